This is an optimization exercise on Yosys and OpenROAD, whose aim is a short achievable clock period and few clock cycles, not a production implementation. The RTL was checked by simulation tests, not by an equivalence proof against the original design. The runs stand in the order in which they began. Some may have run side by side, so a run need not build on the results above it, and the first need not be the original design. Not every run is shown, and edits may drop behaviour that the tests do not exercise. Power and IR drop assume default switching activity.

## design/flow/design.v

```verilog
`timescale 1ns / 1ps
module mux2_1(a,b,s,result);
input [31:0]a,b;
input s;
output [31:0] result;
assign result = s ? b : a ;
endmodule
`timescale 1ns / 1ps
module mux4_1(a,b,c,d,s,result);
input [31:0]a,b,c,d;
input [1:0] s;
output [31:0] result;
assign result = (s==2'b00) ? a :
                 (s==2'b01) ? b :
                 (s==2'b10) ? c :d ;
endmodule
`timescale 1ns / 1ps
module PCPlus4(a,b,s);
input [31:0] a,b;
output [31:0] s;
assign s = a + b;
endmodule
`timescale 1ns / 1ps
module PC_mem(PC_NEXT,clk,rst,PC,en);
input [31:0] PC_NEXT;
input clk,rst,en;
output reg [31:0] PC;
always @ (posedge clk or negedge rst)
if(rst == 1'b0)
begin
    PC <= 32'h00000000; 
end
else if (en)
begin
 PC <= PC;
 end
 else if(rst == 1'b1)
 begin
  PC <= PC_NEXT;
 end
endmodule
`timescale 1ns / 1ps
module Fetch_Cycle(clk,clear,rst,PCTargetE,PCSrcE,imem_addr,imem_rdata,InstrD,PCD,PCPlus4D,EN,StallF);
input [31:0] PCTargetE;
input PCSrcE,clk,rst,clear;
input [31:0] imem_rdata;
output [31:0] imem_addr;
output [31:0] InstrD,PCD,PCPlus4D;
wire [31:0] PC_F,PCF,PCPlus4F,RD_Instruct_F;
input EN,StallF;
reg [31:0] RD_Instruct_reg;
reg [31:0] PCF_reg;
reg [31:0] PCPlus4F_reg;
mux2_1 mux_f(
            .a(PCPlus4F),
            .b(PCTargetE),
            .s(PCSrcE),
            .result(PC_F)
            );
PC_mem PC_module(
                .PC_NEXT(PC_F),
                .clk(clk),
                .rst(rst),
                .PC(PCF),
                .en(StallF)
              );
PCPlus4 PC_adder(
                .a(PCF),
                .b(32'h00000004),
                .s(PCPlus4F)
);
assign imem_addr = PCF;
assign RD_Instruct_F = (rst == 1'b0) ? 32'h00000000 : imem_rdata;
 always @(posedge clk or negedge rst) 
 begin
    if ( rst == 1'b0) begin 
    RD_Instruct_reg <=32'h00000000;
    PCF_reg <=32'h00000000;
    PCPlus4F_reg <=32'h00000000;
    end
   else if (EN)
    begin
         RD_Instruct_reg <=RD_Instruct_reg;
         PCF_reg <=PCF_reg;
         PCPlus4F_reg <=PCPlus4F_reg;
end
else if (clear)
   begin
       RD_Instruct_reg <=32'h00000000;
       PCF_reg <=32'h00000000;
        PCPlus4F_reg <=32'h00000000;
end
else if ( rst == 1'b1)
     begin
     RD_Instruct_reg <=RD_Instruct_F;
     PCF_reg <=PCF;
     PCPlus4F_reg <=PCPlus4F;
       end
end
assign InstrD = (rst == 1'b0) ? 32'h00000000 :  RD_Instruct_reg;
assign PCD  = (rst == 1'b0) ? 32'h00000000 :  PCF_reg;
assign PCPlus4D  = (rst == 1'b0) ? 32'h00000000 :  PCPlus4F_reg;
endmodule
`timescale 1ns / 1ps
module Reg_mem(A1,A2,A3,WD3,clk,rst,WE3,RD1,RD2);
input [19:15] A1;
input [24:20]A2;
input [11:7] A3;
input [31:0] WD3;
input clk,rst,WE3;
output [31:0] RD1,RD2;
reg [31:0] Register_memory [31:0] ;
wire [31:0] RF1,RF2;
assign RF1 = (A1 == 5'h00) ? 32'h00000000 :
             (WE3 & (A3 == A1)) ? WD3 : Register_memory[A1];
assign RF2 = (A2 == 5'h00) ? 32'h00000000 :
             (WE3 & (A3 == A2)) ? WD3 : Register_memory[A2];
assign RD1 = (!rst) ? 32'h00000000 : RF1;
assign RD2 = (!rst) ? 32'h00000000 : RF2;
always @ (posedge clk )
    begin
      if(WE3 & (A3 != 5'h00)) 
        begin
            Register_memory[A3] <= WD3;
        end
    end
endmodule
`timescale 1ns / 1ps
module sign_ext(In,ImmExt,ImmSrc);
input [31:0] In;
input  [1:0] ImmSrc;
output [31:0] ImmExt;
assign ImmExt = (ImmSrc == 2'b01 ) ? {{20{In[31]}}, In[31:25], In[11:7]} :
                (ImmSrc == 2'b10 ) ? {{20{In[31]}}, In[7], In[30:25], In[11:8], 1'b0} :
                (ImmSrc == 2'b11 ) ? {{12{In[31]}}, In[19:12], In[20], In[30:21], 1'b0}:
                {{20{In[31]}}, In[31:20]} ;
endmodule
`timescale 1ns / 1ps
module main_decoder(Op  ,ResultSrc ,MemWrite ,AluSrc,Branch ,ImmSrc ,RegWrite, ALUOp,jump);
 input [6:0] Op;
 output  MemWrite,AluSrc,RegWrite,Branch,jump;
 output   [1:0] ALUOp ;
 output   [1:0] ImmSrc ;
 output  [1:0] ResultSrc;
wire res_or1,res_or2;
 assign RegWrite = (Op==7'b0000011 | Op==7'b0110011| Op == 7'b0010011 | Op==7'b1101111) ? 1'b1 : 1'b0;
 assign AluSrc = (res_or1 | Op==7'b0010011| Op==7'b0100011 ) ? 1'b1 : 1'b0; 
 assign res_or1 = ( Op==7'b0000011  ) ? 1'b1 : 1'b0; 
 assign MemWrite = (Op==7'b0100011) ? 1'b1 : 1'b0;
 assign Branch = (Op==7'b1100011) ? 1'b1 : 1'b0;
  assign jump = (Op==7'b1101111) ? 1'b1 : 1'b0;
 assign ALUOp = (Op==7'b0110011 | Op==7'b0010011 ) ? 2'b10 :
                (Op==7'b1100011) ? 2'b01 : 2'b00;
 assign ImmSrc = (Op==7'b0100011) ? 2'b01 : 
                 (Op==7'b1100011) ? 2'b10 :
                 (Op==7'b1101111) ? 2'b11 : 2'b00;
 assign ResultSrc = (Op==7'b0000011) ? 2'b01 :
                    (Op==7'b1101111) ? 2'b10 :
                     2'b00; 
endmodule
`timescale 1ns / 1ps
module alu_decoder(ALUOp,op,func3,func7,ALUControl);
input [6:0] op;
input [6:0] func7;
input [1:0] ALUOp;
input [2:0] func3;
output [2:0] ALUControl;
wire [1:0] cancatenation;
assign cancatenation = {op[5],func7[5]};
assign ALUControl = (ALUOp == 2'b00) ? 3'b000 :
                    (ALUOp == 2'b01) ? 3'b001 :
                    ((ALUOp == 2'b10) & (func3 == 3'b010)) ? 3'b101 :
                    ((ALUOp == 2'b10) & (func3 == 3'b110)) ? 3'b011 :
                    ((ALUOp == 2'b10) & (func3 == 3'b111)) ? 3'b010 :
                    ((ALUOp == 2'b10) & (func3 == 3'b000) & (cancatenation == 2'b11)) ? 3'b001 :
                    ((ALUOp == 2'b10) & (func3 == 3'b000) & (cancatenation != 2'b11)) ? 3'b000 : 3'b000;
endmodule
`timescale 1ns / 1ps
module Control_unit_top(Op,func3,func7,ResultSrc ,MemWrite,Branch ,AluSrc ,ImmSrc ,RegWrite,ALUControl,jump);
input [6:0] Op;
input [2:0] func3;
input [6:0] func7;
output [2:0] ALUControl;
output MemWrite,AluSrc,RegWrite,Branch,jump;
output [1:0] ImmSrc;
output [1:0] ResultSrc;
wire [1:0] ALUOp;
main_decoder main_Decoder(
                        .Op(Op),
                        .ResultSrc(ResultSrc),
                        .MemWrite(MemWrite),
                        .AluSrc(AluSrc),
                        .ImmSrc(ImmSrc),
                        .RegWrite(RegWrite), 
                        .ALUOp(ALUOp),
                        .Branch(Branch),
                       .jump(jump)
                        );
alu_decoder ALU_decoder(
                        .ALUOp(ALUOp),
                        .op(Op),
                        .func3(func3),
                        .func7(func7),
                        .ALUControl(ALUControl)
                                   );
endmodule
`timescale 1ns / 1ps
module Decode_cycle(clk,clr,rst,RdW,RegWriteW,RdE,InstrD,ResultW,PCD,PCPlus4D,
RD1E,RD2E,PCE,ImmExtE,PCPlus4E,RegWriteE,ResultWSrcE,MemWriteE,BranchE,ALUControlE,ALUSrcE,Rs1E,Rs2E,Rs1D,Rs2D,JumpE);
input [31:0] InstrD,PCD,PCPlus4D,ResultW;
input [4:0] RdW;
input clk,rst,RegWriteW,clr;
output [31:0] RD1E,RD2E,PCE,ImmExtE,PCPlus4E;
output [4:0] RdE,Rs1E,Rs2E,Rs1D,Rs2D;
output RegWriteE,MemWriteE,BranchE,ALUSrcE,JumpE;
output [1:0] ResultWSrcE;
output [2:0] ALUControlE;
wire [31:0] RD1_dec,RD2_dec,ImmExtD;
wire RegWriteD,MemWriteD,BranchD,ALUSrcD,JumpD;
wire [1:0] ImmSrcD_ext,ResultWSrcD;
wire [2:0] ALUControlD;
reg RegWriteD_reg,MemWriteD_reg,BranchD_reg,ALUSrcD_reg,JumpD_reg;
reg [1:0] ResultWSrcD_reg;
reg [2:0] ALUControlD_reg;
reg [31:0] RD1_dec_reg;
reg [31:0] RD2_dec_reg;
reg [31:0] PCD_reg;
reg [31:0] ImmExtD_reg;
reg [31:0] PCPlus4D_reg;
reg [4:0] RdD_reg;
reg [4:0] Rs1D_reg,Rs2D_reg;
Reg_mem Reg_decode_file(
                        .A1(InstrD[19:15]),
                        .A2(InstrD[24:20]),
                        .A3(RdW),
                        .WD3(ResultW),
                        .clk(clk),
                        .rst(rst),
                        .WE3(RegWriteW),
                        .RD1(RD1_dec),
                        .RD2(RD2_dec)
                        );
sign_ext sign_decode_ext(
                         .In(InstrD),
                         .ImmExt(ImmExtD),
                         .ImmSrc(ImmSrcD_ext)
                            );
Control_unit_top Control_unit_decode_top(
                                         .Op(InstrD[6:0]),
                                         .func3(InstrD[14:12]), 
                                         .func7(InstrD[31:25]),
                                         .ResultSrc(ResultWSrcD),
                                         .MemWrite(MemWriteD),
                                         .Branch(BranchD) ,
                                         .AluSrc(ALUSrcD),
                                         .ImmSrc(ImmSrcD_ext),
                                         .RegWrite(RegWriteD),
                                         .ALUControl(ALUControlD),
                                         .jump(JumpD)
                                         );
 always @( posedge clk or negedge rst )
 begin
    if (rst == 1'b0) begin
    RD1_dec_reg <= 32'h00000000;
    RD2_dec_reg <= 32'h00000000;
    PCD_reg <= 32'h00000000;
    ImmExtD_reg <= 32'h00000000;
    PCPlus4D_reg <= 32'h00000000;
    RdD_reg <= 5'h00;
    RegWriteD_reg <= 1'b0;
    MemWriteD_reg <= 1'b0;
   JumpD_reg <= 1'b0;
    BranchD_reg <= 1'b0;
    ALUSrcD_reg <= 1'b0;
    ResultWSrcD_reg <= 2'b00;
    ALUControlD_reg <= 3'b000;
   Rs1D_reg <= 5'h00;
  Rs2D_reg <= 5'h00;
    end
      else if (clr) begin
        RD1_dec_reg <= 32'h00000000;
          RD2_dec_reg <= 32'h00000000;
          PCD_reg <= 32'h00000000;
          ImmExtD_reg <= 32'h00000000;
          PCPlus4D_reg <= 32'h00000000;
          RdD_reg <= 5'h00;
          RegWriteD_reg <= 1'b0;
          MemWriteD_reg <= 1'b0;
        JumpD_reg <= 1'b0;
          BranchD_reg <= 1'b0;
          ALUSrcD_reg <= 1'b0;
          ResultWSrcD_reg <= 2'b00;
          ALUControlD_reg <= 3'b000;
         Rs1D_reg <= 5'h00;
        Rs2D_reg <= 5'h00;
        end
        else if ( rst == 1'b1)
             begin
                RD1_dec_reg <= RD1_dec;
                RD2_dec_reg <= RD2_dec;
                PCD_reg <= PCD;
                ImmExtD_reg <=  ImmExtD;
                PCPlus4D_reg <= PCPlus4D;
                RdD_reg <= InstrD[11:7];
                RegWriteD_reg <= RegWriteD;
                MemWriteD_reg <= MemWriteD;
                JumpD_reg <= JumpD;
                BranchD_reg <= BranchD;
                ALUSrcD_reg <= ALUSrcD;
                ResultWSrcD_reg <= ResultWSrcD;
                ALUControlD_reg <= ALUControlD;
               Rs1D_reg <= InstrD[19:15];
              Rs2D_reg <= InstrD[24:20];
                end
end
assign RD1E = (rst == 1'b0 ) ? 32'h00000000 : RD1_dec_reg;
assign RD2E = (rst == 1'b0 ) ? 32'h00000000 : RD2_dec_reg;
assign PCE = (rst == 1'b0 ) ? 32'h00000000 : PCD_reg;
assign ImmExtE = (rst == 1'b0 ) ? 32'h00000000 : ImmExtD_reg;
assign PCPlus4E = (rst == 1'b0 ) ? 32'h00000000 : PCPlus4D_reg;
assign RdE = (rst == 1'b0 ) ? 5'h00  : RdD_reg;
assign JumpE= (rst == 1'b0 ) ?1'b0 : JumpD_reg;
assign RegWriteE = (rst == 1'b0 ) ? 1'b0 : RegWriteD_reg;
assign ResultWSrcE = (rst == 1'b0 ) ? 2'b00 : ResultWSrcD_reg;
assign MemWriteE = (rst == 1'b0 ) ? 1'b0 : MemWriteD_reg;
assign BranchE = (rst == 1'b0 ) ? 1'b0 : BranchD_reg;
assign ALUControlE = (rst == 1'b0 ) ? 3'b000 : ALUControlD_reg;
assign ALUSrcE = (rst == 1'b0 ) ? 1'b0 : ALUSrcD_reg;
assign Rs1E = (rst == 1'b0 ) ? 5'h00 : Rs1D_reg;
assign Rs2E = (rst == 1'b0 ) ? 5'h00 : Rs2D_reg;
assign Rs1D = (rst == 1'b0 ) ? 5'h00 : InstrD[19:15];
assign Rs2D = (rst == 1'b0 ) ? 5'h00 : InstrD[24:20];
endmodule 
`timescale 1ns / 1ps
module ALU_8(A,B,ALUControls,result,Zero,N,C,V,stl);
input [31:0] A,B;
input [2:0] ALUControls;
output Zero;
output [31:0] result,  N, C, V, stl;
wire [31:0] a_and_b;
wire [31:0] a_or_b;
wire [31:0] not_b;
wire [31:0] mux_1;
wire [31:0] sum;
wire [31:0] mux_2;
wire [31:0] cout;
assign a_and_b = A & B;
assign a_or_b = A | B;
assign not_b = ~B;
assign mux_1= (ALUControls[0] == 1'b0) ? B : not_b; 
assign {cout,sum}= A + mux_1 + ALUControls[0];
assign mux_2= (ALUControls[2:0] == 3'b000) ? sum :
              (ALUControls[2:0] == 3'b001) ? sum :
              (ALUControls[2:0] == 3'b010) ? a_and_b :
              (ALUControls[2:0] == 3'b011) ? a_or_b : 
              (ALUControls[2:0] == 3'b101) ? stl : 32'h00000000;
assign result=mux_2;
assign Zero = (result == 32'h00000000);
assign N = result[31];
assign C = cout & (~ALUControls[1]);
assign V = (~ALUControls[1]) & (A[31] ^ sum[31]) & (~(A[31] ^ B[31] ^ ALUControls[0]));
assign stl = {31'b0000000000000000000000000000000 , sum[31] ^ V[0]};
endmodule
`timescale 1ns / 1ps
module Execute_Cycle(clk,rst,RegWriteE,JumpE,ResultSrcE,MemWriteE,BranchE,ALUControlE,ALUSrcE,RD1E,ForwardBE,
RD2E,PCE,RdE,ImmExtE,PCPlus4E,RegWriteM,ResultSrcM,MemWriteM,ALUResultM,WriteDataM,RdM,PCPlus4M,ForwardAE,
PCTargetE,ResultW,Rs1E,Rs2E,PCSrcE);
input clk,rst,RegWriteE,MemWriteE,BranchE,ALUSrcE,JumpE;
input[2:0] ALUControlE;
input [1:0] ResultSrcE,ForwardAE,ForwardBE;
input [31:0] RD1E,RD2E,PCE,ImmExtE,PCPlus4E,ResultW;
input [4:0] RdE;
input [4:0] Rs1E,Rs2E;
output RegWriteM,MemWriteM;
output [1:0] ResultSrcM;
output [31:0] ALUResultM,WriteDataM,PCPlus4M,PCTargetE;
output [4:0] RdM;
wire [31:0] SrcBE,ALU_result,SrcAE,SrcBE2;
wire ZeroE;
output PCSrcE;
reg RegWriteE_reg,MemWriteE_reg;
reg [1:0] ResultSrcE_reg;
reg [31:0] ALU_result_reg,WriteDataE_reg,PCPlus4E_reg;
reg [4:0] RdE_reg;
ALU_8 ALU_Execute(
                  .A(SrcAE),
                  .B(SrcBE),
                  .ALUControls(ALUControlE),
                  .result(ALU_result),
                  .Zero(ZeroE),
                  .N(),
                  .C(),
                  .V(),
                  .stl()
               );
mux2_1 mux_Execute(
                    .a(SrcBE2),
                    .b(ImmExtE),
                    .s(ALUSrcE),
                    .result(SrcBE)
                );               
mux4_1 mux3_1(
               .a(RD1E),
               .b(ResultW),
               .c(ALUResultM),
               .d(32'h00000000),
               .s(ForwardAE),
               .result(SrcAE)
                );
mux4_1 mux3_2(
                .a(RD2E),
                .b(ResultW),
                .c(ALUResultM),
                .d(32'h00000000),
                .s(ForwardBE),
                .result(SrcBE2)
                );
PCPlus4 Execute_adder(
                        .a(PCE),
                        .b(ImmExtE),
                        .s(PCTargetE)
                        );
always @(posedge clk or negedge rst )
begin
    if (rst == 1'b0)
        begin
        RegWriteE_reg <= 1'b0;
        MemWriteE_reg <= 1'b0;
        ResultSrcE_reg <= 2'b00;
        ALU_result_reg <=32'h00000000;
        WriteDataE_reg <=32'h00000000;
        RdE_reg <=5'h00;
        PCPlus4E_reg <=32'h00000000;
        end
        else begin
        RegWriteE_reg <= RegWriteE;
        MemWriteE_reg <=  MemWriteE;
        ResultSrcE_reg <= ResultSrcE;
        ALU_result_reg <=ALU_result;
        WriteDataE_reg <= SrcBE2;
        RdE_reg <= RdE;
        PCPlus4E_reg <= PCPlus4E;
        end
end
assign RegWriteM = ( rst == 1'b0 ) ? 1'b0 : RegWriteE_reg;
assign MemWriteM = ( rst == 1'b0 ) ? 1'b0 : MemWriteE_reg;
assign ResultSrcM = ( rst == 1'b0 ) ? 2'b00 : ResultSrcE_reg;
assign ALUResultM = ( rst == 1'b0 ) ? 32'h00000000 : ALU_result_reg;
assign WriteDataM = ( rst == 1'b0 ) ? 32'h00000000 : WriteDataE_reg;
assign RdM = ( rst == 1'b0 ) ? 5'h00 : RdE_reg;
assign PCPlus4M = ( rst == 1'b0 ) ? 32'h00000000 : PCPlus4E_reg;
assign PCSrcE =  (JumpE | (ZeroE & BranchE)); 
endmodule
`timescale 1ns / 1ps
module Memory_cycle(rst,clk,RegWriteM,ResultSrcM,MemWriteM,ALUResultM,WriteDataM,RdM,PCPlus4M,
RegWriteW,ResultSrcW,ReadDataW,RdW,PCPlus4W,ALUResultW,dmem_addr,dmem_wdata,dmem_we,dmem_rdata);
input RegWriteM,MemWriteM,rst,clk;
input [1:0] ResultSrcM;
input [31:0] ALUResultM,WriteDataM,PCPlus4M;
input [4:0] RdM;    
output RegWriteW;
output [1:0] ResultSrcW;
output [31:0] ReadDataW,PCPlus4W,ALUResultW;
output [4:0] RdW;
output [31:0] dmem_addr,dmem_wdata;
output dmem_we;
input [31:0] dmem_rdata;
wire [31:0] ReadDataM_top;
reg RegWriteM_reg;
reg [1:0] ResultSrcM_reg;
reg [31:0] ReadDataM_reg,PCPlus4M_reg;
reg [4:0] RdM_reg;
reg [31:0] ALUResultM_reg;
assign dmem_addr = ALUResultM;
assign dmem_wdata = WriteDataM;
assign dmem_we = MemWriteM;
assign ReadDataM_top = (rst == 1'b0 ) ? 32'h00000000 : dmem_rdata;
always @(posedge clk or negedge rst)
begin
    if (rst == 1'b0)begin
    RegWriteM_reg <= 1'b0;
     ResultSrcM_reg <= 2'b00;
    ReadDataM_reg <= 32'h00000000;
    PCPlus4M_reg <= 32'h00000000;
    RdM_reg <= 5'h00;
    ALUResultM_reg <= 32'h00000000;
    end
    else begin
    RegWriteM_reg <= RegWriteM;
         ResultSrcM_reg <=  ResultSrcM;
        ReadDataM_reg <= ReadDataM_top;
        PCPlus4M_reg <= PCPlus4M;
        RdM_reg <=  RdM;
        ALUResultM_reg <= ALUResultM;
        end
end
assign RegWriteW = (rst == 1'b0 ) ? 1'b0 : RegWriteM_reg;
assign ResultSrcW = (rst == 1'b0 ) ? 2'b00 : ResultSrcM_reg;
assign ReadDataW = (rst == 1'b0 ) ? 32'h0000000 : ReadDataM_reg;
assign RdW = (rst == 1'b0 ) ? 5'h00 : RdM_reg;
assign PCPlus4W = (rst == 1'b0 ) ? 32'h0000000 : PCPlus4M_reg;
assign ALUResultW = (rst == 1'b0 ) ? 32'h0000000 : ALUResultM_reg;
endmodule
`timescale 1ns / 1ps
module Writeback_cycle(clk,rst,ResultSrcW,ReadDataW,ALUResultW,
PCPlus4W,ResultW);
input clk,rst;
input [1:0] ResultSrcW;
input [31:0] ReadDataW,ALUResultW,PCPlus4W;
output [31:0] ResultW;
mux4_1 mux_writeback(
                     .a(ALUResultW),
                     .b(ReadDataW),
                     .c(PCPlus4W),
                     .d(32'h00000000),
                     .s(ResultSrcW),
                     .result(ResultW)
                     );
endmodule
`timescale 1ns / 1ps
module Hazard_unit(rst,Rs1E,Rs2E,RdM,RegWriteM,RdW,RegWriteW,ForwardAE,ForwardBE
,StallF,StallD,FlushE,Rs1D,Rs2D,RdE,ResultSrcE,PCSrcE,FlushD);
input  rst,RegWriteW,RegWriteM,PCSrcE;
input [1:0] ResultSrcE;
input [4:0] Rs1E,Rs2E,RdM,RdW,RdE,Rs1D,Rs2D;
output [1:0] ForwardAE,ForwardBE;
output StallF,StallD,FlushE,FlushD;
wire lwStall;
assign ForwardAE = (rst == 1'b0) ? 2'b00 :
                    ((Rs1E == RdM) & (RegWriteM == 1'b1) & (RdM != 5'h00)) ? 2'b10 :
                    ((Rs1E == RdW) & (RegWriteW == 1'b1) & (RdW != 5'h00)) ? 2'b01 : 2'b00;
assign ForwardBE = (rst == 1'b0) ? 2'b00 :
                    ((Rs2E == RdM) & (RegWriteM == 1'b1) & (Rs2E != 5'h00)) ? 2'b10 :
                    ((Rs2E == RdW) & (RegWriteW == 1'b1) & (Rs2E != 5'h00)) ? 2'b01 : 2'b00;
assign lwStall = (rst == 1'b0) ? 1'b0 : ResultSrcE[0] & ((Rs1D == RdE) | (Rs2D == RdE));
assign  StallF = (rst == 1'b0)  ? 1'b0 : lwStall; 
assign  StallD = (rst == 1'b0)  ? 1'b0 : lwStall; 
assign FlushD = PCSrcE;
assign FlushE = lwStall | PCSrcE;
endmodule
`timescale 1ns / 1ps
module Pipeline_top(clk,rst,imem_addr,imem_rdata,dmem_addr,dmem_wdata,dmem_we,dmem_rdata);
input clk,rst;
output [31:0] imem_addr;
input  [31:0] imem_rdata;
output [31:0] dmem_addr;
output [31:0] dmem_wdata;
output dmem_we;
input  [31:0] dmem_rdata;
wire PCSrcE,RegWriteW,RegWriteE,MemWriteE,BranchE,ALUSrcE,RegWriteM,MemWriteM,
StallF,StallD,FlushE,JumpE,FlushD;
wire [31:0] PCTargetE,InstrD,PCD,PCPlus4D,ResultW,RD1E,RD2E,
PCE,ImmExtE,PCPlus4E,ALUResultM,WriteDataM,PCPlus4M,ReadDataW,PCPlus4W,ALUResultW;
wire [4:0] RdW,RdE,RdM,Rs1E,Rs2E,Rs2D,Rs1D;
wire [1:0] ResultSrcE,ResultSrcM,ResultSrcW,ForwardAE,ForwardBE;
wire [2:0] ALUControlE;
Fetch_Cycle Fetch_top(
                    .clk(clk),
                    .rst(rst),
                    .PCTargetE(PCTargetE),
                    .PCSrcE(PCSrcE),
                    .imem_addr(imem_addr),
                    .imem_rdata(imem_rdata),
                    .InstrD(InstrD),
                    .PCD(PCD),
                    .PCPlus4D(PCPlus4D),    
                    .EN(StallD),
                    .StallF(StallF),
                   .clear(FlushD)
                    );
Decode_cycle Decode_top(
                        .clk(clk),
                        .rst(rst),
                        .RdW(RdW),
                        .RegWriteW(RegWriteW),
                        .RdE(RdE),
                        .InstrD(InstrD),
                        .ResultW(ResultW),
                        .PCD(PCD),
                        .PCPlus4D(PCPlus4D),
                        .RD1E(RD1E),
                        .RD2E(RD2E),
                        .PCE(PCE),
                        .ImmExtE(ImmExtE),
                        .PCPlus4E(PCPlus4E),
                        .RegWriteE(RegWriteE),
                        .ResultWSrcE(ResultSrcE),
                        .MemWriteE(MemWriteE),
                        .BranchE(BranchE),
                        .ALUControlE(ALUControlE),
                        .ALUSrcE(ALUSrcE),
                        .Rs1E(Rs1E),
                        .Rs2E(Rs2E),
                        .Rs1D(Rs1D),
                        .Rs2D(Rs2D),
                        .clr(FlushE),
                        .JumpE(JumpE)
                        );
Execute_Cycle Execute_top(
                            .clk(clk),
                            .rst(rst),
                            .RegWriteE(RegWriteE),
                            .ResultSrcE(ResultSrcE),
                            .MemWriteE(MemWriteE),
                            .BranchE(BranchE),
                            .ALUControlE(ALUControlE),
                            .ALUSrcE(ALUSrcE),
                            .RD1E(RD1E),
                            .RD2E(RD2E),
                            .PCE(PCE),
                            .RdE(RdE),
                            .ImmExtE(ImmExtE),
                            .PCPlus4E(PCPlus4E),
                            .RegWriteM(RegWriteM),
                            .ResultSrcM(ResultSrcM),
                            .MemWriteM(MemWriteM),
                            .ALUResultM(ALUResultM),
                            .WriteDataM(WriteDataM),
                            .RdM(RdM),
                            .PCSrcE(PCSrcE),
                            .PCPlus4M(PCPlus4M),
                            .PCTargetE(PCTargetE),
                            .Rs1E(Rs1E),
                            .Rs2E(Rs2E),
                            .ResultW(ResultW),
                            .ForwardBE(ForwardBE),
                            .ForwardAE(ForwardAE),
                            .JumpE(JumpE)
                            );
Memory_cycle Memory_top(
                            .rst(rst),
                            .clk(clk),
                            .RegWriteM(RegWriteM),
                            .ResultSrcM(ResultSrcM),
                            .MemWriteM(MemWriteM),
                            .ALUResultM(ALUResultM),
                            .WriteDataM(WriteDataM),
                            .RdM(RdM),
                            .PCPlus4M(PCPlus4M),
                            .RegWriteW(RegWriteW),
                            .ResultSrcW(ResultSrcW),
                            .ReadDataW(ReadDataW),
                            .RdW(RdW),
                            .PCPlus4W(PCPlus4W),
                            .ALUResultW(ALUResultW),
                            .dmem_addr(dmem_addr),
                            .dmem_wdata(dmem_wdata),
                            .dmem_we(dmem_we),
                            .dmem_rdata(dmem_rdata)
                            );
Writeback_cycle Writeback_top(
                            .clk(clk),
                            .rst(rst),
                            .ResultSrcW(ResultSrcW),
                            .ReadDataW(ReadDataW),
                            .ALUResultW(ALUResultW),
                            .PCPlus4W(PCPlus4W),
                            .ResultW(ResultW)
                            );
Hazard_unit Hazard_top(
                          .rst(rst),
                           .Rs1E(Rs1E),
                           .Rs2E(Rs2E),
                           .RdM(RdM),
                            .RegWriteM(RegWriteM),
                            .RdW(RdW),
                            .RegWriteW(RegWriteW),
                            .ForwardAE(ForwardAE),
                            .ForwardBE(ForwardBE),
                             .StallF(StallF),
                             .StallD(StallD),
                             .FlushE(FlushE),
                             .ResultSrcE(ResultSrcE),
                             .RdE(RdE),
                             .Rs1D(Rs1D),
                             .Rs2D(Rs2D),
                             .PCSrcE(PCSrcE),
                             .FlushD(FlushD)
                            );
endmodule
```

## design/flow/run.sh

```bash
#!/bin/bash
# synth_recipe.tcl (not shown) runs the flow's synth.tcl, then flattens the netlist and writes it again
# the make line also repeats each setting of config.mk as NAME=value (left out here)
make -C /OpenROAD-flow-scripts/flow DESIGN_CONFIG=/design/flow/config.mk WORK_HOME=/design/flow/orfs CLKGATE_MAP_FILE= SYNTH_SCRIPT=/design/flow/synth_recipe.tcl finish
```

## design/flow/config.mk

```make
export PLATFORM = sky130hd
export DESIGN_NAME = Pipeline_top
export DESIGN_NICKNAME = Pipeline_top
export VERILOG_FILES = /design/flow/design.v
export SDC_FILE = /design/flow/constraint.sdc
export NUM_CORES = 4
export LEC_CHECK = 0
export CAP_MARGIN = 20
export CORE_MARGIN = 2
export CORE_UTILIZATION = 40
export PLACE_DENSITY = 0.6
export SLEW_MARGIN = 20
```

## design/flow/constraint.sdc

```tcl
create_clock -name core_clock -period 8.0 [get_ports {clk}]
set_input_delay 1.6000 -clock core_clock [delete_from_list [all_inputs] [get_ports {clk}]]
set_output_delay 1.6000 -clock core_clock [all_outputs]
set_load 0.01 [all_outputs]
```

==> metrics.md, run 1 <==
| Metric | Value |
|---|---|
| Outcome | timing/DRC/antenna clean |
| Die area | 0.1942 sq mm |
| # Post-CTS Setup Buffers | 0 |
| Yosys top cell by area | edfxtp_1 |
| Core Region | 0.1898 sq mm |
| Crit path largest cell delay | 650 ps |
| Proportion of layout cells with a drive suffix above 1 | 20.37% |
| Antenna Nets Post-Route | 0 |
| Buf/Inv on CP | 6 |
| Synth Flop Type | edfxtp_1 |
| Peak Freq | 0.1315 GHz |
| Met1 WL | 111.3 mm |
| Crit share post-route | 95.08% |
| Vias/cell | 6.329 |
| Largest net degree at the start of global routing | 160 |
| Hold path startpoint | Execute_top.PCPlus4E_reg[3]$_DFF_PN0_ |
| Clock buffer depth | 3 |
| Final setup violating endpoints | 0 |
| Post-synth top cells | 1024 x edfxtp_1, 756 x nand2_1, 507 x dfrtp_1 |
| Hold endpoint | Memory_top.PCPlus4M_reg[3]$_DFF_PN0_ |
| Hold Path Depth | 1 |
| Combinational power share | 17.3% |
| Clk network pwr share | 37.1% |
| Root Driver | clkbuf_16 |
| Mapped Area | 0.07626 sq mm |
| Synth warn | 6 |
| Sw frac | 29.06% |
| Final net count | 6309 |
| Reg clk slew, reported paths | 60 ps |
| Vias in the first global route | 54554 |
| Syn avg cell area | 13.00 sq um |
| Drt total wl | 283.6 mm |
| Die H | 440.6 um |
| Number of gates resized after CTS | 0 |
| Worst path arrival time | 8260 ps |
| Placed cell area | 0.08339 sq mm |
| Initial Utilization | 40.18% |
| Crit path top cell by count | buf_4 |
| Pre-CTS setup slack | -166.7 ps |
| Worst R2R Setup Slack | 510 ps |
| Startpoint Class | input pin |
| RR Startpoint | Decode_top.Rs2D_reg[1]$_DFFE_PN0P_ |
| Worst-Skew Late Latency | 860 ps |
| Kind of critical path | in -> reg |
| Avg WL per Cell | 32.11 um |
| Num rows | 160 |
| Final WS setup | 393.8 ps |
| Biggest register | Decode_top.Reg_decode_file.Register_memory |
| R2r endpoint | Fetch_top.PC_module.PC[11]$_DFFE_PN0P_ |
| Final hold vios | 0 |
| Worst Hold Class | reg -> reg |
| Largest register FFs | 1024 |
| Async SR Flop Fraction | 33.12% |
| Most common cell in the netlist | edfxtp_1 |
| Die width | 440.6 um |
| Register share of total power | 45.6% |
| Metal2 WL | 127.1 mm |
| Slowest stage cell, crit path | o311ai_0 |
| # hold bufs at CTS | 0 |
| GR Overflow Total | 0 |
| Minimum clock period | 7606 ps |
| Rel. slew slack | 13.70% |
| EDFF count, synth | 1024 |
| Yosys reg bits | 1531 |
| Routed wl met3 | 30.60 mm |
| Total track usage | 28.92% |
| DRT Pass-1 Iters | 7 |
| Slew @ Worst Pin | 1289 ps |
| I/O pins | 163 |
| Fillers | 16782 |
| Syn Inst Count | 5868 |
| Max-slew violation count | 0 |
| Crit. End Element | register |
| Fin area | 0.08873 sq mm |
| TritonCTS buffer count | 165 |
| First-pass GRT wire length | 403.6 mm |
| Cells on worst reg2reg path | 28 |
| Critical Path Fanout Max | 25 |
| Register area share after synthesis | 56.96% |
| Htree depth | 4 |
| Antenna violations before repair | 10 |
| Crit path max-delay family | compound AO/OA/AOI/OAI gates |
| Worst Path Required | 8650 ps |
| DP Wirelength | 187.4 mm |
| Gpl congestion | 1.015 |
| Routed via count | 55883 |
| # Max-Cap Violations | 0 |
| Cell variety after synth | 100 |
| CTS sink cnt | 1531 |
| Top layer in use | met5 |
| Clock Skews | 51.64 ps |
| Layout area overhead | 16.35% |
| Synth top area share | 40.32% |
| Leak pwr | 0.03293 uW |
| Sw Pwr | 5966 uW |
| Pint | 14570 uW |
| # port buffers | 162 |
| Area contributors post-synth | edfxtp_1 40%, dfrtp_1 17%, mux4_2 13% |
| Pwr/cell area | 231.4 mW/mm^2 |
| Core Util, Final | 46.75% |
| RSZ-0062 raised after global routing | false |
| VDD IR max | 0.2448 mV |
| Residual DRC count | 0 |
| Initial DRC count | 7461 |
| TritonCTS clock tree | built |
-- per-stage QoR --
stage / total power, uW / hold slack [ps] / TNS, ps / instances
2_1_floorplan: 11280 / 433.7 / 0 / 5899
3_5_place_dp: 12980 / 439.3 / -12930 / 8518
6_report: 20530 / 451.6 / 0 / 8830
3_3_place_gp: 12960 / 435.4 / -3631 / 8513
5_1_grt: 21130 / 460.0 / 0 / 8825
4_1_cts: 20530 / 453.1 / 0 / 8824
-- routing by layer --
metal	track usage (%)	up-vias
met2	43.85	3350
met3	7.348	674
met5	0	-
met1	39.30	28609
met4	12.78	8
li1	-	23242
-- final cells by class --
cell class / instances / area (sq um) / area share [%]
clock buffer: 211 / 4474 / 5.043
sequential: 1531 / 43450 / 48.97
clock inverter: 95 / 848.3 / 0.9561
antenna: 6 / 15.01 / 0.01692
inverter: 93 / 356.6 / 0.4019
multi-input combinational: 3800 / 31140 / 35.10
tap: 2511 / 3142 / 3.541
timing repair buffer: 583 / 5293 / 5.965
-- how the worst max path moves through the flow --
| stage | from | end | slack [ps] | cells past startpoint |
|---|---|---|---|---|
| global route | rst | Fetch_top.PC_module.PC[2]$_DFFE_PN0P_ | 210 | 29 |
| global placement | rst | Fetch_top.PC_module.PC[11]$_DFFE_PN0P_ | -120 | 28 |
| finish | rst | Fetch_top.PC_module.PC[11]$_DFFE_PN0P_ | 390 | 28 |
| floorplan | rst | Fetch_top.PC_module.PC[27]$_DFFE_PN0P_ | 20 | 32 |
| CTS | rst | Fetch_top.PC_module.PC[11]$_DFFE_PN0P_ | 660 | 28 |
| detailed placement | rst | Fetch_top.PC_module.PC[11]$_DFFE_PN0P_ | -170 | 28 |
-- power groups by stage --
| stage | clock network, uW | registers [uW] | logic [uW] |
|---|---|---|---|
| after detailed placement | 0 | 9510 | 3470 |
| after global placement | 0 | 9510 | 3450 |
| after floorplan | 0 | 9270 | 2010 |
| after CTS | 7690 | 9350 | 3490 |
| after global routing | 8000 | 9390 | 3740 |
| final | 7620 | 9360 | 3550 |
-- logic make-up after synthesis --
kind of cell	synth area share, %
AND/OR/NAND/NOR	10.73
flip-flops	56.96
AO/OA/AOI/OAI	11.44
multiplexers	15.32
buffers and inverters	2.942
XOR/XNOR	1.436
adder cells (fa/ha/maj)	1.165
other	0.004917
-- cells in the final DEF, fill, tap and decap left out, drive strengths merged, types with 19 or more instances in the layout --
master,synthesis,routed
a221oi,33,33
mux2i,132,132
o31ai,47,47
a2111oi,25,25
buf,131,422
and3,53,53
clkdlybuf4s50,0,161
nor3,63,63
nor2b,19,19
xnor2,75,75
nor2,225,225
a32o,19,19
a22oi,57,57
a31oi,65,65
conb,1,32
xor2,50,50
nand3,225,225
ha,67,67
edfxtp,1024,1024
clkinv,1,66
inv,92,101
o2bb2ai,62,62
a311oi,27,27
and2,234,234
a22o,101,101
o21ai,247,247
a21oi,227,227
o22ai,47,47
nand3b,19,19
a21o,40,40
nand4,25,25
o211ai,48,48
mux2,28,28
nand2,757,757
dfrtp,507,507
nand2b,19,19
mux4,446,446
nor4,21,21
clkbuf,344,211
a211oi,58,58
Testbench counts, summed over its fixed seeds: cycles 24,737.
==> run 2: changes to the inputs <==
==> design/flow/design.v (replaced) <==
`timescale 1ns / 1ps
module Pipeline_top(clk,rst,imem_addr,imem_rdata,dmem_addr,dmem_wdata,dmem_we,dmem_rdata);
input clk,rst;
output [31:0] imem_addr;
input  [31:0] imem_rdata;
output [31:0] dmem_addr;
output [31:0] dmem_wdata;
output dmem_we;
input  [31:0] dmem_rdata;
localparam [6:0] OP_R = 7'b0110011, OP_I = 7'b0010011, OP_L = 7'b0000011,
                 OP_S = 7'b0100011, OP_B = 7'b1100011, OP_J = 7'b1101111;
wire        stall;           
wire        redir;           
wire [31:0] redir_pc;        
reg  [11:1] fpc;
wire [31:0] fi = imem_rdata;
assign imem_addr = {20'h00000, fpc, 1'b0};
wire f_jal  = (fi[6:0] == OP_J);
wire f_beq  = (fi[6:0] == OP_B);
wire f_take = f_jal | (f_beq & ((fi[19:15] == fi[24:20]) | fi[31]));
wire [11:1] f_seq = fpc + 11'd2;
wire [11:1] f_tgt_j = fpc + {fi[20], fi[30:21]};
wire [11:1] f_tgt_b = fpc + {fi[7], fi[30:25], fi[11:8]};
always @(posedge clk or negedge rst)
  if (!rst)          fpc <= 11'd0;
  else if (redir)    fpc <= redir_pc[11:1];
  else if (stall)    fpc <= fpc;
  else if (f_take)   fpc <= f_jal ? f_tgt_j : f_tgt_b;
  else               fpc <= f_seq;
reg        vD;           
reg [31:0] iD;
reg        ptD;          
reg        newD;         
reg [31:0] rpc;
reg [31:0] pcD;
always @(posedge clk or negedge rst)
  if (!rst) begin
    vD <= 1'b0; newD <= 1'b1; rpc <= 32'h0;
  end else if (redir) begin
    vD <= 1'b0; newD <= 1'b1; rpc <= redir_pc;
  end else if (!stall) begin
    vD <= 1'b1; newD <= 1'b0;
  end
wire [6:0] opD = iD[6:0];
wire [4:0] rdD = iD[11:7];
wire [4:0] rs1D = iD[19:15];
wire [4:0] rs2D = iD[24:20];
wire [2:0] f3D = iD[14:12];
wire isR = (opD == OP_R);
wire isI = (opD == OP_I);
wire isL = (opD == OP_L);
wire isS = (opD == OP_S);
wire isB = (opD == OP_B);
wire isJ = (opD == OP_J);
wire [31:0] immI = {{20{iD[31]}}, iD[31:20]};
wire [31:0] immS = {{20{iD[31]}}, iD[31:25], iD[11:7]};
wire [31:0] immB = {{20{iD[31]}}, iD[7], iD[30:25], iD[11:8], 1'b0};
wire [31:0] immJ = {{12{iD[31]}}, iD[19:12], iD[20], iD[30:21], 1'b0};
wire [31:0] pcD4   = pcD + 32'd4;
wire [31:0] pcDimm = pcD + (iD[3] ? immJ : immB);
wire [31:0] pcF    = newD ? rpc : (ptD ? pcDimm : pcD4);
always @(posedge clk)
  if (!stall) begin
    iD  <= fi;
    ptD <= f_take;
    pcD <= pcF;
  end
reg  [31:0] rf [1:31];
reg         wrW;
reg  [4:0]  rdW;
reg  [31:0] resW;
always @(posedge clk)
  if (wrW) rf[rdW] <= resW;
wire [31:0] rd1 = (rs1D == 5'd0) ? 32'h0 : (wrW & (rdW == rs1D)) ? resW : rf[rs1D];
wire [31:0] rd2 = (rs2D == 5'd0) ? 32'h0 : (wrW & (rdW == rs2D)) ? resW : rf[rs2D];
wire use1 = isR | isI | isL | isS | isB;
wire use2 = isR | isS | isB;
wire wrD  = vD & (isR | isI | isL | isJ) & (rdD != 5'd0);
wire useImm = isI | isL | isS | isJ;
reg        wrE, ldE, stE, brE;
reg  [4:0] rdE;
reg        wrM, ldM, stM;
reg  [4:0] rdM;
reg  [31:0] resM;
assign stall = vD & ldE & wrE & ((use1 & (rdE == rs1D)) | (use2 & (rdE == rs2D)));
wire go = vD & ~stall & ~redir;
wire a_m = use1 & wrE & (rdE == rs1D);
wire a_w = use1 & wrM & (rdM == rs1D) & ~a_m;
wire r2_m = use2 & wrE & (rdE == rs2D);
wire r2_w = use2 & wrM & (rdM == rs2D) & ~r2_m;
wire alu_slt = (isR | isI) & (f3D == 3'b010);
wire alu_or  = (isR | isI) & (f3D == 3'b110);
wire alu_and = (isR | isI) & (f3D == 3'b111);
wire alu_sub = isR & iD[30] & ~alu_slt & ~alu_or & ~alu_and;
wire alu_add = ~alu_slt & ~alu_or & ~alu_and & ~alu_sub;
wire [31:0] immD = isJ ? pcD4 : isS ? immS : immI;
reg [31:0] aE, bE, sdE, altE;
reg        am_E, aw_E, bm_E, bw_E, sm_E, sw_E;
reg        addE, subE, andE, orE, sltE, ptE;
always @(posedge clk or negedge rst)
  if (!rst) begin
    wrE <= 1'b0; ldE <= 1'b0; stE <= 1'b0; brE <= 1'b0;
  end else begin
    wrE <= go & wrD;
    ldE <= go & isL;
    stE <= go & isS;
    brE <= go & isB;
  end
always @(posedge clk) begin
  rdE  <= rdD;
  aE   <= isJ ? 32'h0 : rd1;
  bE   <= useImm ? immD : rd2;
  sdE  <= rd2;
  am_E <= a_m & ~isJ;
  aw_E <= a_w & ~isJ;
  bm_E <= r2_m & ~useImm;
  bw_E <= r2_w & ~useImm;
  sm_E <= r2_m;
  sw_E <= r2_w;
  addE <= alu_add;
  subE <= alu_sub;
  andE <= alu_and;
  orE  <= alu_or;
  sltE <= alu_slt;
  ptE  <= ptD;
  altE <= ptD ? pcD4 : pcDimm;
end
wire [31:0] A  = am_E ? resM : aw_E ? resW : aE;
wire [31:0] B  = bm_E ? resM : bw_E ? resW : bE;
wire [31:0] SD = sm_E ? resM : sw_E ? resW : sdE;
wire [31:0] sum = A + B;
wire [31:0] dif = A - B;
wire        lt  = (A[31] ^ B[31]) ? A[31] : dif[31];
wire [31:0] res = ({32{addE}} & sum) | ({32{subE}} & dif) | ({32{andE}} & (A & B)) |
                  ({32{orE}} & (A | B)) | {31'h0, sltE & lt};
wire eq = (A == B);
assign redir    = brE & (eq ^ ptE);
assign redir_pc = altE;
reg [31:0] sdM;
always @(posedge clk or negedge rst)
  if (!rst) begin
    wrM <= 1'b0; ldM <= 1'b0; stM <= 1'b0;
  end else begin
    wrM <= wrE; ldM <= ldE; stM <= stE;
  end
always @(posedge clk) begin
  rdM  <= rdE;
  resM <= res;
  sdM  <= SD;
end
assign dmem_addr  = resM;
assign dmem_wdata = sdM;
assign dmem_we    = stM;
always @(posedge clk or negedge rst)
  if (!rst) wrW <= 1'b0;
  else      wrW <= wrM;
always @(posedge clk) begin
  rdW  <= rdM;
  resW <= ldM ? dmem_rdata : resM;
end
endmodule
==> run 2 against run 1 <==
  * Sequential share of layout area grew 0.67 points
  * Clock power shrank 9.2%
  * Routed wire length shrank 16%
  * Cell count shrank 16%
  * Setup slack gained 1900 ps
  * Flip-flop and latch count shrank 165
  * Power shrank 0.38%
==> metrics.md, run 2 <==
| Metric | Value |
|---|---|
| Die H | 416.9 um |
| Antenna violations before repair | 4 |
| Initial DRC count | 5472 |
| Root Driver | clkbuf_16 |
| # Post-CTS Setup Buffers | 0 |
| Fin area | 0.07701 sq mm |
| Crit path max-delay family | simple AND/OR/NAND/NOR gates |
| # Max-Cap Violations | 0 |
| Antenna diode count | 0 |
| Commonest non-fill, non-tap cell in the layout | edfxtp_1 |
| Met3 Usage GRT | 5.097% |
| Startpoint Class | register |
| EDFF count, synth | 1057 |
| Placed cell area | 0.07217 sq mm |
| Initial Utilization | 40.24% |
| Leak pwr | 0.02660 uW |
| Rel. slew slack | 24.53% |
| Htree depth | 4 |
| # port buffers | 141 |
| Antenna Nets Post-Route | 0 |
| Syn Inst Count | 5004 |
| Slowest stage cell, crit path | dfxtp_2 |
| Pwr/cell area | 265.6 mW/mm^2 |
| Die area | 0.1738 sq mm |
| TritonCTS clock tree | built |
| DRT Pass-1 Iters | 6 |
| Biggest register | rf |
| RSZ-0062 raised after global routing | false |
| Top Usage Layer GRT | met2 |
| Final hold vios | 0 |
| Pre-CTS setup slack | 2428 ps |
| Core Region | 0.1695 sq mm |
| Yosys reg bits | 1366 |
| Reg clk slew, reported paths | 60 ps |
| Layout area overhead | 12.91% |
| Clock buffer depth | 3 |
| Slew @ Worst Pin | 1132 ps |
| Number of gates resized after CTS | 0 |
| CTS sink cnt | 1366 |
| Crit path largest cell delay | 770 ps |
| VDD IR max | 0.1912 mV |
| DP Wirelength | 140.1 mm |
| Residual DRC count | 0 |
| Worst path arrival time | 6370 ps |
| Vias in the first global route | 45941 |
| Proportion of layout cells with a drive suffix above 1 | 17.56% |
| Crit. End Element | register |
| Async SR Flop Fraction | 3.880% |
| Most common cell in the netlist | edfxtp_1 |
| I/O pins | 163 |
| Met2 Track Usage GR | 42.94% |
| Final net count | 5264 |
| Vias/cell | 6.300 |
| Largest net degree at the start of global routing | 109 |
| Routed via count | 46592 |
| Final Power | 20450 uW |
| # hold bufs at CTS | 0 |
| Cell variety after synth | 94 |
| Worst-Skew Late Latency | 790 ps |
| Area contributors post-synth | edfxtp_1 47%, mux4_2 14%, dfxtp_1 7.5% |
| Total track usage | 26.88% |
| Buf/Inv on CP | 3 |
| Outcome | timing/DRC/antenna clean |
| Final WS setup | 2305 ps |
| Met1 Track Usage GR | 35.61% |
| Worst Hold Class | reg -> reg |
| Synth top area share | 46.54% |
| Sum of negative setup slack | 0 ps |
| Yosys top cell by area | edfxtp_1 |
| Minimum clock period | 5695 ps |
| Synth Flop Type | edfxtp_1 |
| Num rows | 151 |
| Crit path cell chain | buf_4 > mux2i_1 > o21a_1 > ha_1 > nor3_1 > nand2_1 > nor2_1 > nand4_1 > nor3_1 > xnor2_1 > nor2b_4 > buf_4 > inv_2 > nand3_1 > nor4b_1 |
| Synth warn | 1 |
| Register area share after synthesis | 56.00% |
| Post-synth top cells | 1057 x edfxtp_1, 425 x nand2_1, 411 x mux4_2 |
| Syn avg cell area | 13.63 sq um |
| Peak Freq | 0.1756 GHz |
| Gpl congestion | 0.9639 |
| Worst Path Required | 8680 ps |
| First-pass GRT wire length | 336.1 mm |
| Crit share post-route | 71.19% |
| Largest register FFs | 992 |
| GR Overflow Total | 0 |
| Most frequent cells in the layout | 1057 x edfxtp_1, 424 x nand2_1, 411 x mux4_2 |
| TritonCTS buffer count | 146 |
| Drt total wl | 237.6 mm |
| Die width | 416.9 um |
| Kind of critical path | reg -> reg |
| Max-slew violation count | 0 |
| Final setup violating endpoints | 0 |
| Clock Skews | 28.14 ps |
| Critical Path Fanout Max | 45 |
| Avg WL per Cell | 32.13 um |
| Mapped Area | 0.06820 sq mm |
-- run 2: cells by family after synthesis --
| logic type | Yosys count | share of synthesized area [%] |
|---|---|---|
| fa+ha+maj | 142 | 2.660 |
| flops | 1366 | 56.00 |
| mux | 865 | 20.33 |
| buf+inv | 509 | 3.143 |
| xor+xnor | 112 | 1.438 |
| other cells | 1 | 0.005498 |
| simple gates | 977 | 6.238 |
| compound gates | 1032 | 10.18 |
-- run 2: layer usage --
layer  up-vias  part of all wire [%]
li1      19627                     -
met1     24048                    40
met2      2376                    47
met3       537                   8.5
met4         4                   5.0
met5         -                 0.017
-- run 2: path summary, 6_finish.rpt --
path                               start             endpoint  slack (ps)  depth (start not counted)
setup / recovery            aw_E$_DFF_P_        ldE$_DFF_PN0_        2300                         15
hold / removal             stE$_DFF_PN0_        stM$_DFF_PN0_         360                          0
setup reg to reg            aw_E$_DFF_P_        ldE$_DFF_PN0_        2300                         15
hold reg to reg            stE$_DFF_PN0_        stM$_DFF_PN0_         360                          0
max in group asynchronous            rst  rpc[25]$_DFFE_PN0P_        6480                          2
min in group asynchronous            rst   fpc[1]$_DFFE_PN0P_         990                          2
-- run 2: metrics by stage --
stage	util (%)	hold WS, ps	std cells
global route	45.44	375.6	7396
global placement	42.58	353.7	7125
detailed placement	42.58	353.0	7126
floorplan	-	331.2	5024
CTS	45.43	364.6	7396
finish	45.44	357.7	7396
-- run 2: where the power goes --
part,total [uW],switching (uW),internal [uW]
logic,4110,2540,1570
registers,9420,688,8730
clock network,6920,2960,3960
-- run 2: area by class of cell --
type,count,area (sq um)
Fill cell,14930,92470
Clock inverter,72,750.7
Timing Repair Buffer,263,2445
Inverter,130,488.0
Multi-Input combinational cell,3149,28240
Clock buffer,198,4075
Tap cell,2218,2775
Sequential cell,1366,38230
Testbench counts for the RTL of run 2, summed over its fixed seeds: cycles 19,944.
==> run 3: changes to the inputs <==
--- a/design/flow/design.v
+++ b/design/flow/design.v
@@ -21,12 +21,15 @@
 wire [11:1] f_seq = fpc + 11'd2;
 wire [11:1] f_tgt_j = fpc + {fi[20], fi[30:21]};
 wire [11:1] f_tgt_b = fpc + {fi[7], fi[30:25], fi[11:8]};
+wire s_j = ~redir & ~stall & f_jal;
+wire s_b = ~redir & ~stall & f_take & ~f_jal;
+wire s_s = ~redir & ~stall & ~f_take;
+wire s_h = ~redir & stall;
+wire [11:1] fpc_n = ({11{redir}} & redir_pc[11:1]) | ({11{s_h}} & fpc) |
+                    ({11{s_j}} & f_tgt_j) | ({11{s_b}} & f_tgt_b) | ({11{s_s}} & f_seq);
 always @(posedge clk or negedge rst)
-  if (!rst)          fpc <= 11'd0;
-  else if (redir)    fpc <= redir_pc[11:1];
-  else if (stall)    fpc <= fpc;
-  else if (f_take)   fpc <= f_jal ? f_tgt_j : f_tgt_b;
-  else               fpc <= f_seq;
+  if (!rst) fpc <= 11'd0;
+  else      fpc <= fpc_n;
 reg        vD;           
 reg [31:0] iD;
 reg        ptD;          
@@ -36,10 +39,13 @@
 always @(posedge clk or negedge rst)
   if (!rst) begin
     vD <= 1'b0; newD <= 1'b1; rpc <= 32'h0;
-  end else if (redir) begin
-    vD <= 1'b0; newD <= 1'b1; rpc <= redir_pc;
-  end else if (!stall) begin
-    vD <= 1'b1; newD <= 1'b0;
+  end else begin
+    rpc <= redir_pc;
+    if (redir) begin
+      vD <= 1'b0; newD <= 1'b1;
+    end else if (!stall) begin
+      vD <= 1'b1; newD <= 1'b0;
+    end
   end
 wire [6:0] opD = iD[6:0];
 wire [4:0] rdD = iD[11:7];
@@ -77,13 +83,18 @@
 wire use2 = isR | isS | isB;
 wire wrD  = vD & (isR | isI | isL | isJ) & (rdD != 5'd0);
 wire useImm = isI | isL | isS | isJ;
-reg        wrE, ldE, stE, brE;
+reg        wrE0, ldE0, stE0, brE0, sqE;
+wire       wrE = wrE0 & ~sqE;
+wire       ldE = ldE0 & ~sqE;
+wire       stE = stE0 & ~sqE;
+wire       brE = brE0 & ~sqE;
 reg  [4:0] rdE;
 reg        wrM, ldM, stM;
 reg  [4:0] rdM;
 reg  [31:0] resM;
 assign stall = vD & ldE & wrE & ((use1 & (rdE == rs1D)) | (use2 & (rdE == rs2D)));
-wire go = vD & ~stall & ~redir;
+wire go = vD & ~stall;
+wire [31:0] resW_n = ldM ? dmem_rdata : resM;
 wire a_m = use1 & wrE & (rdE == rs1D);
 wire a_w = use1 & wrM & (rdM == rs1D) & ~a_m;
 wire r2_m = use2 & wrE & (rdE == rs2D);
@@ -95,28 +106,26 @@
 wire alu_add = ~alu_slt & ~alu_or & ~alu_and & ~alu_sub;
 wire [31:0] immD = isJ ? pcD4 : isS ? immS : immI;
 reg [31:0] aE, bE, sdE, altE;
-reg        am_E, aw_E, bm_E, bw_E, sm_E, sw_E;
+reg        am_E, bm_E, sm_E;
 reg        addE, subE, andE, orE, sltE, ptE;
 always @(posedge clk or negedge rst)
   if (!rst) begin
-    wrE <= 1'b0; ldE <= 1'b0; stE <= 1'b0; brE <= 1'b0;
+    wrE0 <= 1'b0; ldE0 <= 1'b0; stE0 <= 1'b0; brE0 <= 1'b0; sqE <= 1'b0;
   end else begin
-    wrE <= go & wrD;
-    ldE <= go & isL;
-    stE <= go & isS;
-    brE <= go & isB;
+    wrE0 <= go & wrD;
+    ldE0 <= go & isL;
+    stE0 <= go & isS;
+    brE0 <= go & isB;
+    sqE  <= redir;
   end
 always @(posedge clk) begin
   rdE  <= rdD;
-  aE   <= isJ ? 32'h0 : rd1;
-  bE   <= useImm ? immD : rd2;
-  sdE  <= rd2;
+  aE   <= isJ ? 32'h0 : a_w ? resW_n : rd1;
+  bE   <= useImm ? immD : r2_w ? resW_n : rd2;
+  sdE  <= r2_w ? resW_n : rd2;
   am_E <= a_m & ~isJ;
-  aw_E <= a_w & ~isJ;
   bm_E <= r2_m & ~useImm;
-  bw_E <= r2_w & ~useImm;
   sm_E <= r2_m;
-  sw_E <= r2_w;
   addE <= alu_add;
   subE <= alu_sub;
   andE <= alu_and;
@@ -125,9 +134,9 @@
   ptE  <= ptD;
   altE <= ptD ? pcD4 : pcDimm;
 end
-wire [31:0] A  = am_E ? resM : aw_E ? resW : aE;
-wire [31:0] B  = bm_E ? resM : bw_E ? resW : bE;
-wire [31:0] SD = sm_E ? resM : sw_E ? resW : sdE;
+wire [31:0] A  = am_E ? resM : aE;
+wire [31:0] B  = bm_E ? resM : bE;
+wire [31:0] SD = sm_E ? resM : sdE;
 wire [31:0] sum = A + B;
 wire [31:0] dif = A - B;
 wire        lt  = (A[31] ^ B[31]) ? A[31] : dif[31];
@@ -156,6 +165,6 @@
   else      wrW <= wrM;
 always @(posedge clk) begin
   rdW  <= rdM;
-  resW <= ldM ? dmem_rdata : resM;
+  resW <= resW_n;
 end
 endmodule
--- a/design/flow/config.mk
+++ b/design/flow/config.mk
@@ -5,8 +5,11 @@
 export SDC_FILE = /design/flow/constraint.sdc
 export NUM_CORES = 4
 export LEC_CHECK = 0
+export ABC_CLOCK_PERIOD_IN_PS = 2500
 export CAP_MARGIN = 20
 export CORE_MARGIN = 2
 export CORE_UTILIZATION = 40
 export PLACE_DENSITY = 0.6
+export SETUP_SLACK_MARGIN = 5
 export SLEW_MARGIN = 20
+export TNS_END_PERCENT = 100
==> run 3 against run 2 <==
  * First-iteration DRC count increased by 8.9%
  * Combinational power increased by 28%
  * Maximum frequency increased by 46%
  * Sequential power increased by 7%
  * Critical endpoint is now resM[31]$_DFF_P_
==> metrics.md, run 3 <==
| Metric | Value |
|---|---|
| TritonCTS buffer count | 150 |
| GR Overflow Total | 0 |
| Worst path arrival time | 4600 ps |
| Critical Path Fanout Max | 7 |
| Synth Flop Type | edfxtp_1 |
| Startpoint Class | register |
| Die width | 415.1 um |
| Core Region | 0.1676 sq mm |
| Yosys top cell by area | edfxtp_1 |
| Clock buffer depth | 3 |
| DRT Pass-1 Iters | 7 |
| Core Util, Final | 49.52% |
| Vias in the first global route | 43954 |
| CTS sink cnt | 1369 |
| Leak pwr | 0.02877 uW |
| Crit path top cell by count | a221o_1 |
| Synth warn | 1 |
| Initial DRC count | 5957 |
| Proportion of layout cells with a drive suffix above 1 | 34.95% |
| Non-Filler Instances | 7285 |
| Placed cell area | 0.07196 sq mm |
| Worst-Skew Late Latency | 810 ps |
| Gpl congestion | 0.9546 |
| # port buffers | 141 |
| Final net count | 5167 |
| Area contributors post-synth | edfxtp_1 47%, mux4_2 18%, dfxtp_1 7.6% |
| Commonest non-fill, non-tap cell in the layout | edfxtp_1 |
| Initial Utilization | 40.33% |
| First-pass GRT wire length | 325.9 mm |
| Crit share post-route | 48.86% |
| Kind of critical path | reg -> reg |
| Pwr/cell area | 266.5 mW/mm^2 |
| Total track usage | 26.31% |
| Fin area | 0.08300 sq mm |
| Async SR Flop Fraction | 3.944% |
| Register area share after synthesis | 56.60% |
| # Max-Cap Violations | 0 |
| Root Driver | clkbuf_16 |
| EDFF count, synth | 1057 |
| Post-synth top cells | 1057 x edfxtp_1, 550 x mux4_2, 265 x nand2_1 |
| Crit path largest cell delay | 470 ps |
| Vias/cell | 6.252 |
| Final Power | 22120 uW |
| Max-slew violation count | 0 |
| Drt total wl | 236.7 mm |
| Antenna violations before repair | 7 |
| DP Wirelength | 130.5 mm |
| Syn Inst Count | 4575 |
| Rel. slew slack | 15.83% |
| Clock Skews | 39.47 ps |
| Synth top area share | 46.96% |
| RSZ-0062 raised after global routing | true |
| Avg WL per Cell | 32.49 um |
| Most common cell in the netlist | edfxtp_1 |
| Slew @ Worst Pin | 1227 ps |
| Crit path cell chain | buf_12 > mux2i_4 > buf_4 > buf_6 > inv_1 > ha_4 > a211oi_2 > o211ai_1 > a32oi_2 > o21ai_2 > a221o_1 > a221oi_4 > o31ai_2 > xor2_1 > a221o_1 |
| Crit. End Element | register |
| Num rows | 150 |
| Die H | 415.1 um |
| Cell variety after synth | 91 |
| Biggest register | rf |
| Final setup violating endpoints | 0 |
| Antenna Nets Post-Route | 0 |
| Layout area overhead | 22.79% |
| VDD IR max | 0.1795 mV |
| Fillers | 13936 |
| Sum of negative setup slack | 0 ps |
| Routed via count | 45544 |
| Worst Hold Class | reg -> reg |
| Worst Path Required | 8690 ps |
| Reg clk slew, reported paths | 70 ps |
| I/O pins | 163 |
| Peak Freq | 0.2559 GHz |
| TritonCTS clock tree | built |
| Placed Cells | 6694 |
| Outcome | timing/DRC/antenna clean |
| Syn avg cell area | 14.78 sq um |
| Most frequent cells in the layout | 1057 x edfxtp_1, 550 x mux4_2, 254 x nand2_1 |
| Residual DRC count | 0 |
| Largest register FFs | 992 |
| Final hold vios | 0 |
| Die area | 0.1723 sq mm |
| Yosys reg bits | 1369 |
| Largest net degree at the start of global routing | 65 |
| Htree depth | 4 |
| Slowest stage cell, crit path | dfxtp_4 |
| Mapped Area | 0.06760 sq mm |
| Minimum clock period | 3908 ps |
==> run 3: cell type report <==
type	instances	area, sq um	area share (%)
flip-flops and latches	1369	38450	46.33
well taps	2204	2758	3.322
clock inverters	78	659.4	0.7944
inverters	163	630.6	0.7598
clock buffers	200	4055	4.886
repair buffers	537	6177	7.442
diodes	2	5.005	0.006030
multi-input cells	2732	30260	36.46
==> run 3: timing repair <==
action                     CTS  global route
setup buffers              162           109
setup endpoints to repair  360           219
pin swaps                  105           110
gates resized for setup    747           273
cloned                      23            16
hold buffers                 0             0
==> run 3: logic make-up after synthesis <==
logic type	share of synthesized area (%)
flip-flops	56.60
multiplexers	22.98
AO/OA/AOI/OAI	7.611
AND/OR/NAND/NOR	5.253
buffers and inverters	3.126
adder cells (fa/ha/maj)	2.806
XOR/XNOR	1.620
other	0.005548
==> run 3: layer usage <==
metal	routed length (um)	vias up	global-route usage (%)
met5	26	-	0
met1	92480	23753	35.49
li1	-	18835	-
met2	111300	2477	41.62
met3	22620	475	5.594
met4	10230	4	10.45
==> run 3: per-stage QoR <==
| step | worst slack (ps) | hold WS (ps) |
|---|---|---|
| global placement | 2420 | 317.3 |
| detailed placement | 2401 | 319.5 |
| finish | 4092 | 322.7 |
| global route | 4058 | 328.1 |
| floorplan | 4470 | 316.3 |
| CTS | 4117 | 321.4 |
==> run 3: power breakdown <==
| part | total, uW | internal [uW] | switching (uW) |
|---|---|---|---|
| clock network | 6730 | 3760 | 2980 |
| logic | 5250 | 2400 | 2860 |
| registers | 10100 | 8960 | 1170 |
| total | 22100 | 15100 | 7000 |
==> run 3: final timing paths <==
kind,startpoint,endpoint,slack [ps],cells past startpoint
max in group asynchronous,rst,fpc[9]$_DFF_PN0_,6360,2
hold reg to reg,altE[17]$_DFF_P_,rpc[17]$_DFF_PN0_,320,0
min in group asynchronous,rst,rpc[9]$_DFF_PN0_,960,2
hold / removal,altE[17]$_DFF_P_,rpc[17]$_DFF_PN0_,320,0
setup reg to reg,am_E$_DFF_P_,resM[31]$_DFF_P_,4090,15
setup / recovery,am_E$_DFF_P_,resM[31]$_DFF_P_,4090,15
==> run 3: critical path, delay by kind of cell (launching register included) <==
| family | cells | cell delay, ps |
|---|---|---|
| xor+xnor | 1 | 200 |
| mux | 1 | 280 |
| fa+ha+maj | 1 | 180 |
| flops | 1 | 470 |
| buf+inv | 4 | 460 |
| compound gates | 8 | 2160 |
Testbench counts for the RTL of run 3, summed over its fixed seeds: cycles 19,944.
==> run 4: changes to the inputs <==
==> design/flow/design.v (replaced) <==
`timescale 1ns / 1ps
module Pipeline_top(clk,rst,imem_addr,imem_rdata,dmem_addr,dmem_wdata,dmem_we,dmem_rdata);
input clk,rst;
output [31:0] imem_addr;
input  [31:0] imem_rdata;
output [31:0] dmem_addr;
output [31:0] dmem_wdata;
output dmem_we;
input  [31:0] dmem_rdata;
localparam [6:0] OP_R = 7'b0110011, OP_I = 7'b0010011, OP_L = 7'b0000011,
                 OP_S = 7'b0100011, OP_B = 7'b1100011, OP_J = 7'b1101111;
wire        stall;           
wire        redir;           
wire [11:1] redir_lo;        
reg  [11:1] fpc;
wire [31:0] fi = imem_rdata;
assign imem_addr = {20'h00000, fpc, 1'b0};
wire f_jal  = (fi[6:0] == OP_J);
wire f_beq  = (fi[6:0] == OP_B);
wire f_take = f_jal | (f_beq & ((fi[19:15] == fi[24:20]) | fi[31]));
wire [11:1] f_seq = fpc + 11'd2;
wire [11:1] f_tgt_j = fpc + {fi[20], fi[30:21]};
wire [11:1] f_tgt_b = fpc + {fi[7], fi[30:25], fi[11:8]};
wire s_j = ~redir & ~stall & f_jal;
wire s_b = ~redir & ~stall & f_take & ~f_jal;
wire s_s = ~redir & ~stall & ~f_take;
wire s_h = ~redir & stall;
wire [11:1] fpc_n = ({11{redir}} & redir_lo) | ({11{s_h}} & fpc) |
                    ({11{s_j}} & f_tgt_j) | ({11{s_b}} & f_tgt_b) | ({11{s_s}} & f_seq);
always @(posedge clk or negedge rst)
  if (!rst) fpc <= 11'd0;
  else      fpc <= fpc_n;
reg        vD;           
reg [31:0] iD;
reg        ptD;          
reg        newD;         
reg [31:0] rpcS, rpcC;   
reg [31:0] altS, altC;   
always @(posedge clk or negedge rst)
  if (!rst) begin
    vD <= 1'b0; newD <= 1'b1; rpcS <= 32'h0; rpcC <= 32'h0;
  end else begin
    rpcS <= altS;
    rpcC <= altC;
    if (redir) begin
      vD <= 1'b0; newD <= 1'b1;
    end else if (!stall) begin
      vD <= 1'b1; newD <= 1'b0;
    end
  end
wire [6:0] opD = iD[6:0];
wire [4:0] rdD = iD[11:7];
wire [4:0] rs1D = iD[19:15];
wire [4:0] rs2D = iD[24:20];
wire [2:0] f3D = iD[14:12];
wire isR = (opD == OP_R);
wire isI = (opD == OP_I);
wire isL = (opD == OP_L);
wire isS = (opD == OP_S);
wire isB = (opD == OP_B);
wire isJ = (opD == OP_J);
wire [31:0] immI = {{20{iD[31]}}, iD[31:20]};
wire [31:0] immS = {{20{iD[31]}}, iD[31:25], iD[11:7]};
wire [31:0] immB = {{20{iD[31]}}, iD[7], iD[30:25], iD[11:8], 1'b0};
wire [31:0] immJ = {{12{iD[31]}}, iD[19:12], iD[20], iD[30:21], 1'b0};
reg  [31:0] pcS, pcC;
function [63:0] csa(input [31:0] x, input [31:0] y, input [31:0] z);
  reg [31:0] c;
  begin
    c = (x & y) | (x & z) | (y & z);
    csa = {x ^ y ^ z, c[30:0], 1'b0};
  end
endfunction
wire [31:0] offF = ptD ? (iD[3] ? immJ : immB) : 32'd4;    
wire [31:0] offA = ptD ? 32'd4 : immB;                      
wire [63:0] pcF2 = csa(pcS, pcC, offF);
wire [63:0] lnk2 = csa(pcS, pcC, 32'd4);
wire [63:0] alt2 = csa(pcS, pcC, offA);
always @(posedge clk)
  if (!stall) begin
    iD  <= fi;
    ptD <= f_take;
    pcS <= newD ? rpcS : pcF2[63:32];
    pcC <= newD ? rpcC : pcF2[31:0];
  end
reg  [31:0] rf [1:31];
reg         wrW;
reg  [4:0]  rdW;
reg  [31:0] resW;
always @(posedge clk)
  if (wrW) rf[rdW] <= resW;
wire [31:0] rd1 = (rs1D == 5'd0) ? 32'h0 : (wrW & (rdW == rs1D)) ? resW : rf[rs1D];
wire [31:0] rd2 = (rs2D == 5'd0) ? 32'h0 : (wrW & (rdW == rs2D)) ? resW : rf[rs2D];
wire use1 = isR | isI | isL | isS | isB;
wire use2 = isR | isS | isB;
wire wrD  = vD & (isR | isI | isL | isJ) & (rdD != 5'd0);
wire l_slt = (isR | isI) & (f3D == 3'b010);
wire l_or  = (isR | isI) & (f3D == 3'b110);
wire l_and = (isR | isI) & (f3D == 3'b111);
wire k_log = l_slt | l_or | l_and;
wire k_dif = isR & iD[30] & ~k_log;
wire k_sum = ~k_log & ~k_dif;
reg        wrE0, ldE0, stE0, brE0, sqE;
wire       wrE = wrE0 & ~sqE;
wire       ldE = ldE0 & ~sqE;
wire       stE = stE0 & ~sqE;
wire       brE = brE0 & ~sqE;
reg  [4:0] rdE;
reg        ksE, kdE, klE;
reg        wrM, ldM, stM;
reg  [4:0] rdM;
reg  [31:0] sumM, difM, logM;
reg        ksM, kdM, klM;
assign stall = vD & ldE & wrE & ((use1 & (rdE == rs1D)) | (use2 & (rdE == rs2D)));
wire go = vD & ~stall;
wire [31:0] resM   = ({32{ksM}} & sumM) | ({32{kdM}} & difM) | ({32{klM}} & logM);
wire [31:0] resW_n = ldM ? dmem_rdata : resM;
wire a_m  = use1 & ~isJ & wrE & (rdE == rs1D);
wire a_w  = use1 & wrM & (rdM == rs1D);
wire r2_m = use2 & wrE & (rdE == rs2D);
wire r2_w = use2 & wrM & (rdM == rs2D);
wire b_m  = r2_m & ~isS;
wire [31:0] aD  = isJ ? lnk2[63:32] : a_w ? resW_n : rd1;
wire [31:0] bD  = isJ ? lnk2[31:0] : (isI | isL) ? immI : isS ? immS : r2_w ? resW_n : rd2;
wire [31:0] sdD = r2_w ? resW_n : rd2;
reg [31:0] aE, bE, sdE;
reg        aR, aS, aDf, aL;         
reg        bR, bS, bDf, bL;         
reg        sR, sS, sDf, sL;         
reg        e_rr, e_sr, e_dr, e_lr, e_rs, e_rd, e_rl, e_mm;    
reg        andE, orE, sltE, ptE;
always @(posedge clk or negedge rst)
  if (!rst) begin
    wrE0 <= 1'b0; ldE0 <= 1'b0; stE0 <= 1'b0; brE0 <= 1'b0; sqE <= 1'b0;
  end else begin
    wrE0 <= go & wrD;
    ldE0 <= go & isL;
    stE0 <= go & isS;
    brE0 <= go & isB;
    sqE  <= redir;
  end
always @(posedge clk) begin
  rdE  <= rdD;
  ksE  <= k_sum;
  kdE  <= k_dif;
  klE  <= k_log;
  aE   <= aD;
  bE   <= bD;
  sdE  <= sdD;
  aR   <= ~a_m;
  aS   <= a_m & ksE;
  aDf  <= a_m & kdE;
  aL   <= a_m & klE;
  bR   <= ~b_m;
  bS   <= b_m & ksE;
  bDf  <= b_m & kdE;
  bL   <= b_m & klE;
  sR   <= ~r2_m;
  sS   <= r2_m & ksE;
  sDf  <= r2_m & kdE;
  sL   <= r2_m & klE;
  e_rr <= ~a_m & ~b_m;
  e_sr <= a_m & ksE & ~b_m;
  e_dr <= a_m & kdE & ~b_m;
  e_lr <= a_m & klE & ~b_m;
  e_rs <= ~a_m & b_m & ksE;
  e_rd <= ~a_m & b_m & kdE;
  e_rl <= ~a_m & b_m & klE;
  e_mm <= a_m & b_m;
  andE <= l_and;
  orE  <= l_or;
  sltE <= l_slt;
  ptE  <= ptD;
  altS <= alt2[63:32];
  altC <= alt2[31:0];
end
wire [31:0] A  = ({32{aR}} & aE) | ({32{aS}} & sumM) | ({32{aDf}} & difM) | ({32{aL}} & logM);
wire [31:0] B  = ({32{bR}} & bE) | ({32{bS}} & sumM) | ({32{bDf}} & difM) | ({32{bL}} & logM);
wire [31:0] SD = ({32{sR}} & sdE) | ({32{sS}} & sumM) | ({32{sDf}} & difM) | ({32{sL}} & logM);
wire [31:0] sum = A + B;
wire [31:0] dif = A - B;
wire        lt  = (A[31] ^ B[31]) ? A[31] : dif[31];
wire [31:0] lgc = ({32{andE}} & (A & B)) | ({32{orE}} & (A | B)) | {31'h0, sltE & lt};
wire eq = (e_rr & (aE == bE)) | (e_sr & (sumM == bE)) | (e_dr & (difM == bE)) | (e_lr & (logM == bE)) |
          (e_rs & (aE == sumM)) | (e_rd & (aE == difM)) | (e_rl & (aE == logM)) | e_mm;
assign redir = brE & (eq ^ ptE);
wire [11:0] alt_lo = altS[11:0] + altC[11:0];
assign redir_lo = alt_lo[11:1];
reg [31:0] sdM;
always @(posedge clk or negedge rst)
  if (!rst) begin
    wrM <= 1'b0; ldM <= 1'b0; stM <= 1'b0;
  end else begin
    wrM <= wrE; ldM <= ldE; stM <= stE;
  end
always @(posedge clk) begin
  rdM  <= rdE;
  ksM  <= ksE;
  kdM  <= kdE;
  klM  <= klE;
  sumM <= sum;
  difM <= dif;
  logM <= lgc;
  sdM  <= SD;
end
assign dmem_addr  = sumM;
assign dmem_wdata = sdM;
assign dmem_we    = stM;
always @(posedge clk or negedge rst)
  if (!rst) wrW <= 1'b0;
  else      wrW <= wrM;
always @(posedge clk) begin
  rdW  <= rdM;
  resW <= resW_n;
end
endmodule
==> run 4 against run 3 <==
  * Still clean on timing, DRC and antenna
  * Maximum frequency rose by 2.5%
  * Setup slack improved by 95 ps
  * Die area is 11% higher
  * First-iteration DRC count rose by 19%
  * Register-to-register slack improved by 90 ps
  * Global-route usage rose by 0.073 points
  * Critical path depth rose by 1
  * Flip-flop and latch count up 174
  * Non-clock buffer count decreased by 15
  * Critical path type unchanged
  * Highest routed layer is now met4
==> metrics.md, run 4 <==
| Metric | Value |
|---|---|
| Outcome | timing/DRC/antenna clean |
| Register area share after synthesis | 56.01% |
| Drt total wl | 259.5 mm |
| # port buffers | 141 |
| # Max-Cap Violations | 0 |
| VDD IR max | 0.2405 mV |
| Routed via count | 49968 |
| Most frequent cells in the layout | 1087 x edfxtp_1, 544 x mux4_2, 265 x dfxtp_1 |
| Sum of negative setup slack | 0 ps |
| Startpoint Class | register |
| Commonest non-fill, non-tap cell in the layout | edfxtp_1 |
| Die width | 438.0 um |
| I/O pins | 163 |
| Final hold vios | 0 |
| Crit. End Element | register |
| Worst-Skew Late Latency | 830 ps |
| GR Overflow Total | 0 |
| Main combinational cell family by area after synthesis | multiplexers |
| Final WS setup | 4186 ps |
| Num rows | 159 |
| Yosys reg bits | 1543 |
| Synth Area in Compound Gates | 8.045% |
| Final net count | 5658 |
| Die H | 438.0 um |
| Residual DRC count | 0 |
| Synth top area share | 43.33% |
| Peak Freq | 0.2622 GHz |
| Synth warn | 1 |
| Post-synth top cells | 1087 x edfxtp_1, 544 x mux4_2, 372 x dfxtp_1 |
| Initial DRC count | 7116 |
| Clock Skews | 43.31 ps |
| Antenna violations before repair | 5 |
| Critical Path Fanout Max | 16 |
| Minimum clock period | 3814 ps |
| Xor/xnor share of the synthesized area | 3.895% |
| Mux contribution to synthesized area | 19.49% |
| Worst Hold Class | reg -> reg |
| Most common cell in the netlist | edfxtp_1 |
| Layout area overhead | 19.13% |
| Synth Area in Adders | 4.193% |
| Proportion of layout cells with a drive suffix above 1 | 32.75% |
| Root Driver | clkbuf_16 |
| Cell variety after synth | 85 |
| Slew @ Worst Pin | 1165 ps |
| Die area | 0.1918 sq mm |
| Largest net degree at the start of global routing | 76 |
| Mapped Area | 0.07532 sq mm |
| Vias/cell | 6.234 |
| DP Wirelength | 153.6 mm |
| Max-slew violation count | 0 |
| Synth Flop Type | edfxtp_1 |
| Pre-CTS setup slack | 3557 ps |
| EDFF count, synth | 1087 |
| WHS | 323.2 ps |
| Final setup violating endpoints | 0 |
| Avg WL per Cell | 32.37 um |
| DRT Pass-1 Iters | 10 |
| Area contributors post-synth | edfxtp_1 43%, mux4_2 16%, dfxtp_1 9.9% |
| Syn avg cell area | 14.58 sq um |
| Htree depth | 4 |
| Async SR Flop Fraction | 5.444% |
| Reg clk slew, reported paths | 60 ps |
| Crit share post-route | 47.67% |
| Yosys top cell by area | edfxtp_1 |
| Worst path arrival time | 4540 ps |
| Largest register FFs | 992 |
| Rel. slew slack | 22.26% |
| Gpl congestion | 0.9484 |
| CTS sink cnt | 1543 |
| Total track usage | 26.38% |
| Antenna Nets Post-Route | 0 |
| TritonCTS buffer count | 166 |
| Biggest register | rf |
| TritonCTS clock tree | built |
| Leak pwr | 0.03178 uW |
| Syn Inst Count | 5167 |
| Clock buffer depth | 3 |
| Kind of critical path | reg -> reg |
| Worst R2R Setup Slack | 4190 ps |
| Core Region | 0.1874 sq mm |
| Initial Utilization | 40.19% |
| Pwr/cell area | 273.9 mW/mm^2 |
| Vias in the first global route | 48743 |
| First-pass GRT wire length | 362.8 mm |
| Fillers | 15855 |
| Synth Area in Simple Gates | 4.400% |
| Worst Path Required | 8730 ps |
| RSZ-0062 raised after global routing | true |
[run 4: stage by stage]
stage                     power [uW]  util [%]  instances  area (sq um)
after global routing           25360     47.88       8015         89730
after global placement         15960     42.12       7405         78930
after floorplan                13920         -       5187         75860
after detailed placement       16040     42.13       7406         78950
after CTS                      24270     47.09       7930         88250
final                          24580     47.88       8016         89730
[run 4: worst max-delay path, cell delays in order (launching register included)]
cell	delay [ps]
dfxtp_4	400
buf_6	190
a22oi_1	200
nand2_1	140
ha_2	250
a2111oi_4	350
o41ai_2	150
a211o_1	290
or3_1	320
a21oi_2	140
o211ai_1	110
buf_4	160
a2111o_1	400
o21ai_4	120
fa_2	330
nand2_1	80
o211ai_1	80
[run 4: cells by family (layout without fill, tap and decap cells)]
logic type	Yosys count	in the layout
multiplexers	779	779
other	1	22
AND/OR/NAND/NOR	722	724
AO/OA/AOI/OAI	893	893
buffers and inverters	680	1011
XOR/XNOR	335	335
flip-flops	1543	1543
adder cells (fa/ha/maj)	214	214
[run 4: routing by layer]
| layer | share of wire, % | GRT usage (%) | vias to the layer above |
|---|---|---|---|
| met5 | 0 | 0 | - |
| met4 | 5.2 | 11.86 | 0 |
| met1 | 39 | 35.68 | 25933 |
| li1 | - | - | 20368 |
| met2 | 47 | 41.75 | 3016 |
| met3 | 9.3 | 4.607 | 651 |
[run 4: area by class of cell]
type / instances / area [sq um] / area share (%)
clock inverters: 76 / 671.9 / 0.7488
diodes: 1 / 2.502 / 0.002789
repair buffers: 522 / 5555 / 6.191
clock buffers: 234 / 4663 / 5.197
flip-flops and latches: 1543 / 42460 / 47.32
well taps: 2495 / 3122 / 3.479
multi-input cells: 2966 / 32560 / 36.28
inverters: 179 / 699.4 / 0.7794
[run 4: power breakdown]
part | switching [uW] | leakage, uW | internal [uW]
Clock | 3350 | 0.00260 | 4230
Sequential | 1680 | 0.0141 | 10200
Combinational | 2830 | 0.0151 | 2320
[run 4: final timing paths]
path                             startpoint                 end  cells past startpoint
max in group asynchronous               rst  rpcC[23]$_DFF_PN0_                      2
min in group asynchronous               rst  rpcS[14]$_DFF_PN0_                      1
hold / removal             altS[23]$_DFF_P_  rpcS[23]$_DFF_PN0_                      0
setup / recovery                 aR$_DFF_P_     logM[0]$_DFF_P_                     16
setup reg to reg                 aR$_DFF_P_     logM[0]$_DFF_P_                     16
hold reg to reg            altS[23]$_DFF_P_  rpcS[23]$_DFF_PN0_                      0
[run 4: what timing repair did]
action,CTS,global route
buffers inserted,191,75
endpoints found under the setup margin,599,228
gates resized for setup,727,176
cloned,23,9
hold buffers,0,0
pin swaps,101,83
Testbench counts for the RTL of run 4, summed over its fixed seeds: cycles 19,944.
==> run 5: changes to the inputs <==
--- a/design/flow/design.v
+++ b/design/flow/design.v
@@ -97,23 +97,25 @@
 wire l_slt = (isR | isI) & (f3D == 3'b010);
 wire l_or  = (isR | isI) & (f3D == 3'b110);
 wire l_and = (isR | isI) & (f3D == 3'b111);
-wire k_log = l_slt | l_or | l_and;
-wire k_dif = isR & iD[30] & ~k_log;
-wire k_sum = ~k_log & ~k_dif;
+wire k_log = l_or | l_and;
+wire k_slt = l_slt;
+wire k_dif = isR & iD[30] & ~k_log & ~k_slt;
+wire k_sum = ~k_log & ~k_dif & ~k_slt;
 reg        wrE0, ldE0, stE0, brE0, sqE;
 wire       wrE = wrE0 & ~sqE;
 wire       ldE = ldE0 & ~sqE;
 wire       stE = stE0 & ~sqE;
 wire       brE = brE0 & ~sqE;
 reg  [4:0] rdE;
-reg        ksE, kdE, klE;
-reg        wrM, ldM, stM;
+reg        ksE, kdE, klE, ktE;
+reg        wrM, ldM;
 reg  [4:0] rdM;
 reg  [31:0] sumM, difM, logM;
-reg        ksM, kdM, klM;
+reg        sltM;
+reg        ksM, kdM, klM, ktM;
 assign stall = vD & ldE & wrE & ((use1 & (rdE == rs1D)) | (use2 & (rdE == rs2D)));
 wire go = vD & ~stall;
-wire [31:0] resM   = ({32{ksM}} & sumM) | ({32{kdM}} & difM) | ({32{klM}} & logM);
+wire [31:0] resM   = ({32{ksM}} & sumM) | ({32{kdM}} & difM) | ({32{klM}} & logM) | {31'h0, ktM & sltM};
 wire [31:0] resW_n = ldM ? dmem_rdata : resM;
 wire a_m  = use1 & ~isJ & wrE & (rdE == rs1D);
 wire a_w  = use1 & wrM & (rdM == rs1D);
@@ -123,12 +125,15 @@
 wire [31:0] aD  = isJ ? lnk2[63:32] : a_w ? resW_n : rd1;
 wire [31:0] bD  = isJ ? lnk2[31:0] : (isI | isL) ? immI : isS ? immS : r2_w ? resW_n : rd2;
 wire [31:0] sdD = r2_w ? resW_n : rd2;
+reg  [31:0] daddr, dwdata;
+reg         dwe;
 reg [31:0] aE, bE, sdE;
-reg        aR, aS, aDf, aL;         
-reg        bR, bS, bDf, bL;         
-reg        sR, sS, sDf, sL;         
-reg        e_rr, e_sr, e_dr, e_lr, e_rs, e_rd, e_rl, e_mm;    
-reg        andE, orE, sltE, ptE;
+reg [31:0] bEn;                     
+reg        aR, aS, aDf, aL, aT;     
+reg        bR, bS, bDf, bL, bT;     
+reg        sR, sS, sDf, sL, sT;     
+reg        e_rr, e_sr, e_dr, e_lr, e_tr, e_rs, e_rd, e_rl, e_rt, e_mm;    
+reg        andE, orE, ptE;
 always @(posedge clk or negedge rst)
   if (!rst) begin
     wrE0 <= 1'b0; ldE0 <= 1'b0; stE0 <= 1'b0; brE0 <= 1'b0; sqE <= 1'b0;
@@ -144,68 +149,84 @@
   ksE  <= k_sum;
   kdE  <= k_dif;
   klE  <= k_log;
+  ktE  <= k_slt;
   aE   <= aD;
   bE   <= bD;
+  bEn  <= ~bD;
   sdE  <= sdD;
   aR   <= ~a_m;
   aS   <= a_m & ksE;
   aDf  <= a_m & kdE;
   aL   <= a_m & klE;
+  aT   <= a_m & ktE;
   bR   <= ~b_m;
   bS   <= b_m & ksE;
   bDf  <= b_m & kdE;
   bL   <= b_m & klE;
+  bT   <= b_m & ktE;
   sR   <= ~r2_m;
   sS   <= r2_m & ksE;
   sDf  <= r2_m & kdE;
   sL   <= r2_m & klE;
+  sT   <= r2_m & ktE;
   e_rr <= ~a_m & ~b_m;
   e_sr <= a_m & ksE & ~b_m;
   e_dr <= a_m & kdE & ~b_m;
   e_lr <= a_m & klE & ~b_m;
+  e_tr <= a_m & ktE & ~b_m;
   e_rs <= ~a_m & b_m & ksE;
   e_rd <= ~a_m & b_m & kdE;
   e_rl <= ~a_m & b_m & klE;
+  e_rt <= ~a_m & b_m & ktE;
   e_mm <= a_m & b_m;
   andE <= l_and;
   orE  <= l_or;
-  sltE <= l_slt;
   ptE  <= ptD;
   altS <= alt2[63:32];
   altC <= alt2[31:0];
 end
-wire [31:0] A  = ({32{aR}} & aE) | ({32{aS}} & sumM) | ({32{aDf}} & difM) | ({32{aL}} & logM);
-wire [31:0] B  = ({32{bR}} & bE) | ({32{bS}} & sumM) | ({32{bDf}} & difM) | ({32{bL}} & logM);
-wire [31:0] SD = ({32{sR}} & sdE) | ({32{sS}} & sumM) | ({32{sDf}} & difM) | ({32{sL}} & logM);
+wire [31:0] A  = ({32{aR}} & aE) | ({32{aS}} & sumM) | ({32{aDf}} & difM) | ({32{aL}} & logM) | {31'h0, aT & sltM};
+wire [31:0] B  = ({32{bR}} & bE) | ({32{bS}} & sumM) | ({32{bDf}} & difM) | ({32{bL}} & logM) | {31'h0, bT & sltM};
+wire [31:0] Bn = ({32{bR}} & bEn) | ({32{bS}} & ~sumM) | ({32{bDf}} & ~difM) | ({32{bL}} & ~logM) |
+                 {{31{bT}}, bT & ~sltM};
+wire [31:0] SD = ({32{sR}} & sdE) | ({32{sS}} & sumM) | ({32{sDf}} & difM) | ({32{sL}} & logM) | {31'h0, sT & sltM};
 wire [31:0] sum = A + B;
-wire [31:0] dif = A - B;
+wire [31:0] dif = A + Bn + 32'd1;
 wire        lt  = (A[31] ^ B[31]) ? A[31] : dif[31];
-wire [31:0] lgc = ({32{andE}} & (A & B)) | ({32{orE}} & (A | B)) | {31'h0, sltE & lt};
+wire [31:0] lgc = ({32{andE}} & (A & B)) | ({32{orE}} & (A | B));
 wire eq = (e_rr & (aE == bE)) | (e_sr & (sumM == bE)) | (e_dr & (difM == bE)) | (e_lr & (logM == bE)) |
-          (e_rs & (aE == sumM)) | (e_rd & (aE == difM)) | (e_rl & (aE == logM)) | e_mm;
+          (e_tr & ({31'h0, sltM} == bE)) |
+          (e_rs & (aE == sumM)) | (e_rd & (aE == difM)) | (e_rl & (aE == logM)) |
+          (e_rt & (aE == {31'h0, sltM})) | e_mm;
 assign redir = brE & (eq ^ ptE);
 wire [11:0] alt_lo = altS[11:0] + altC[11:0];
 assign redir_lo = alt_lo[11:1];
-reg [31:0] sdM;
-always @(posedge clk or negedge rst)
-  if (!rst) begin
-    wrM <= 1'b0; ldM <= 1'b0; stM <= 1'b0;
-  end else begin
-    wrM <= wrE; ldM <= ldE; stM <= stE;
+always @(posedge clk or negedge rst)
+  if (!rst) begin
+    wrM <= 1'b0; ldM <= 1'b0;
+  end else begin
+    wrM <= wrE; ldM <= ldE;
   end
 always @(posedge clk) begin
   rdM  <= rdE;
   ksM  <= ksE;
   kdM  <= kdE;
   klM  <= klE;
+  ktM  <= ktE;
   sumM <= sum;
   difM <= dif;
   logM <= lgc;
-  sdM  <= SD;
+  sltM <= lt;
 end
-assign dmem_addr  = sumM;
-assign dmem_wdata = sdM;
-assign dmem_we    = stM;
+always @(posedge clk or negedge rst)
+  if (!rst) begin
+    daddr <= 32'h0; dwdata <= 32'h0; dwe <= 1'b0;
+  end else begin
+    daddr <= sum; dwdata <= SD; dwe <= stE;
+  end
+assign dmem_addr  = daddr;
+assign dmem_wdata = dwdata;
+assign dmem_we    = dwe;
 always @(posedge clk or negedge rst)
   if (!rst) wrW <= 1'b0;
   else      wrW <= wrM;
==> run 5 against run 4 <==
  * Clock-buffer cell count grew 1
  * Critical path depth shrank 1
  * Combinational power shrank 0.8%
  * Routed wire length grew 12%
  * Power grew 5.5%
  * Via count grew 6.2%
  * Setup slack gained 290 ps
  * Clock power grew 8.2%
  * Core utilization grew 0.92 points
  * Largest cell class unchanged
  * Register-to-register slack gained 290 ps
==> metrics.md, run 5 <==
| Metric | Value |
|---|---|
| Outcome | timing/DRC/antenna clean |
| Avg WL per Cell | 34.50 um |
| Die H | 446.2 um |
| Routed via count | 53064 |
| Syn Inst Count | 5482 |
| Mapped Area | 0.07822 sq mm |
| Core Region | 0.1946 sq mm |
| Final hold vios | 0 |
| Residual DRC count | 0 |
| Drt total wl | 290.6 mm |
| Reg clk slew, reported paths | 60 ps |
| Vias/cell | 6.301 |
| Sw frac | 31.96% |
| Rel. slew slack | 17.86% |
| I/O pins | 163 |
| Register share of total power | 48.6% |
| Largest register FFs | 992 |
| EDFF count, synth | 1087 |
| Worst-Skew Late Latency | 860 ps |
| Placed Cells | 7769 |
| GR Overflow Total | 0 |
| Initial Utilization | 40.20% |
| Leak pwr | 0.03422 uW |
| Final net count | 6006 |
| Proportion of layout cells with a drive suffix above 1 | 34.18% |
| TritonCTS buffer count | 172 |
| Cell variety after synth | 77 |
| Crit path largest cell delay | 360 ps |
| Peak Freq | 0.2840 GHz |
| Max-slew violation count | 0 |
| Initial DRC count | 6837 |
| Clock Skews | 42.29 ps |
| Final setup violating endpoints | 0 |
| Crit. End Element | register |
| Layout area overhead | 21.41% |
| Pwr/cell area | 273.1 mW/mm^2 |
| Sw Pwr | 8290 uW |
| Htree depth | 4 |
| Yosys reg bits | 1615 |
| Worst Path Required | 8740 ps |
| Clock buffer depth | 3 |
| Root Driver | clkbuf_16 |
| Gpl congestion | 1.035 |
| TritonCTS clock tree | built |
| Sum of negative setup slack | 0 ps |
| Biggest register | rf |
| Minimum clock period | 3521 ps |
| Worst Hold Class | reg -> reg |
| Total track usage | 28.60% |
| Synth Flop Type | edfxtp_1 |
| First-pass GRT wire length | 401.4 mm |
| Die width | 446.2 um |
| Largest net degree at the start of global routing | 89 |
| DP Wirelength | 172.9 mm |
| Pint | 17650 uW |
| Antenna violations before repair | 14 |
| Syn avg cell area | 14.27 sq um |
| Slowest stage cell, crit path | dfxtp_4 |
| Post-synth top cells | 1087 x edfxtp_1, 556 x mux4_2, 391 x clkbuf_1 |
| Vias in the first global route | 52588 |
| RSZ-0062 raised after global routing | true |
| Worst path arrival time | 4260 ps |
| Most common cell in the netlist | edfxtp_1 |
| Slew @ Worst Pin | 1198 ps |
| Die area | 0.1991 sq mm |
| Yosys top cell by area | edfxtp_1 |
| Startpoint Class | register |
| Core Util, Final | 48.81% |
| # port buffers | 141 |
| Commonest non-fill, non-tap cell in the layout | edfxtp_1 |
| Critical Path Fanout Max | 6 |
| Crit path cell chain | buf_12 > inv_16 > buf_12 > o22ai_2 > or3_4 > ha_4 > o21a_1 > o31a_1 > o31ai_4 > a21oi_2 > o211ai_1 > a31o_2 > a311oi_4 > nor3_2 > o31a_1 |
| Async SR Flop Fraction | 9.164% |
| Antenna Nets Post-Route | 0 |
| Synth top area share | 41.73% |
| Num rows | 162 |
| DRT Pass-1 Iters | 8 |
| CTS sink cnt | 1615 |
| # Max-Cap Violations | 0 |
| Combinational power share | 19.7% |
| Non-Filler Instances | 8422 |
| Kind of critical path | reg -> reg |
| Synth warn | 1 |
| VDD IR max | 0.1986 mV |
| Clk network pwr share | 31.7% |
| Area contributors post-synth | edfxtp_1 42%, mux4_2 16%, dfxtp_1 9.7% |
| Most frequent cells in the layout | 1087 x edfxtp_1, 556 x mux4_2, 312 x nand2_1 |
| Register area share after synthesis | 56.19% |
| Crit share post-route | 44.01% |
-- run 5: final cells by class --
class	instances	area [sq um]
Timing Repair inverter	4	37.54
Sequential cell	1615	44230
Fill cell	16316	99620
Antenna cell	8	20.02
Tap cell	2542	3181
Clock inverter	84	918.4
Timing Repair Buffer	559	6482
Inverter	159	654.4
Multi-Input combinational cell	3216	34600
Clock buffer	235	4842
-- run 5: stage by stage --
stage          hold slack (ps)  cell area (sq um)  setup slack [ps]  power [uW]
3_3_place_gp             316.6              82280              3387       16710
2_1_floorplan            316.3              78700              4426       14450
4_1_cts                  315.1              92850              4617       25490
3_5_place_dp             319.5              82290              3379       16780
6_report                 316.9              94970              4479       25940
5_1_grt                  319.7              94950              4519       26720
-- run 5: path summary, 6_finish.rpt --
check                                 start                  end  slack, ps  cells after the start
setup reg to reg                 bS$_DFF_P_         sltM$_DFF_P_       4480                     15
setup / recovery                 bS$_DFF_P_         sltM$_DFF_P_       4480                     15
max in group asynchronous               rst     fpc[5]$_DFF_PN0_       5890                      2
hold reg to reg            altS[12]$_DFF_P_   rpcS[12]$_DFF_PN0_        320                      0
hold / removal             altS[12]$_DFF_P_   rpcS[12]$_DFF_PN0_        320                      0
min in group asynchronous               rst  daddr[19]$_DFF_PN0_        750                      1
-- run 5: logic make-up after synthesis --
kind of cell,after synthesis,synth area share [%]
AOI/OAI and AO/OA,950,8.067
DFF,1615,56.19
other,1,0.004794
buffers and inverters,673,3.423
xor gates and xnor gates,328,3.673
and+or+nand+nor,903,5.408
adders and majority gates,213,4.012
muxes,799,19.22
-- run 5: timing repair --
item	CTS	global route
endpoints found under the setup margin	532	316
pin swaps	176	127
buffers inserted	192	81
cloned	41	12
hold buffers	0	0
resized for setup	942	282
-- run 5: per-layer routing --
metal	routed length [um]	GRT usage [%]	part of all wire, %
met1	103700	34.92	36
met2	138500	45.94	48
met3	26710	6.434	9.2
met4	21580	18.13	7.4
met5	60	0	0.021
-- run 5: power by group through the flow --
stage | clock, uW | combinational (uW) | sequential (uW)
2_1_floorplan | 0 | 3020 | 11400
3_3_place_gp | 0 | 4090 | 12600
3_5_place_dp | 0 | 4120 | 12700
4_1_cts | 8280 | 4700 | 12500
5_1_grt | 8620 | 5400 | 12700
6_report | 8210 | 5110 | 12600
-- run 5: critical path, delay by kind of cell (launching register included) --
kind                     cells  cell delay, ps
AO/OA/AOI/OAI                9            1910
adder cells (fa/ha/maj)      1             280
buffers and inverters        3             380
flip-flops                   1             360
AND/OR/NAND/NOR              2             430
Testbench counts for the RTL of run 5, summed over its fixed seeds: cycles 19,944.
==> run 6: changes to the inputs <==
==> design/flow/config.mk (replaced) <==
export PLATFORM = sky130hd
export DESIGN_NAME = Pipeline_top
export DESIGN_NICKNAME = Pipeline_top
export VERILOG_FILES = /design/flow/design.v
export SDC_FILE = /design/flow/constraint.sdc
export NUM_CORES = 4
export LEC_CHECK = 0
export CAP_MARGIN = 20
export CORE_MARGIN = 2
export CORE_UTILIZATION = 40
export PLACE_DENSITY = 0.75
export SETUP_SLACK_MARGIN = 5
export SLEW_MARGIN = 20
export TNS_END_PERCENT = 100
==> run 6 against run 5 <==
  * Core utilization up 0.11 points
  * Register-to-register slack worse by 20 ps
  * Global-route usage down 0.12 points
  * Critical endpoint is now daddr[30]$_DFF_PN0_
  * Non-clock buffer count up 41
  * Cell area up 0.22%
  * Setup slack worse by 24 ps
  * Clock power down 1%
  * Combinational power up 0.8%
  * Critical path type unchanged
  * Power about the same
  * First-iteration DRC count up 29%
  * Highest routed layer unchanged
==> metrics.md, run 6 <==
| Metric | Value |
|---|---|
| Final WS setup | 4455 ps |
| Crit. End Element | register |
| EDFF count, synth | 1087 |
| Crit share post-route | 44.32% |
| RSZ-0062 raised after global routing | true |
| CTS sink cnt | 1615 |
| Reg clk slew, reported paths | 70 ps |
| Antenna Nets Post-Route | 0 |
| Die H | 446.2 um |
| Commonest non-fill, non-tap cell in the layout | edfxtp_1 |
| Sw frac | 32.13% |
| Peak Freq | 0.2821 GHz |
| Syn Inst Count | 5482 |
| Slowest stage cell, crit path | dfxtp_4 |
| Final Power | 25930 uW |
| Biggest register | rf |
| Antenna violations before repair | 12 |
| Pwr/cell area | 272.4 mW/mm^2 |
| Most common cell in the netlist | edfxtp_1 |
| Cell variety after synth | 77 |
| Drt total wl | 296.0 mm |
| # port buffers | 141 |
| Initial Utilization | 40.20% |
| DP Wirelength | 170.5 mm |
| Synth top area share | 41.73% |
| Max-slew violation count | 0 |
| Synth Flop Type | edfxtp_1 |
| # hold bufs at CTS | 0 |
| Yosys top cell by area | edfxtp_1 |
| Area contributors post-synth | edfxtp_1 42%, mux4_2 16%, dfxtp_1 9.7% |
| Register share of total power | 48.8% |
| Die area | 0.1991 sq mm |
| Slew @ Worst Pin | 1225 ps |
| Core Region | 0.1946 sq mm |
| Largest net degree at the start of global routing | 114 |
| TritonCTS clock tree | built |
| # Max-Cap Violations | 0 |
| Minimum clock period | 3545 ps |
| Vias/cell | 6.560 |
| TritonCTS buffer count | 163 |
| Crit path top cell by count | o21a_1 |
| Post-synth top cells | 1087 x edfxtp_1, 556 x mux4_2, 391 x clkbuf_1 |
| Combinational power share | 19.8% |
| Clk network pwr share | 31.3% |
| Startpoint Class | register |
| Async SR Flop Fraction | 9.164% |
| Mapped Area | 0.07822 sq mm |
| Proportion of layout cells with a drive suffix above 1 | 34.07% |
| Worst Hold Class | reg -> reg |
| DRT Pass-1 Iters | 12 |
| Clock buffer depth | 3 |
| Crit path largest cell delay | 390 ps |
| Yosys reg bits | 1615 |
| Pre-CTS setup slack | 3612 ps |
| Num rows | 162 |
| Register area share after synthesis | 56.19% |
| Core Util, Final | 48.91% |
| Syn avg cell area | 14.27 sq um |
| Sw Pwr | 8333 uW |
| Root Driver | clkbuf_16 |
| Most frequent cells in the layout | 1087 x edfxtp_1, 556 x mux4_2, 317 x nand2_1 |
| Synth warn | 1 |
| Layout area overhead | 21.68% |
| First-pass GRT wire length | 403.7 mm |
| Final net count | 6034 |
| Clock Skews | 35.27 ps |
| Leak pwr | 0.03431 uW |
| Initial DRC count | 8812 |
| Residual DRC count | 0 |
| Avg WL per Cell | 35.06 um |
| Critical Path Fanout Max | 7 |
| Fillers | 15713 |
| Worst path arrival time | 4280 ps |
| Worst-Skew Late Latency | 870 ps |
| Kind of critical path | reg -> reg |
| Die width | 446.2 um |
| Total track usage | 28.47% |
| VDD IR max | 0.2147 mV |
| Rel. slew slack | 18.25% |
| Final hold vios | 0 |
| Pint | 17600 uW |
| Htree depth | 4 |
| Routed via count | 55387 |
| Outcome | timing/DRC/antenna clean |
| I/O pins | 163 |
| Gpl congestion | 1.053 |
| Largest register FFs | 992 |
| Crit path cell chain | buf_12 > a22oi_2 > nand4_1 > ha_4 > inv_2 > fa_2 > nor2b_2 > o21a_1 > o21a_1 > a41o_1 > nor3b_4 > o221ai_4 > o21ai_4 > a21oi_2 > o311ai_2 |
| Vias in the first global route | 54241 |
| Sum of negative setup slack | 0 ps |
| Worst Path Required | 8740 ps |
| GR Overflow Total | 0 |
| Worst R2R Setup Slack | 4450 ps |
| Final setup violating endpoints | 0 |
## run 6: changes by cell type in the layout (fill, tap and decap cells not counted), sizes merged
cell           delta
dlygate4sd2       -6
inv               -8
clkdlybuf4s50     +8
dlymetal6s2s      -1
clkinvlp          +4
clkdlybuf4s15     +2
buf              +36
clkbuf           -20
bufinv            +5
bufbuf            +1
or2               -1
clkinv            +1
## run 6: repair_timing
item	CTS	global route
gates resized for setup	886	349
setup buffers	157	137
gates cloned	39	15
setup endpoints to repair	431	310
pin swaps	118	132
## run 6: per-layer routing
metal	share of wire (%)	global-route usage, %
met1	32	33.33
met2	46	44.93
met3	12	7.899
met4	9.6	20.94
met5	0.024	0
## run 6: critical path: cells and delay by family (launching register included)
kind	cells	cell delay, ps
compound gates	8	1700
simple gates	3	600
fa+ha+maj	2	490
flops	1	390
buf+inv	2	240
## run 6: per-stage QoR
step	cell area (sq um)	instances	hold slack (ps)
4_1_cts	92270	8282	323.8
3_3_place_gp	82370	7783	316.5
2_1_floorplan	78700	5502	316.3
3_5_place_dp	82370	7783	319.5
5_1_grt	95170	8437	318.2
6_report	95180	8443	323.4
## run 6: cells by family (layout without fill, tap and decap cells)
| family | count (synthesis) | after routing | share of synthesized area [%] |
|---|---|---|---|
| mux | 799 | 799 | 19.22 |
| other cells | 1 | 29 | 0.004794 |
| compound gates | 950 | 950 | 8.067 |
| flops | 1615 | 1615 | 56.19 |
| fa+ha+maj | 213 | 213 | 4.012 |
| buf+inv | 673 | 1063 | 3.423 |
| xor+xnor | 328 | 328 | 3.673 |
| simple gates | 903 | 904 | 5.408 |
## run 6: power groups by stage
stage	sequential [uW]	clock, uW	combinational, uW
after floorplan	11400	0	3020
after global placement	12600	0	4050
after detailed placement	12700	0	4100
after CTS	12500	8120	4600
after global routing	12700	8450	5430
final	12700	8120	5150
## run 6: final cells by class
| type | count | area [sq um] | share of cell area, % |
|---|---|---|---|
| sequential | 1615 | 44210 | 46.45 |
| timing repair buffer | 600 | 6965 | 7.318 |
| multi-input combinational | 3215 | 34530 | 36.28 |
| inverter | 159 | 654.4 | 0.6875 |
| tap | 2542 | 3181 | 3.342 |
| clock inverter | 89 | 1045 | 1.098 |
| clock buffer | 214 | 4561 | 4.792 |
| antenna | 8 | 20.02 | 0.02103 |
| timing repair inverter | 1 | 11.26 | 0.01183 |
## run 6: final timing paths
check,from,end,cells after the start
max in group asynchronous,rst,fpc[7]$_DFF_PN0_,2
worst min-delay path,altC[28]$_DFF_P_,rpcC[28]$_DFF_PN0_,0
worst max-delay path,bDf$_DFF_P_,daddr[30]$_DFF_PN0_,15
min in group asynchronous,rst,daddr[19]$_DFF_PN0_,1
worst max register to register,bDf$_DFF_P_,daddr[30]$_DFF_PN0_,15
worst min register to register,altC[28]$_DFF_P_,rpcC[28]$_DFF_PN0_,0
==> run 7: changes to the inputs <==
--- a/design/flow/design.v
+++ b/design/flow/design.v
@@ -12,6 +12,9 @@
 wire        stall;           
 wire        redir;           
 wire [11:1] redir_lo;        
+wire        redD;            
+wire [11:1] redD_lo;
+wire        fz;              
 reg  [11:1] fpc;
 wire [31:0] fi = imem_rdata;
 assign imem_addr = {20'h00000, fpc, 1'b0};
@@ -21,11 +24,12 @@
 wire [11:1] f_seq = fpc + 11'd2;
 wire [11:1] f_tgt_j = fpc + {fi[20], fi[30:21]};
 wire [11:1] f_tgt_b = fpc + {fi[7], fi[30:25], fi[11:8]};
-wire s_j = ~redir & ~stall & f_jal;
-wire s_b = ~redir & ~stall & f_take & ~f_jal;
-wire s_s = ~redir & ~stall & ~f_take;
+wire s_d = ~redir & redD;
+wire s_j = ~redir & ~redD & ~stall & f_jal;
+wire s_b = ~redir & ~redD & ~stall & f_take & ~f_jal;
+wire s_s = ~redir & ~redD & ~stall & ~f_take;
 wire s_h = ~redir & stall;
-wire [11:1] fpc_n = ({11{redir}} & redir_lo) | ({11{s_h}} & fpc) |
+wire [11:1] fpc_n = ({11{redir}} & redir_lo) | ({11{s_d}} & redD_lo) | ({11{s_h}} & fpc) |
                     ({11{s_j}} & f_tgt_j) | ({11{s_b}} & f_tgt_b) | ({11{s_s}} & f_seq);
 always @(posedge clk or negedge rst)
   if (!rst) fpc <= 11'd0;
@@ -40,9 +44,9 @@
   if (!rst) begin
     vD <= 1'b0; newD <= 1'b1; rpcS <= 32'h0; rpcC <= 32'h0;
   end else begin
-    rpcS <= altS;
-    rpcC <= altC;
-    if (redir) begin
+    rpcS <= redir ? altS : alt2[63:32];
+    rpcC <= redir ? altC : alt2[31:0];
+    if (redir | redD) begin
       vD <= 1'b0; newD <= 1'b1;
     end else if (!stall) begin
       vD <= 1'b1; newD <= 1'b0;
@@ -133,6 +137,8 @@
 reg        bR, bS, bDf, bL, bT;     
 reg        sR, sS, sDf, sL, sT;     
 reg        e_rr, e_sr, e_dr, e_lr, e_tr, e_rs, e_rd, e_rl, e_rt, e_mm;    
+reg [31:0] nbE;                     
+reg        aiE;                     
 reg        andE, orE, ptE;
 always @(posedge clk or negedge rst)
   if (!rst) begin
@@ -141,7 +147,7 @@
     wrE0 <= go & wrD;
     ldE0 <= go & isL;
     stE0 <= go & isS;
-    brE0 <= go & isB;
+    brE0 <= go & isB & ~fz;
     sqE  <= redir;
   end
 always @(posedge clk) begin
@@ -153,6 +159,8 @@
   aE   <= aD;
   bE   <= bD;
   bEn  <= ~bD;
+  nbE  <= ~immI + 32'd1;
+  aiE  <= isI & k_sum;
   sdE  <= sdD;
   aR   <= ~a_m;
   aS   <= a_m & ksE;
@@ -190,8 +198,9 @@
 wire [31:0] Bn = ({32{bR}} & bEn) | ({32{bS}} & ~sumM) | ({32{bDf}} & ~difM) | ({32{bL}} & ~logM) |
                  {{31{bT}}, bT & ~sltM};
 wire [31:0] SD = ({32{sR}} & sdE) | ({32{sS}} & sumM) | ({32{sDf}} & difM) | ({32{sL}} & logM) | {31'h0, sT & sltM};
-wire [31:0] sum = A + B;
-wire [31:0] dif = A + Bn + 32'd1;
+wire [31:0] sum, dif;
+add32 u_sum (.a(A), .b(B),  .ci(1'b0), .s(sum));
+add32 u_dif (.a(A), .b(Bn), .ci(1'b1), .s(dif));
 wire        lt  = (A[31] ^ B[31]) ? A[31] : dif[31];
 wire [31:0] lgc = ({32{andE}} & (A & B)) | ({32{orE}} & (A | B));
 wire eq = (e_rr & (aE == bE)) | (e_sr & (sumM == bE)) | (e_dr & (difM == bE)) | (e_lr & (logM == bE)) |
@@ -199,6 +208,12 @@
           (e_rs & (aE == sumM)) | (e_rd & (aE == difM)) | (e_rl & (aE == logM)) |
           (e_rt & (aE == {31'h0, sltM})) | e_mm;
 assign redir = brE & (eq ^ ptE);
+wire eqn = (aR & (aE == nbE)) | (aS & (sumM == nbE)) | (aDf & (difM == nbE)) | (aL & (logM == nbE)) |
+           (aT & ({31'h0, sltM} == nbE));
+assign fz = vD & isB & ~stall & (kdE | aiE) & (((rs2D == 5'd0) & a_m) | ((rs1D == 5'd0) & r2_m));
+assign redD = fz & ((kdE ? eq : eqn) ^ ptD);
+wire [11:0] altD_lo = alt2[43:32] + alt2[11:0];
+assign redD_lo = altD_lo[11:1];
 wire [11:0] alt_lo = altS[11:0] + altC[11:0];
 assign redir_lo = alt_lo[11:1];
 always @(posedge clk or negedge rst)
@@ -235,3 +250,9 @@
   resW <= resW_n;
 end
 endmodule
+module add32(a, b, ci, s);
+input  [31:0] a, b;
+input         ci;
+output [31:0] s;
+assign s = a + b + {31'h0, ci};
+endmodule
--- a/design/flow/config.mk
+++ b/design/flow/config.mk
@@ -5,10 +5,13 @@
 export SDC_FILE = /design/flow/constraint.sdc
 export NUM_CORES = 4
 export LEC_CHECK = 0
+export ABC_CLOCK_PERIOD_IN_PS = 2500
 export CAP_MARGIN = 20
 export CORE_MARGIN = 2
 export CORE_UTILIZATION = 40
-export PLACE_DENSITY = 0.75
+export PLACE_DENSITY = 0.6
 export SETUP_SLACK_MARGIN = 5
 export SLEW_MARGIN = 20
+export SYNTH_HIERARCHICAL = 1
+export SYNTH_MINIMUM_KEEP_SIZE = 0
 export TNS_END_PERCENT = 100
==> run 7 against run 6 <==
  * Cell area rose by 4.8%
  * Via count rose by 3.8%
  * Register-to-register slack got worse by 270 ps
  * Sequential share of layout area fell by 1.2 points
  * Die area rose by 5.1%
==> metrics.md, run 7 <==
| Metric | Value |
|---|---|
| Outcome | timing/DRC/antenna clean |
| Area contributors post-synth | edfxtp_1 40%, mux4_2 15%, dfxtp_1 10% |
| Vias/cell | 6.375 |
| Antenna Nets Post-Route | 0 |
| Yosys top cell by area | edfxtp_1 |
| Minimum clock period | 3817 ps |
| Pwr/cell area | 282.6 mW/mm^2 |
| Synth top area share | 39.67% |
| # Max-Cap Violations | 0 |
| Largest register FFs | 992 |
| Biggest register | rf |
| WHS | 395.6 ps |
| Largest net degree at the start of global routing | 69 |
| DP Wirelength | 189.7 mm |
| Async SR Flop Fraction | 8.991% |
| Synth Flop Type | edfxtp_1 |
| Mapped Area | 0.08228 sq mm |
| GR Overflow Total | 0 |
| Commonest non-fill, non-tap cell in the layout | edfxtp_1 |
| Most frequent cells in the layout | 1087 x edfxtp_1, 564 x mux4_2, 352 x nand2_1 |
| Non-Filler Instances | 9020 |
| Root Driver | clkbuf_16 |
| Crit share post-route | 47.72% |
| # port buffers | 141 |
| Num rows | 166 |
| DRT Pass-1 Iters | 10 |
| Worst Hold Class | reg -> reg |
| Worst path arrival time | 4560 ps |
| Rel. slew slack | 20.58% |
| Register area share after synthesis | 54.17% |
| Initial DRC count | 7727 |
| Fin area | 0.09972 sq mm |
| Final setup violating endpoints | 0 |
| RSZ-0062 raised after global routing | true |
| Clock Skews | 38.05 ps |
| Vias in the first global route | 56498 |
| First-pass GRT wire length | 437.7 mm |
| TritonCTS clock tree | built |
| Leak pwr | 0.03554 uW |
| Placed cell area | 0.08559 sq mm |
| Drt total wl | 319.8 mm |
| TritonCTS buffer count | 179 |
| Total track usage | 29.65% |
| Post-synth top cells | 1087 x edfxtp_1, 564 x mux4_2, 411 x dfxtp_1 |
| Clock buffer depth | 3 |
| Setup crit start | bT$_DFF_P_ |
| Critical Path Fanout Max | 4 |
| Sum of negative setup slack | 0 ps |
| Peak Freq | 0.2620 GHz |
| Kind of critical path | reg -> reg |
| Pre-CTS setup slack | 3484 ps |
| CTS sink cnt | 1646 |
| Initial Utilization | 40.22% |
| Final hold vios | 0 |
| Htree depth | 4 |
| Yosys reg bits | 1646 |
| Synth warn | 7 |
| Die area | 0.2094 sq mm |
| Final WS setup | 4183 ps |
| Most common cell in the netlist | edfxtp_1 |
| EDFF count, synth | 1087 |
| Die width | 457.6 um |
| Final net count | 6433 |
| Slew @ Worst Pin | 1190 ps |
| Worst R2R Setup Slack | 4180 ps |
| Cell variety after synth | 91 |
| R2r endpoint | difM[30]$_DFF_P_ |
| Startpoint Class | register |
| Layout area overhead | 21.19% |
| Worst Path Required | 8740 ps |
| Hold path startpoint | rdE[4]$_DFF_P_ |
| Core Region | 0.2046 sq mm |
| Syn avg cell area | 13.90 sq um |
| Syn Inst Count | 5918 |
| Placed Cells | 8308 |
| Residual DRC count | 0 |
| RR Startpoint | bT$_DFF_P_ |
| Worst-Skew Late Latency | 880 ps |
| Cells on worst reg2reg path | 12 |
| Avg WL per Cell | 35.46 um |
| Hold Path Depth | 0 |
| Antenna violations before repair | 18 |
| Hold endpoint | rdM[4]$_DFF_P_ |
| Max-slew violation count | 0 |
| Proportion of layout cells with a drive suffix above 1 | 34.56% |
| Reg clk slew, reported paths | 60 ps |
| I/O pins | 163 |
| VDD IR max | 0.2324 mV |
| Die H | 457.6 um |
| Routed via count | 57502 |
| Crit. End Element | register |
| Gpl congestion | 1.106 |
==> run 7: how the worst max path moves through the flow <==
stage                   endpoint  depth (start not counted)
5_1_grt         difM[30]$_DFF_P_                         12
3_3_place_gp       bE[8]$_DFF_P_                         11
3_5_place_dp      bE[11]$_DFF_P_                         11
4_1_cts             sltM$_DFF_P_                         13
6_report        difM[30]$_DFF_P_                         12
2_1_floorplan  fpc[11]$_DFF_PN0_                         13
==> run 7: power by group <==
part	internal [uW]	leakage, uW	total (uW)	switching (uW)
logic	2930	0.0173	6320	3380
registers	10800	0.0152	13200	2370
clock network	4970	0.00299	8660	3690
==> run 7: per-layer routing <==
metal	vias to the layer above	GRT usage (%)	wire, um
li1	23179	-	-
met1	29564	37.09	115500
met2	3723	46.00	146300
met3	1024	7.600	33150
met4	12	18.66	24780
met5	-	0	73
==> run 7: worst max-delay path, cell delays in order, from the launching register on <==
cell and delay (ps):
dfxtp_4 360, buf_12 140, a222oi_1 760, o221ai_2 250
fa_2 460, fa_2 420, a21oi_4 210, o2111ai_4 160
nand2_4 130, o22ai_4 100, a211oi_4 360, o32ai_2 150
xor2_1 170
==> run 7: kinds of logic (layout without fill, tap and decap cells) <==
family / count (synthesis) / after routing / share of synthesized area, %
buffers and inverters: 676 / 1058 / 3.995
muxes: 810 / 810 / 18.61
and+or+nand+nor: 1101 / 1103 / 6.362
other: 2 / 32 / 0.009127
adders and majority gates: 199 / 199 / 3.628
DFF: 1646 / 1646 / 54.17
AOI/OAI and AO/OA: 999 / 999 / 8.065
xor gates and xnor gates: 485 / 485 / 5.162
==> run 7: final cells by class <==
class	instances	area, sq um
diodes	9	22.52
clock buffers	231	4952
clock inverters	105	1207
fillers	17164	104900
inverters	109	449.2
multi-input cells	3619	37450
flip-flops and latches	1646	45120
well taps	2688	3363
repair buffers	613	7149
==> run 7: what timing repair did <==
| action | CTS | global route |
|---|---|---|
| cloned | 39 | 18 |
| hold buffers | 0 | 0 |
| resized for setup | 1054 | 404 |
| endpoints found under the setup margin | 525 | 351 |
| pin swaps | 134 | 158 |
| buffers inserted | 191 | 119 |
==> run 7: stage by stage <==
stage | total power [uW] | util, %
final | 28180 | 48.74
after global routing | 28990 | 48.73
after CTS | 27440 | 47.24
after detailed placement | 18110 | 41.83
after global placement | 18060 | 41.83
after floorplan | 15510 | -
==> run 7: per-module statistics from Yosys (local to each module, per instance) <==
module        copies in the design  flip-flops and latches
add32                            2                       0
Pipeline_top                     1                    1646
Testbench counts for the RTL of run 7, summed over its fixed seeds: cycles 19,546.
==> run 8: changes to the inputs <==
--- a/design/flow/design.v
+++ b/design/flow/design.v
@@ -12,9 +12,6 @@
 wire        stall;           
 wire        redir;           
 wire [11:1] redir_lo;        
-wire        redD;            
-wire [11:1] redD_lo;
-wire        fz;              
 reg  [11:1] fpc;
 wire [31:0] fi = imem_rdata;
 assign imem_addr = {20'h00000, fpc, 1'b0};
@@ -24,12 +21,11 @@
 wire [11:1] f_seq = fpc + 11'd2;
 wire [11:1] f_tgt_j = fpc + {fi[20], fi[30:21]};
 wire [11:1] f_tgt_b = fpc + {fi[7], fi[30:25], fi[11:8]};
-wire s_d = ~redir & redD;
-wire s_j = ~redir & ~redD & ~stall & f_jal;
-wire s_b = ~redir & ~redD & ~stall & f_take & ~f_jal;
-wire s_s = ~redir & ~redD & ~stall & ~f_take;
+wire s_j = ~redir & ~stall & f_jal;
+wire s_b = ~redir & ~stall & f_take & ~f_jal;
+wire s_s = ~redir & ~stall & ~f_take;
 wire s_h = ~redir & stall;
-wire [11:1] fpc_n = ({11{redir}} & redir_lo) | ({11{s_d}} & redD_lo) | ({11{s_h}} & fpc) |
+wire [11:1] fpc_n = ({11{redir}} & redir_lo) | ({11{s_h}} & fpc) |
                     ({11{s_j}} & f_tgt_j) | ({11{s_b}} & f_tgt_b) | ({11{s_s}} & f_seq);
 always @(posedge clk or negedge rst)
   if (!rst) fpc <= 11'd0;
@@ -44,9 +40,9 @@
   if (!rst) begin
     vD <= 1'b0; newD <= 1'b1; rpcS <= 32'h0; rpcC <= 32'h0;
   end else begin
-    rpcS <= redir ? altS : alt2[63:32];
-    rpcC <= redir ? altC : alt2[31:0];
-    if (redir | redD) begin
+    rpcS <= altS;
+    rpcC <= altC;
+    if (redir) begin
       vD <= 1'b0; newD <= 1'b1;
     end else if (!stall) begin
       vD <= 1'b1; newD <= 1'b0;
@@ -93,8 +89,17 @@
 reg  [31:0] resW;
 always @(posedge clk)
   if (wrW) rf[rdW] <= resW;
-wire [31:0] rd1 = (rs1D == 5'd0) ? 32'h0 : (wrW & (rdW == rs1D)) ? resW : rf[rs1D];
-wire [31:0] rd2 = (rs2D == 5'd0) ? 32'h0 : (wrW & (rdW == rs2D)) ? resW : rf[rs2D];
+reg  [31:1] oh1, oh2;
+reg  [31:0] rfr1, rfr2;
+integer ri;
+always @* begin
+  rfr1 = 32'h0;
+  rfr2 = 32'h0;
+  for (ri = 1; ri < 32; ri = ri + 1) begin
+    rfr1 = rfr1 | ({32{oh1[ri]}} & rf[ri]);
+    rfr2 = rfr2 | ({32{oh2[ri]}} & rf[ri]);
+  end
+end
 wire use1 = isR | isI | isL | isS | isB;
 wire use2 = isR | isS | isB;
 wire wrD  = vD & (isR | isI | isL | isJ) & (rdD != 5'd0);
@@ -122,13 +127,44 @@
 wire [31:0] resM   = ({32{ksM}} & sumM) | ({32{kdM}} & difM) | ({32{klM}} & logM) | {31'h0, ktM & sltM};
 wire [31:0] resW_n = ldM ? dmem_rdata : resM;
 wire a_m  = use1 & ~isJ & wrE & (rdE == rs1D);
-wire a_w  = use1 & wrM & (rdM == rs1D);
 wire r2_m = use2 & wrE & (rdE == rs2D);
-wire r2_w = use2 & wrM & (rdM == rs2D);
 wire b_m  = r2_m & ~isS;
-wire [31:0] aD  = isJ ? lnk2[63:32] : a_w ? resW_n : rd1;
-wire [31:0] bD  = isJ ? lnk2[31:0] : (isI | isL) ? immI : isS ? immS : r2_w ? resW_n : rd2;
-wire [31:0] sdD = r2_w ? resW_n : rd2;
+wire f_J  = (fi[6:0] == OP_J);
+wire f_IL = (fi[6:0] == OP_I) | (fi[6:0] == OP_L);
+wire f_S  = (fi[6:0] == OP_S);
+wire n_J  = stall ? isJ : f_J;
+wire n_IL = stall ? (isI | isL) : f_IL;
+wire n_S  = stall ? isS : f_S;
+wire n_fw1 = wrE & (stall ? (rdE == rs1D) : (rdE == fi[19:15]));
+wire n_fw2 = wrE & (stall ? (rdE == rs2D) : (rdE == fi[24:20]));
+wire n_wt1 = wrM & (stall ? (rdM == rs1D) : (rdM == fi[19:15]));
+wire n_wt2 = wrM & (stall ? (rdM == rs2D) : (rdM == fi[24:20]));
+reg sa_j, sa_w, sa_t, sa_r;              
+reg sb_j, sb_i, sb_s, sb_w, sb_t, sb_r;  
+reg sd_w, sd_t, sd_r;                    
+always @(posedge clk) begin
+  if (!stall) begin
+    oh1 <= (32'h1 << fi[19:15]) >> 1;
+    oh2 <= (32'h1 << fi[24:20]) >> 1;
+  end
+  sa_j <= n_J;
+  sa_w <= ~n_J & n_fw1;
+  sa_t <= ~n_J & ~n_fw1 & n_wt1;
+  sa_r <= ~n_J & ~n_fw1 & ~n_wt1;
+  sb_j <= n_J;
+  sb_i <= n_IL;
+  sb_s <= n_S;
+  sb_w <= ~n_J & ~n_IL & ~n_S & n_fw2;
+  sb_t <= ~n_J & ~n_IL & ~n_S & ~n_fw2 & n_wt2;
+  sb_r <= ~n_J & ~n_IL & ~n_S & ~n_fw2 & ~n_wt2;
+  sd_w <= n_fw2;
+  sd_t <= ~n_fw2 & n_wt2;
+  sd_r <= ~n_fw2 & ~n_wt2;
+end
+wire [31:0] aD  = ({32{sa_j}} & lnk2[63:32]) | ({32{sa_w}} & resW_n) | ({32{sa_t}} & resW) | ({32{sa_r}} & rfr1);
+wire [31:0] bD  = ({32{sb_j}} & lnk2[31:0]) | ({32{sb_i}} & immI) | ({32{sb_s}} & immS) |
+                  ({32{sb_w}} & resW_n) | ({32{sb_t}} & resW) | ({32{sb_r}} & rfr2);
+wire [31:0] sdD = ({32{sd_w}} & resW_n) | ({32{sd_t}} & resW) | ({32{sd_r}} & rfr2);
 reg  [31:0] daddr, dwdata;
 reg         dwe;
 reg [31:0] aE, bE, sdE;
@@ -137,8 +173,6 @@
 reg        bR, bS, bDf, bL, bT;     
 reg        sR, sS, sDf, sL, sT;     
 reg        e_rr, e_sr, e_dr, e_lr, e_tr, e_rs, e_rd, e_rl, e_rt, e_mm;    
-reg [31:0] nbE;                     
-reg        aiE;                     
 reg        andE, orE, ptE;
 always @(posedge clk or negedge rst)
   if (!rst) begin
@@ -147,7 +181,7 @@
     wrE0 <= go & wrD;
     ldE0 <= go & isL;
     stE0 <= go & isS;
-    brE0 <= go & isB & ~fz;
+    brE0 <= go & isB;
     sqE  <= redir;
   end
 always @(posedge clk) begin
@@ -159,8 +193,6 @@
   aE   <= aD;
   bE   <= bD;
   bEn  <= ~bD;
-  nbE  <= ~immI + 32'd1;
-  aiE  <= isI & k_sum;
   sdE  <= sdD;
   aR   <= ~a_m;
   aS   <= a_m & ksE;
@@ -208,12 +240,6 @@
           (e_rs & (aE == sumM)) | (e_rd & (aE == difM)) | (e_rl & (aE == logM)) |
           (e_rt & (aE == {31'h0, sltM})) | e_mm;
 assign redir = brE & (eq ^ ptE);
-wire eqn = (aR & (aE == nbE)) | (aS & (sumM == nbE)) | (aDf & (difM == nbE)) | (aL & (logM == nbE)) |
-           (aT & ({31'h0, sltM} == nbE));
-assign fz = vD & isB & ~stall & (kdE | aiE) & (((rs2D == 5'd0) & a_m) | ((rs1D == 5'd0) & r2_m));
-assign redD = fz & ((kdE ? eq : eqn) ^ ptD);
-wire [11:0] altD_lo = alt2[43:32] + alt2[11:0];
-assign redD_lo = altD_lo[11:1];
 wire [11:0] alt_lo = altS[11:0] + altC[11:0];
 assign redir_lo = alt_lo[11:1];
 always @(posedge clk or negedge rst)
==> run 8 against run 7 <==
  * Still clean on timing, DRC and antenna
  * Clock skew is 43 ps higher
  * Non-clock buffer count is 114 lower
  * Hold slack worse by 84 ps
  * Cell count is 4.7% lower
  * Global-route usage is 6.4 points higher
  * Critical path type unchanged
  * Critical endpoint is now difM[22]$_DFF_P_
==> metrics.md, run 8 <==
| Metric | Value |
|---|---|
| # Max-Cap Violations | 0 |
| Sw frac | 32.96% |
| Syn Inst Count | 5782 |
| Num rows | 158 |
| Kind of critical path | reg -> reg |
| Most common cell in the netlist | edfxtp_1 |
| Yosys reg bits | 1679 |
| Proportion of layout cells with a drive suffix above 1 | 20.52% |
| DRT Pass-1 Iters | 13 |
| Worst path arrival time | 4310 ps |
| Avg WL per Cell | 41.57 um |
| Crit path largest cell delay | 410 ps |
| Cell variety after synth | 90 |
| Outcome | timing/DRC/antenna clean |
| Final setup violating endpoints | 0 |
| RR Startpoint | bS$_DFF_P_ |
| TritonCTS clock tree | built |
| Pint | 17810 uW |
| Largest net degree at the start of global routing | 124 |
| Area contributors post-synth | edfxtp_1 46%, dfxtp_1 10%, a22oi_1 5.2% |
| Reg clk slew, reported paths | 60 ps |
| Routed via count | 62190 |
| GR Overflow Total | 0 |
| Largest register FFs | 992 |
| Die H | 436.9 um |
| Sw Pwr | 8756 uW |
| Rel. slew slack | 19.21% |
| Startpoint Class | register |
| Residual DRC count | 0 |
| Fillers | 16240 |
| Clock Skews | 80.62 ps |
| FF+latch area | 0.04605 sq mm |
| Register area share after synthesis | 61.19% |
| Placed cell area | 0.07926 sq mm |
| Vias/cell | 7.236 |
| Synth Flop Type | edfxtp_1 |
| Final net count | 6204 |
| Max-slew violation count | 0 |
| Htree depth | 4 |
| Commonest non-fill, non-tap cell in the layout | edfxtp_1 |
| Layout area overhead | 18.98% |
| Sum of negative setup slack | 0 ps |
| EDFF count, synth | 1149 |
| Clock buffer depth | 3 |
| Peak Freq | 0.2757 GHz |
| Crit share post-route | 45.33% |
| Hold path startpoint | altC[12]$_DFF_P_ |
| Die area | 0.1908 sq mm |
| Antenna Nets Post-Route | 0 |
| Final hold vios | 0 |
| Die width | 436.9 um |
| TritonCTS buffer count | 176 |
| Clk network pwr share | 31.8% |
| # hold bufs at CTS | 0 |
| Post-synth top cells | 1149 x edfxtp_1, 521 x a22oi_1, 446 x clkbuf_1 |
| Minimum clock period | 3627 ps |
| Pwr/cell area | 297.9 mW/mm^2 |
| Crit. End Element | register |
| # port buffers | 141 |
| RSZ-0062 raised after global routing | true |
| Vias in the first global route | 58535 |
| Worst Path Required | 8680 ps |
| Slowest stage cell, crit path | a2111o_1 |
| Total track usage | 36.01% |
| DP Wirelength | 209.6 mm |
| Slew @ Worst Pin | 1199 ps |
| Crit path cell chain | buf_12 > clkinvlp_4 > buf_6 > buf_12 > o22ai_2 > a2111o_1 > ha_4 > a21o_1 > buf_4 > a21oi_2 > a211oi_4 > nor2_4 > buf_4 > buf_6 > nor3_2 > nor4_2 > xnor2_1 |
| Crit path max-delay family | compound AO/OA/AOI/OAI gates |
| Biggest register | rf |
| Async SR Flop Fraction | 8.815% |
| Core Util, Final | 47.99% |
| Syn avg cell area | 12.96 sq um |
| Initial Utilization | 40.33% |
| Worst Hold Class | reg -> reg |
| Area of the multi-input gates | 0.02879 sq mm |
| Synth top area share | 46.04% |
| First-pass GRT wire length | 480.1 mm |
| Leak pwr | 0.03232 uW |
| Critical Path Fanout Max | 7 |
| Fin area | 0.08917 sq mm |
| Root Driver | clkbuf_16 |
| Drt total wl | 357.3 mm |
| Register share of total power | 47.7% |
| Combinational power share | 20.5% |
| Worst-Skew Late Latency | 870 ps |
| Most frequent cells in the layout | 1149 x edfxtp_1, 514 x a22oi_1, 297 x a221oi_1 |
| WHS | 311.2 ps |
| Initial DRC count | 14331 |
| VDD IR max | 0.2021 mV |
| Buf/Inv on CP | 7 |
| Yosys top cell by area | edfxtp_1 |
| CTS sink cnt | 1679 |
| Antenna violations before repair | 10 |
| Gpl congestion | 1.006 |
| Setup crit start | bS$_DFF_P_ |
| Mapped Area | 0.07494 sq mm |
| I/O pins | 163 |
| Core Region | 0.1858 sq mm |
| Synth warn | 7 |
run 8: what timing repair did:
item,CTS,global route
buffers inserted,89,66
setup endpoints to repair,522,196
pin swaps,81,82
cloned,16,2
resized for setup,745,196
run 8: path summary, 6_finish.rpt:
kind	endpoint	slack, ps	cells after the start
worst max register to register	difM[22]$_DFF_P_	4370	17
max in group asynchronous	rpcC[27]$_DFF_PN0_	6220	2
worst min-delay path	rpcC[12]$_DFF_PN0_	310	0
worst max-delay path	difM[22]$_DFF_P_	4370	17
worst min register to register	rpcC[12]$_DFF_PN0_	310	0
min in group asynchronous	daddr[13]$_DFF_PN0_	640	1
run 8: final cells by class:
class	instances	share of cell area, %
flip-flops and latches	1679	51.64
multi-input cells	3450	32.28
clock buffers	233	5.444
repair buffers	499	5.228
well taps	2480	3.480
clock inverters	95	1.209
inverters	147	0.6637
repair inverters	3	0.03087
diodes	9	0.02526
run 8: power groups by stage:
stage | Clock (uW) | Combinational, uW | Sequential (uW)
detailed placement | 0 | 4630 | 12700
floorplan | 0 | 2810 | 11900
finish | 8440 | 5460 | 12700
global placement | 0 | 4580 | 12700
CTS | 8450 | 5030 | 12500
global route | 8810 | 5720 | 12700
run 8: layer usage:
metal / vias up / track usage [%] / part of all wire [%]
li1: 23409 / - / -
met2: 6555 / 48.39 / 39
met5: - / 0 / 0.063
met1: 30621 / 47.60 / 36
met3: 1587 / 14.89 / 17
met4: 18 / 22.66 / 8.1
run 8: per-stage QoR:
step                      power, uW  worst slack (ps)  cells
after floorplan               14730              4525   5803
after global placement        17260              3190   8082
after detailed placement      17320              3142   8084
after CTS                     26010              4616   8517
after global routing          27220              4346   8587
final                         26570              4374   8595
run 8: modules after synthesis, one instance, submodules excluded:
module | times used | cells | flops+latches | cell area (sq um)
Pipeline_top | 1 | 5318 | 1679 | 71600
add32 | 2 | 232 | 0 | 1672
run 8: cells by family (layout without fill, tap and decap cells):
| kind of cell | Yosys count | in the layout | share of synthesized area, % |
|---|---|---|---|
| AOI/OAI and AO/OA | 1729 | 1729 | 18.63 |
| DFF | 1679 | 1679 | 61.19 |
| and+or+nand+nor | 1056 | 1056 | 7.276 |
| buffers and inverters | 674 | 977 | 3.516 |
| xor gates and xnor gates | 340 | 340 | 3.983 |
| adders and majority gates | 182 | 182 | 3.690 |
| muxes | 120 | 120 | 1.711 |
| other | 2 | 32 | 0.01002 |
Testbench counts for the RTL of run 8, summed over its fixed seeds: cycles 19,944.

[separate check: timing with driven ports]
No port has a modelled driver above. Below, the same layouts with a new extraction and two added sets of constraints. Step 1 (the two cells are an assumption about what drives the block):
set clk [get_ports {clk}]
set_driving_cell -lib_cell sky130_fd_sc_hd__clkbuf_16 $clk
set_driving_cell -lib_cell sky130_fd_sc_hd__buf_2 [delete_from_list [all_inputs] $clk]
Step 2 moves the port delays by t, midway between the first and last clock arrival at a register: inputs arrive t later, outputs are due t later. That takes back most of the time a late clock gives input paths. Slacks: ideal / step 1 / step 2; pairs: ideal / step 1.
| run | t, ns | slack for setup (ns) | worst hold slack (ns) | cell pins on the clock port's net |
|---|---|---|---|---|
| run 1 | 0.926 | 0.394 / 0.449 / -0.477 | 0.452 / 0.452 / 0.452 | 1 |
| run 2 | 0.849 | 2.305 / 2.305 / 2.305 | 0.358 / 0.358 / 0.358 | 1 |
| run 3 | 0.883 | 4.092 / 4.092 / 3.496 | 0.323 / 0.323 / 0.323 | 1 |
| run 4 | 0.905 | 4.186 / 4.186 / 4.086 | 0.323 / 0.323 / 0.323 | 1 |
| run 5 | 0.929 | 4.479 / 4.479 / 4.000 | 0.317 / 0.317 / 0.317 | 1 |
| run 6 | 0.935 | 4.455 / 4.455 / 3.983 | 0.323 / 0.323 / 0.323 | 1 |
| run 7 | 0.952 | 4.183 / 4.183 / 3.692 | 0.396 / 0.396 / 0.396 | 1 |
| run 8 | 0.911 | 4.373 / 4.373 / 4.109 | 0.311 / 0.311 / 0.311 | 1 |
Met with ideal ports but missed after step 2: setup timing in run 1. The setup slack of run 1, which loses most, moves by +0.055 ns with the drivers and by -0.871 ns with both steps.
